This is an optimization exercise on Yosys and OpenROAD, whose aim is small area, not a production implementation. RTL that was checked went through simulation tests only; none was proved equivalent to the original. The runs stand in the order in which they began. Some may have run side by side, so a run need not build on the results above it, and the first need not be the original design. The series may have gaps, and a smaller design here may also do less where the tests do not look. Function not checked in runs 2 to 4: the RTL went through the layout flow alone. Power figures rest on the tool's default switching activity, not on a simulated workload.

==> flow/run.sh <==
#!/bin/bash
# synth_recipe.tcl (not shown) runs the flow's synth.tcl, then flattens the netlist and writes it again
# the make line also repeats each setting of config.mk as NAME=value (left out here)
make -C /OpenROAD-flow-scripts/flow DESIGN_CONFIG=/design/flow/config.mk WORK_HOME=/design/flow/orfs CLKGATE_MAP_FILE= SYNTH_SCRIPT=/design/flow/synth_recipe.tcl finish
==> flow/config.mk <==
export PLATFORM = sky130hd
export DESIGN_NAME = iwm
export DESIGN_NICKNAME = iwm
export VERILOG_FILES = /design/flow/design.v
export SDC_FILE = /design/flow/constraint.sdc
export NUM_CORES = 4
export LEC_CHECK = 0
export CAP_MARGIN = 20
export CORE_MARGIN = 2
export CORE_UTILIZATION = 40
export SLEW_MARGIN = 20
==> flow/constraint.sdc <==
create_clock -name core_clock -period 10.0 [get_ports {clk}]
set_input_delay 2.0000 -clock core_clock [delete_from_list [all_inputs] [get_ports {clk}]]
set_output_delay 2.0000 -clock core_clock [all_outputs]
set_load 0.01 [all_outputs]
==> flow/design.v <==
/*verilator lint_off UNUSED*/
/*verilator lint_off UNDRIVEN*/
/*verilator lint_off CASEINCOMPLETE*/
module floppy_track_encoder (
   input 			clk,  
   input				ready,
   input 			rst,
   input 			side,
   input 			sides,
   input [6:0] 	track,  
	output reg [21:0] 	addr,    
   input [7:0] 	idata,
   output [7:0] 	odata 
);
always @(posedge clk) begin
	addr <= 
		{ 3'b00, soff, 9'd0 } +                  
		(sides?{ 3'b00, soff, 9'd0 }:22'd0) +    
		(side?{ 9'd0, spt, 9'd0 }:22'd0) +       
		{ 9'd0, sector, src_offset };            
end
   wire [3:0] spt =
	      (track[6:4] == 3'd0)?4'd12:  
	      (track[6:4] == 3'd1)?4'd11:  
	      (track[6:4] == 3'd2)?4'd10:  
	      (track[6:4] == 3'd3)?4'd9:   
	      4'd8;                        
   wire [9:0] track_times_12 =        
	      { track, 3'b000 } +          
	      { 1'b0, track, 2'b00 };      
   wire [9:0] track_times_11 =        
	      { track, 3'b000 } +          
	      { 2'b00, track, 1'b0 } +     
	      { 3'b000, track };           
   wire [9:0] track_times_10 =        
	      { track, 3'b000 } +          
	      { 2'b00, track, 1'b0 };      
   wire [9:0] track_times_9 =         
	      { track, 3'b000 } +          
	      { 3'b000, track };           
   wire [9:0] track_times_8 =         
	      { track, 3'b000 };           
   wire [6:0] trackm1 = track - 7'd1;
   wire [9:0] soff =
      (track == 0)?10'd0:                                                  
      (trackm1[6:4] == 3'd0)?track_times_12:                               
      (trackm1[6:4] == 3'd1)?(track_times_11 + 10'd16):                    
      (trackm1[6:4] == 3'd2)?(track_times_10 + 10'd32 + 10'd16):           
      (trackm1[6:4] == 3'd3)?(track_times_9 + 10'd48 + 10'd32 + 10'd16):   
      (track_times_8 + 10'd64 + 10'd48 + 10'd32 + 10'd16);                 
   wire [5:0] sec_in_tr = {2'b00, sector};
   wire [5:0] track_low = track[5:0];
   wire [5:0] track_hi = { side, 4'b0000, track[6] };
   wire [5:0] format = { sides, 5'h2 };           
   wire [5:0] checksum = track_low ^ sec_in_tr ^ track_hi ^ format;
   wire [5:0] sony_addr_in =
	      (count == 3)?track_low:
	      (count == 4)?sec_in_tr:
	      (count == 5)?track_hi:
	      (count == 6)?format:
	      checksum;
   wire [5:0] sony_dhdr_in = sec_in_tr;
   wire [5:0] sony_dsum_in =
	      (count == 0)?{ c3[7:6], c2[7:6], c1[7:6] }:
	      (count == 1)?c3[5:0]:
	      (count == 2)?c2[5:0]:
	      c1[5:0];
   wire [5:0] si = 
	      (state == STATE_ADDR)?sony_addr_in:
	      (state == STATE_DHDR)?sony_dhdr_in:
	      (state == STATE_DZRO)?nib_out:
	      (state == STATE_DPRE)?nib_out:
	      (state == STATE_DATA)?nib_out:
	      (state == STATE_DSUM)?sony_dsum_in:
	      6'h3f;
   wire [7:0] sony_to_disk_byte =
	      (si==6'h00)?8'h96:(si==6'h01)?8'h97:(si==6'h02)?8'h9a:(si==6'h03)?8'h9b:  
	      (si==6'h04)?8'h9d:(si==6'h05)?8'h9e:(si==6'h06)?8'h9f:(si==6'h07)?8'ha6:
	      (si==6'h08)?8'ha7:(si==6'h09)?8'hab:(si==6'h0a)?8'hac:(si==6'h0b)?8'had:
	      (si==6'h0c)?8'hae:(si==6'h0d)?8'haf:(si==6'h0e)?8'hb2:(si==6'h0f)?8'hb3:
	      (si==6'h10)?8'hb4:(si==6'h11)?8'hb5:(si==6'h12)?8'hb6:(si==6'h13)?8'hb7:  
	      (si==6'h14)?8'hb9:(si==6'h15)?8'hba:(si==6'h16)?8'hbb:(si==6'h17)?8'hbc:
	      (si==6'h18)?8'hbd:(si==6'h19)?8'hbe:(si==6'h1a)?8'hbf:(si==6'h1b)?8'hcb:
	      (si==6'h1c)?8'hcd:(si==6'h1d)?8'hce:(si==6'h1e)?8'hcf:(si==6'h1f)?8'hd3:
	      (si==6'h20)?8'hd6:(si==6'h21)?8'hd7:(si==6'h22)?8'hd9:(si==6'h23)?8'hda:  
	      (si==6'h24)?8'hdb:(si==6'h25)?8'hdc:(si==6'h26)?8'hdd:(si==6'h27)?8'hde:
	      (si==6'h28)?8'hdf:(si==6'h29)?8'he5:(si==6'h2a)?8'he6:(si==6'h2b)?8'he7:
	      (si==6'h2c)?8'he9:(si==6'h2d)?8'hea:(si==6'h2e)?8'heb:(si==6'h2f)?8'hec:
	      (si==6'h30)?8'hed:(si==6'h31)?8'hee:(si==6'h32)?8'hef:(si==6'h33)?8'hf2:  
	      (si==6'h34)?8'hf3:(si==6'h35)?8'hf4:(si==6'h36)?8'hf5:(si==6'h37)?8'hf6:
	      (si==6'h38)?8'hf7:(si==6'h39)?8'hf9:(si==6'h3a)?8'hfa:(si==6'h3b)?8'hfb:
	      (si==6'h3c)?8'hfc:(si==6'h3d)?8'hfd:(si==6'h3e)?8'hfe:            8'hff;
   localparam STATE_SYN0 = 4'd0;       
   localparam STATE_ADDR = 4'd1;       
   localparam STATE_SYN1 = 4'd2;       
   localparam STATE_DHDR = 4'd3;       
   localparam STATE_DZRO = 4'd4;       
   localparam STATE_DPRE = 4'd5;       
   localparam STATE_DATA = 4'd6;       
   localparam STATE_DSUM = 4'd7;       
   localparam STATE_DTRL = 4'd8;       
   localparam STATE_WAIT = 4'd15;      
   wire [7:0] odata_addr =
	      (count == 0)?8'hd5:
	      (count == 1)?8'haa:
	      (count == 2)?8'h96:
	      (count == 8)?8'hde:
	      (count == 9)?8'haa:
	      sony_to_disk_byte;
   wire [7:0] odata_dhdr =
	      (count == 0)?8'hd5:
	      (count == 1)?8'haa:
	      (count == 2)?8'had:
	      sony_to_disk_byte;
   wire [7:0] odata_dtrl =
	      (count == 0)?8'hde:
	      (count == 1)?8'haa:
	      8'hff;
   assign odata = (state == STATE_ADDR)?odata_addr:
		  (state == STATE_DHDR)?odata_dhdr:
		  (state == STATE_DZRO)?sony_to_disk_byte:
		  (state == STATE_DPRE)?sony_to_disk_byte:
		  (state == STATE_DATA)?sony_to_disk_byte:
		  (state == STATE_DSUM)?sony_to_disk_byte:
		  (state == STATE_DTRL)?odata_dtrl:
		  8'hff;
   reg [7:0]  c1;
   reg [7:0]  c2;
   reg 	      c2x;
   reg [7:0]  c3;
   reg 	      c3x;
   wire       nibbler_reset = (state == STATE_DHDR);
   reg [1:0]  cnt;
   reg [7:0] nib_xor_0;
   reg [7:0] nib_xor_1;
   reg [7:0] nib_xor_2;
   wire strobe = ((state == STATE_DPRE) || 
		    ((state == STATE_DATA) && (count < 683-4-1))) 
					&& (cnt != 3);
reg [7:0] data_latch;
always @(posedge clk) if(ready && strobe) data_latch <= idata;
always @(posedge clk) begin
   if(nibbler_reset) begin
		c1 <= 8'h00;
		c2 <= 8'h00;
		c2x <= 1'b0;
		c3 <= 8'h00;
		c3x <= 1'b0;
		cnt <= 2'd0;
		nib_xor_0 <= 8'h00;
		nib_xor_1 <= 8'h00;
		nib_xor_2 <= 8'h00;
   end else if(ready && ((state == STATE_DPRE) || (state == STATE_DATA))) begin
		cnt <= cnt + 2'd1;
		if(count < 683-4) begin
			if(cnt == 1) begin
				c1 <= { c1[6:0], c1[7] };
				{ c3x, c3 } <= { 1'b0, c3 } + { 1'b0, nib_in } + { 8'd0, c1[7] };
				nib_xor_0 <= nib_in ^ { c1[6:0], c1[7] };
			end
			if(cnt == 2) begin
				{ c2x, c2 } <= { 1'b0, c2 } + { 1'b0, nib_in } + { 8'd0, c3x };
				c3x <= 1'b0;
				nib_xor_1 <= nib_in ^ c3;
			end
			if(cnt == 3) begin
				c1 <= c1 + nib_in + { 7'd0, c2x };
				c2x <= 1'b0;
				nib_xor_2 <= nib_in ^ c2;
			end
		end else begin
			if(cnt == 3)
				nib_xor_2 <= 8'h00;
		end
	end
end
wire [7:0] nib_in = 
			(state == STATE_DZRO)?8'h00:
			data_latch;
wire [5:0] nib_out =
			(cnt == 1)?nib_xor_0[5:0]:
	      (cnt == 2)?nib_xor_1[5:0]:
	      (cnt == 3)?nib_xor_2[5:0]:
	      { nib_xor_0[7:6], nib_xor_1[7:6], nib_xor_2[7:6] };
reg [3:0]  state; 
reg [9:0]  count;
reg [3:0]  sector;
reg [8:0] src_offset;
always @(posedge clk or posedge rst) begin
	if(rst) begin
		count <= 10'd0;
		state <= STATE_SYN0;
		sector <= 4'd0;
	   src_offset <= 9'd0;
	end else if(ready) begin
		count <= count + 10'd1;
	   if(strobe)
			src_offset <= src_offset + 9'd1;
		case(state)
			STATE_SYN0: begin
				if(count == 55) begin
					state <= STATE_ADDR;
					count <= 10'd0;
				end
			end
			STATE_ADDR: begin
				if(count == 9) begin
					state <= STATE_SYN1;
					count <= 10'd0;
				end
			end
			STATE_SYN1: begin
				if(count == 4) begin
					state <= STATE_DHDR;
					count <= 10'd0;
				end
			end
			STATE_DHDR: begin
				if(count == 3) begin
					state <= STATE_DZRO;
					count <= 10'd0;
				end
			end
			STATE_DZRO: begin
				if(count == 11) begin
					state <= STATE_DPRE;
					count <= 10'd0;
				end
			end
			STATE_DPRE: begin
				if(count == 3) begin
					state <= STATE_DATA;
					count <= 10'd0;
				end
			end
			STATE_DATA: begin
				if(count == 682) begin
					state <= STATE_DSUM;
					count <= 10'd0;
				end
			end
			STATE_DSUM: begin
				if(count == 3) begin
					state <= STATE_DTRL;
					count <= 10'd0;
				end
			end
			STATE_DTRL: begin
				if(count == 2) begin
					state <= STATE_WAIT;
					count <= 10'd0;
				end
			end
			STATE_WAIT: begin
				begin
					count <= 10'd0;
					state <= STATE_SYN0;
				   src_offset <= 9'd0;
					if((sector == spt-4'd2) || 
						(sector == spt-4'd1))   sector <= { 3'd0, !sector[0] }; 
					else						      sector <= sector + 4'd2;
				end
			end
		endcase
   end 
end
endmodule
module floppy
(
	input clk,
	input cep,
	input cen,
	input _reset,
	input ca0,				 
	input ca1,				 
	input ca2,				 
	input SEL, 				 
	input lstrb,			 
	input _enable, 			
	input [7:0] writeData,		
	output [7:0] readData,
	input advanceDriveHead,   
	output reg newByteReady,
	input insertDisk,
	input diskSides,
	output diskEject,
	output motor,
	output act,
	output [21:0] dskReadAddr,
	input dskReadAck,
	input [7:0] dskReadData
);
	assign motor = ~driveRegs[4   ];
	assign act = lstrbEdge;
	reg [15:0] driveRegs;
	reg [6:0] driveTrack;
	reg driveSide;
	reg [7:0] diskDataIn;  
	wire [15:0] driveRegsAsRead = {
		1'b0,  
		1'b0,  
		1'b0,  
		1'b1,  
		1'b0,  
		1'b0,  
		1'b0,  
		1'b0,  
		driveRegs[7   ],  
		1'b0,  
		~(driveTrack == 7'h00),  
		driveRegs[4   ],  
		1'b0,  
		1'b1,  
		driveRegs[1   ],  
		driveRegs[0   ]  
	};
	reg dskReadAckD;
	always @(posedge clk) if(cen) dskReadAckD <= dskReadAck;
	reg [7:0] dskReadDataLatch;
	always @(posedge clk) if(cep && dskReadAckD) dskReadDataLatch <= dskReadData;
	wire [7:0] dskReadDataEnc;
	reg old_newByteReady;
	always @(posedge clk) old_newByteReady <= newByteReady;
	floppy_track_encoder enc
	(
		.clk		( clk ),
		.ready	( ~old_newByteReady & newByteReady ),
		.rst     ( !_reset ),
		.side    ( driveSide ),
		.sides   ( doubleSidedDisk ),
		.track   ( driveTrack ),
		.addr    ( dskReadAddr ),
		.idata   ( dskReadDataLatch ),
		.odata   ( dskReadDataEnc )
	);
	wire doubleSidedDisk = diskSides;
	wire [3:0] driveReadAddr = {ca2,ca1,ca0,SEL};
	reg [6:0] diskDataByteTimer; 
	reg [7:0] diskImageData;	
	reg readyToAdvanceHead;
	always @(posedge clk or negedge _reset) begin
		if (_reset == 0) begin		
			driveSide <= 0;
			diskImageData <= 8'h00;
			diskDataIn <= 8'hFF;
			diskDataByteTimer <= 0;
			readyToAdvanceHead <= 1;
			newByteReady <= 1'b0;
		end 
		else begin			
			if(cep) begin
			if (diskDataByteTimer == 0 && readyToAdvanceHead && diskImageData != 0) begin
				diskDataIn <= diskImageData;
				newByteReady <= 1;
				diskDataByteTimer <= 1;   
				diskImageData <= 0;
				readyToAdvanceHead <= 1'b1;  
			end
			else begin
				diskDataByteTimer <= diskDataByteTimer + 1'b1;
				newByteReady <= 1'b0;
				if (dskReadAck) begin
					diskImageData <= dskReadDataEnc;   
 				end
				if (advanceDriveHead) begin
					readyToAdvanceHead <= 1'b1;
				end
			end
			if (driveReadAddr == 8    && lstrb == 1'b0)
				driveSide <= 0;
			if (driveReadAddr == 9    && lstrb == 1'b0)
				driveSide <= 1;	
		end
	end
	end
	reg lstrbPrev;
	always @(posedge clk) if(cep) lstrbPrev <= lstrb;
	wire lstrbEdge = lstrb == 1'b0 && lstrbPrev == 1'b1;
	assign readData = _enable ? 8'hFF :
	                  (driveReadAddr == 8    || driveReadAddr == 9   ) ? diskDataIn :
	                  { driveRegsAsRead[driveReadAddr], 7'h00 };
	wire [2:0] driveWriteAddr = {ca1,ca0,SEL};
	always @(posedge clk or negedge _reset) begin
		if (_reset == 1'b0) begin		
			driveRegs[0   ] <= 1'b0;
		end 
		else if(cep && _enable == 1'b0 && lstrbEdge == 1'b1 && driveWriteAddr == 0   ) begin
			driveRegs[0   ] <= ca2;
		end
	end
	reg [23:0] ejectIndicatorTimer;
	assign diskEject = (ejectIndicatorTimer != 0);
	always @(posedge clk or negedge _reset) begin
		if (_reset == 1'b0) begin		
			driveRegs[1   ] <= 1'b1;
			ejectIndicatorTimer <= 24'd0;
		end 
		else if(cep) begin
			if (_enable == 1'b0 && lstrbEdge == 1'b1 && driveWriteAddr == 6    && ca2 == 1'b1) begin
				driveRegs[1   ] <= 1'b1;
				ejectIndicatorTimer <= 24'hFFFFFF;
			end
			else if (insertDisk) begin
				driveRegs[1   ] <= 1'b0;
			end
			else begin
				if (ejectIndicatorTimer != 0)
					ejectIndicatorTimer <= ejectIndicatorTimer - 1'b1;
			end
		end
	end									
	always @(posedge clk or negedge _reset) begin
		if (_reset == 1'b0) begin	
			driveTrack <= 0; 
		end 
		else if(cep && _enable == 1'b0 && lstrbEdge == 1'b1 && driveWriteAddr == 2    && ca2 == 1'b0) begin
			if (driveRegs[0   ] == 1'b0 && driveTrack != 7'h4F) begin
				driveTrack <= driveTrack + 1'b1;
			end
			if (driveRegs[0   ] == 1'b1 && driveTrack != 0) begin
				driveTrack <= driveTrack - 1'b1;
			end
		end
	end
	always @(posedge clk or negedge _reset) begin
		if (_reset == 1'b0) begin		
			driveRegs[4   ] <= 1'b1;
		end 
		else if (cep && _enable == 1'b0 && lstrbEdge == 1'b1 && driveWriteAddr == 4   ) begin
			driveRegs[4   ] <= ca2;
		end
	end
	reg [13:0] driveTachTimer; 
	reg [13:0] driveTachPeriod;
	always @(*) begin
		case (driveTrack[6:4])
			0:  
				driveTachPeriod <= 9996;
			1:  
				driveTachPeriod <= 9122;
			2:  
				driveTachPeriod <= 8292;
			3:  
				driveTachPeriod <= 7463;
			default:  
				driveTachPeriod <= 6634;	
		endcase
	end
	always @(posedge clk or negedge _reset) begin
		if (_reset == 1'b0) begin		
			driveRegs[7   ] <= 1'b0;
			driveTachTimer <= 0;
		end 
		else if(cep) begin
			if (driveTachTimer == driveTachPeriod) begin
				driveTachTimer <= 0;
				driveRegs[7   ] <= ~driveRegs[7   ];
			end
			else begin
				driveTachTimer <= driveTachTimer + 1'b1;
			end
		end
	end	
endmodule
module iwm
(
	input clk,
	input cep,
	input cen,
	input _reset,
	input selectIWM,
	input _cpuRW,
	input _cpuLDS,	
	input [15:0] dataIn,
	input [3:0] cpuAddrRegHi,
	input SEL,  
	input driveSel,  
	output [15:0] dataOut,
	input [1:0] insertDisk,
	output [1:0] diskEject,
	input [1:0] diskSides,
	output [1:0] diskMotor,
	output [1:0] diskAct,
	output [21:0] dskReadAddrInt,
	input dskReadAckInt,
	output [21:0] dskReadAddrExt,
	input dskReadAckExt,
	input [7:0] dskReadData
);
	wire [7:0] dataInLo = dataIn[7:0];
	reg [7:0] dataOutLo;
	assign dataOut = { 8'hBE, dataOutLo };
	reg ca0, ca1, ca2, lstrb, selectExternalDrive, q6, q7;
	reg ca0Next, ca1Next, ca2Next, lstrbNext, selectExternalDriveNext, q6Next, q7Next;
	wire advanceDriveHead;  
	reg [7:0] writeData;
	reg [7:0] readDataLatch;
	wire _iwmBusy, _writeUnderrun;
	assign _iwmBusy = 1'b1;  
	assign _writeUnderrun = 1'b1;
	reg diskEnableExt, diskEnableInt;
	reg diskEnableExtNext, diskEnableIntNext;
	wire newByteReadyInt;
	wire [7:0] readDataInt;
	wire senseInt = readDataInt[7];  
	wire newByteReadyExt;
	wire [7:0] readDataExt;
	wire senseExt = readDataExt[7];  
	floppy floppyInt
	(
		.clk(clk),
		.cep(cep),
		.cen(cen),
		._reset(_reset),
		.ca0(ca0),
		.ca1(ca1),
		.ca2(ca2),
		.SEL(SEL),
		.lstrb(lstrb),
		._enable(~(diskEnableInt & driveSel)),
		.writeData(writeData),
		.readData(readDataInt),
		.advanceDriveHead(advanceDriveHead),
		.newByteReady(newByteReadyInt),
		.insertDisk(insertDisk[0]),
		.diskSides(diskSides[0]),
		.diskEject(diskEject[0]),	
		.motor(diskMotor[0]),
		.act(diskAct[0]),
		.dskReadAddr(dskReadAddrInt),
		.dskReadAck(dskReadAckInt),
		.dskReadData(dskReadData)
	);
	floppy floppyExt
	(
		.clk(clk),
		.cep(cep),
		.cen(cen),
		._reset(_reset),
		.ca0(ca0),
		.ca1(ca1),
		.ca2(ca2),
		.SEL(SEL),
		.lstrb(lstrb),
		._enable(~diskEnableExt),
		.writeData(writeData),
		.readData(readDataExt),
		.advanceDriveHead(advanceDriveHead),
		.newByteReady(newByteReadyExt),
		.insertDisk(insertDisk[1]),
		.diskSides(diskSides[1]),
		.diskEject(diskEject[1]),
		.motor(diskMotor[1]),
		.act(diskAct[1]),
		.dskReadAddr(dskReadAddrExt),
		.dskReadAck(dskReadAckExt),
		.dskReadData(dskReadData)
	);
	wire [7:0] readData = selectExternalDrive ? readDataExt : readDataInt;
	wire newByteReady = selectExternalDrive ? newByteReadyExt : newByteReadyInt;
	reg [4:0] iwmMode;
	always @(*) begin
		ca0Next <= ca0;
		ca1Next <= ca1;
		ca2Next <= ca2;
		lstrbNext <= lstrb;
		diskEnableExtNext <= diskEnableExt;
		diskEnableIntNext <= diskEnableInt;
		selectExternalDriveNext <= selectExternalDrive;
		q6Next <= q6;
		q7Next <= q7;
		if (selectIWM == 1'b1 && _cpuLDS == 1'b0) begin
			case (cpuAddrRegHi[3:1])
				3'h0:  
					ca0Next <= cpuAddrRegHi[0];
				3'h1:  
					ca1Next <= cpuAddrRegHi[0];
				3'h2:  
					ca2Next <= cpuAddrRegHi[0];
				3'h3:  
					lstrbNext <= cpuAddrRegHi[0];
				3'h4:  
					if (selectExternalDrive)
						diskEnableExtNext <= cpuAddrRegHi[0];
					else
						diskEnableIntNext <= cpuAddrRegHi[0];
				3'h5:  
					selectExternalDriveNext <= cpuAddrRegHi[0];
				3'h6:  
					q6Next <= cpuAddrRegHi[0];
				3'h7:  
					q7Next <= cpuAddrRegHi[0];
			endcase
		end
	end
	always @(posedge clk or negedge _reset) begin
		if (_reset == 1'b0) begin
			ca0 <= 0;
			ca1 <= 0;
			ca2 <= 0;
			lstrb <= 0;
			diskEnableExt <= 0;
			diskEnableInt <= 0;
			selectExternalDrive <= 0;
			q6 <= 0;
			q7 <= 0;
		end
		else begin
			ca0 <= ca0Next;
			ca1 <= ca1Next;
			ca2 <= ca2Next;
			lstrb <= lstrbNext;
			diskEnableExt <= diskEnableExtNext;
			diskEnableInt <= diskEnableIntNext;
			selectExternalDrive <= selectExternalDriveNext;
			q6 <= q6Next;
			q7 <= q7Next;
		end
	end
	always @(*) begin
		dataOutLo = 8'hEF;
		case ({q7Next,q6Next}) 
			2'b00:  
				dataOutLo <= readDataLatch;
			2'b01:  
				dataOutLo <= { (selectExternalDriveNext ? senseExt : senseInt), 1'b0, diskEnableExt & diskEnableInt, iwmMode }; 
			2'b10:  
				dataOutLo <= { _iwmBusy, _writeUnderrun, 6'b000000 };
			2'b11:  
				dataOutLo <= 0;
		endcase
	end
	always @(posedge clk or negedge _reset) begin
		if (_reset == 1'b0) begin		
			iwmMode <= 0;
			writeData <= 0;
		end
		else if(cen) begin
			if (_cpuRW == 0 && selectIWM == 1'b1 && _cpuLDS == 1'b0) begin
				case ({q7Next,q6Next})
					2'b11: begin
						if (diskEnableExt | diskEnableInt)
							writeData <= dataInLo;
						else
							iwmMode <= dataInLo[4:0];
					end
				endcase
			end
		end
	end
	wire iwmRead = (_cpuRW == 1'b1 && selectIWM == 1'b1 && _cpuLDS == 1'b0);
	reg [3:0] readLatchClearTimer; 
	always @(posedge clk or negedge _reset) begin
		if (_reset == 1'b0) begin	
			readDataLatch <= 0;
			readLatchClearTimer <= 0;
		end 
		else if(cen) begin
			if (readLatchClearTimer != 0) begin
				readLatchClearTimer <= readLatchClearTimer - 1'b1;
			end
			if (iwmRead && readDataLatch[7]) begin
				readLatchClearTimer <= 4'hD;  
			end
			if (newByteReady) begin
				readDataLatch <= readData;
			end
			else if (readLatchClearTimer == 1'b1) begin
				readDataLatch <= 0;
			end
		end
	end
	assign advanceDriveHead = readLatchClearTimer == 1'b1;  
endmodule
==> out/metrics.yaml, run 1 <==
finish:
  drive_gt1_share_pct: 7.16
  fill_cells: 6901
  syn_to_final_growth_pct: 11.7
  final_nets: 3553
  mostFrequentLayoutCell: "nand2_1"
  diodes: 0
  final_cell_mix: "418 x nand2_1, 253 x nor2_1, 233 x a21oi_1"
  final_area_sq_mm: 0.0316
synthesis:
  netlist_area_sq_mm: 0.0283
  synth_top_area_share_pct: 18.3
  async_flop_share_pct: 55.4
  ys_types: 103
  syn_inst: 3301
  synth_top_area_cell: "dfrtp_1"
  synth_seq_cells: 410
  synth-main-ff-cell: "dfrtp_1"
  synth.area.top_cells: "dfrtp_1 18%, dfxtp_1 10%, ha_1 7.9%"
  synth_edf_count: 35
  ys_warn_count: 3
  syn_area_per_cell_sq_um: 8.58
  ys_seq_area_share_pct: 34.3
sta:
  worstMarginPinSlew_ns: 1.06
  fin_worst_skew_ns: 0.0267
  hold_viol_final: 0
  drv_slew: 0
  slew_headroom_pct: 29.0
  post-route-period-util_pct: 70.9
  grt_setup_unrepaired: "false"
  setup_viol: 0
  fmax_mhz: 141
  fin_tns_setup_ns: 0
  finalCriticalPeriod_ns: 7.09
placed_design:
  gp_congestion: 0.929
  io_buffer_count: 87
  dpl.hpwl_mm: 53.9
  placed_area_sq_mm: 0.0298
critical_path:
  worstReg2RegEnd: "floppyExt.enc.addr[20]$_DFF_P_"
  start_kind: "input pin"
  rr_worst_depth: 23
  end_kind: "output port"
  critPathMaxFanout: 9
  arrival_ns: 5.09
  reg2reg_from: "floppyExt.driveTrack[4]$_DFFE_PN0P_"
  crit_required_ns: 8.00
  ff2ff_setup_slack_ns: 3.20
  critPathKind: "input pin to output port"
clocking:
  hold_buffers: 0
  cts.sinks: 410
  ctsResizeCount: 0
  cts_setup_buffers: 0
  clock_latency_ns: 0.62
  cts_tree: "done"
  clockBufferDepth: 3
  numCtsBuffers: 51
  cts_root_buf: "clkbuf_16"
  clk_pin_slew_ns: 0.06
  htree_levels: 2
route:
  via_per_inst: 5.48
  wl_per_cell_um: 17.4
  vias: 23400
  dr.pass1.iters: 5
  ant_nets: 0
  drtIter0Drc: 1839
  wl_mm: 74.3
  drc: 0
run:
  maxCapViolCount: 0
global_route:
  overflow: 0
  grt_max_degree: 111
  grt_pass1_vias: 22300
  grt_util_all_layers_pct: 20.0
  grt_antenna_before_repair: 0
  grt_first_pass_wirelength_mm: 121
die:
  start_util_pct: 40.4
  fp.coreArea_sq_mm: 0.0700
  ios: 109
  die_area_sq_mm: 0.0729
  rows: 97
  die_w_um: 270
  die_h_um: 270
outcome:
  run_status: "timing/DRC/antenna clean"
min_path:
  hold_class: "flop to flop"
  min_to: "floppyExt.enc.addr[8]$_DFF_P_"
  min_from: "floppyExt.enc.src_offset[8]$_DFFE_PN0P_"
  min_path_cells: 0
power_and_ir_drop:
  ir_worst_vdd_uv: 135
  power.density_mw_per_mm2: 179
  p_leak_nw: 13.4
-- per-layer routing --
metal,vias up,part of all wire [%],GRT usage [%]
li1,11700,-,-
met4,0,2.1,5.25
met3,97,4.0,2.45
met2,477,47,33.2
met5,-,0,0
met1,11200,47,27.6
-- cell type report --
| type | instances | area (sq um) | area share, % |
|---|---|---|---|
| clock buffer | 65 | 1420 | 4.49 |
| clock inverter | 30 | 384 | 1.21 |
| inverter | 156 | 586 | 1.85 |
| multi-input combinational | 2565 | 17300 | 54.7 |
| sequential | 410 | 9720 | 30.7 |
| tap | 940 | 1180 | 3.72 |
| timing repair buffer | 111 | 1050 | 3.32 |
-- through the flow --
stage               total power [mW]  hold WS (ns)  std cells  worst slack (ns)  utilization (%)
floorplan                       3.30         0.365       3319              4.11                -
global placement                3.73         0.392       4182              2.97             42.6
detailed placement              3.74         0.394       4182              2.94             42.6
CTS                             5.73         0.405       4277              2.93             45.2
global route                    6.03         0.418       4277              2.51             45.2
finish                          5.68         0.401       4277              2.91             45.2
-- cell usage after synthesis (all sizes together) (19+ instances only) --
cell type	number
a211oi	51
a21o	65
a21oi	234
a22oi	28
a31oi	42
and2	43
and3	38
buf	46
clkbuf	142
dfrtp	207
dfstp	20
dfxtp	148
edfxtp	35
fa	36
ha	179
inv	155
mux2	46
mux2i	57
nand2	420
nand2b	34
nand3	85
nand3b	19
nand4	31
nor2	254
nor2b	46
nor3	61
nor4	34
o211ai	34
o21ai	182
o22ai	22
o31ai	28
or3	20
xnor2	149
xor2	90
-- power breakdown --
part	internal, mW	total, mW	switching (mW)
Sequential	1.96	2.24	0.284
Combinational	0.622	1.48	0.854
Clock	1.17	1.96	0.784
-- state kept, by name, summed over array words and instances (netlist names), 9 cells and up --
signal	cells
floppyExt.ejectIndicatorTimer	24
floppyInt.ejectIndicatorTimer	24
floppyExt.enc.addr	21
floppyInt.enc.addr	21
floppyExt.driveTachTimer	14
floppyInt.driveTachTimer	14
floppyExt.enc.count	10
floppyInt.enc.count	10
floppyExt.enc.src_offset	9
floppyInt.enc.src_offset	9
-- how the worst max path moves through the flow --
stage | endpoint | cells past startpoint | slack (ns) | startpoint
6_report | dataOut[5] | 10 | 2.91 | selectIWM
5_1_grt | floppyExt.enc.addr[20]$_DFF_P_ | 24 | 2.51 | floppyExt.driveTrack[4]$_DFFE_PN0P_
4_1_cts | dataOut[5] | 10 | 2.93 | selectIWM
3_5_place_dp | dataOut[5] | 10 | 2.94 | selectIWM
3_3_place_gp | dataOut[5] | 10 | 2.97 | selectIWM
2_1_floorplan | floppyExt.enc.addr[20]$_DFF_P_ | 27 | 4.11 | floppyExt.driveTrack[4]$_DFFE_PN0P_
-- worst max-delay path: stages --
cell and delay [ns]:
clkdlybuf4s50_1 0.44, nor2b_1 0.33, nand2_1 0.16, nor3b_1 0.26, mux2i_1 0.80, inv_1 0.21, and3_1 0.24, a21oi_1 0.12
nor2_1 0.05, clkdlybuf4s50_1 0.48
-- cells by family after synthesis --
logic type	count (synthesis)	synth area share, %
simple gates	1141	19.5
compound gates	843	19.3
flops	410	34.3
buf+inv	344	4.95
xor+xnor	239	7.39
fa+ha+maj	218	10.6
mux	104	3.92
other cells	2	0.0265
==> inputs of run 2 (changes only) <==
==> flow/design.v (replaced) <==
module floppy_track_encoder (
	input             clk,
	input             ready,
	input             _reset,
	input             side,
	input             sides,
	input      [6:0]  track,
	output     [21:0] addr,
	input      [7:0]  idata,
	output     [6:0]  odata    
);
	localparam STATE_SYN0 = 4'd0;
	localparam STATE_ADDR = 4'd1;
	localparam STATE_SYN1 = 4'd2;
	localparam STATE_DHDR = 4'd3;
	localparam STATE_DZRO = 4'd4;
	localparam STATE_DPRE = 4'd5;
	localparam STATE_DATA = 4'd6;
	localparam STATE_DSUM = 4'd7;
	localparam STATE_DTRL = 4'd8;
	localparam STATE_WAIT = 4'd15;
	reg [3:0] state;
	reg [9:0] count;
	reg [3:0] sector;
	wire sSYN0 = state == STATE_SYN0;
	wire sADDR = state == STATE_ADDR;
	wire sSYN1 = state == STATE_SYN1;
	wire sDHDR = state == STATE_DHDR;
	wire sDZRO = state == STATE_DZRO;
	wire sDPRE = state == STATE_DPRE;
	wire sDATA = state == STATE_DATA;
	wire sDSUM = state == STATE_DSUM;
	wire sDTRL = state == STATE_DTRL;
	wire sWAIT = state == STATE_WAIT;
	wire [1:0] cnt = count[1:0];
	wire [2:0] z = track[6:4];
	wire [3:0] r = track[3:0];
	wire [3:0] spt = 4'd12 - {1'b0, z};
	reg [9:0] kz;
	always @(*) begin
		case (z)
			3'd0: kz = 10'd0;
			3'd1: kz = 10'd192;
			3'd2: kz = 10'd368;
			3'd3: kz = 10'd528;
			default: kz = 10'd672;
		endcase
	end
	wire [9:0] soff = kz + r * spt;
	wire [10:0] upper = { 1'b0, soff } + (sides ? { 1'b0, soff } : 11'd0) +
	                    (side ? { 7'd0, spt } : 11'd0) + { 7'd0, sector };
	reg [10:0] addr_hi;
	always @(posedge clk) addr_hi <= upper;
	reg [8:0] src_offset;
	reg       src_inc;
	always @(posedge clk) begin
		src_inc <= ready & strobe;
		if (!_reset)
			src_offset <= 9'd0;
		else if (src_inc)
			src_offset <= src_offset + 9'd1;
	end
	assign addr = { 2'b00, addr_hi, src_offset };
	wire hi = count[9] & count[7] & count[5];
	wire strobe = (sDPRE & (cnt != 2'd3)) |
	              (sDATA & (cnt != 2'd3) & !(hi & (count[3] | (count[1] & count[2]))));
	wire upd    = sDPRE | (sDATA & !(hi & (count[3] | (cnt == 2'd3 & count[2]))));
	wire x2clr  = sDATA & hi & count[2] & (cnt == 2'd3);
	reg [7:0] data_latch;
	always @(posedge clk) if (ready && strobe) data_latch <= idata;
	reg [7:0] ca, cb, cc;
	reg       cx;
	reg [7:0] x0, x1, x2;
	wire step1 = cnt == 2'd1;
	wire [7:0] xop = step1 ? { ca[6:0], ca[7] } : ca;
	wire [8:0] sum = { 1'b0, cc } + { 1'b0, data_latch } + { 8'd0, step1 ? ca[7] : cx };
	wire [7:0] nx = data_latch ^ xop;
	wire step = ready & upd & (cnt != 2'd0);
	always @(posedge clk) begin
		if (sDHDR) begin
			ca <= 8'd0;
			cb <= 8'd0;
			cc <= 8'd0;
		end else if (step) begin
			ca <= sum[7:0];
			cb <= xop;
			cc <= cb;
			cx <= sum[8];
		end
	end
	always @(posedge clk) begin
		if (step && cnt == 2'd1) x0 <= nx;
		if (step && cnt == 2'd2) x1 <= nx;
		if (step && cnt == 2'd3) x2 <= nx;
		if (ready && x2clr) x2[7:6] <= 2'b00;
	end
	wire [5:0] nib_out =
		(cnt == 2'd1) ? x0[5:0] :
		(cnt == 2'd2) ? x1[5:0] :
		(cnt == 2'd3) ? x2[5:0] :
		{ x0[7:6], x1[7:6], x2[7:6] };
	wire [5:0] dsum =
		(cnt == 2'd0) ? { cb[7:6], ca[7:6], cc[7:6] } :
		(cnt == 2'd1) ? cb[5:0] :
		(cnt == 2'd2) ? ca[5:0] :
		cc[5:0];
	wire [5:0] track_hi = { side, 4'b0000, track[6] };
	wire [5:0] format = { sides, 5'h2 };
	wire [5:0] sec6 = { 2'b00, sector };
	wire [5:0] checksum = track[5:0] ^ sec6 ^ track_hi ^ format;
	reg mark;       
	reg markAA;     
	reg [5:0] si;
	always @(*) begin
		mark = 1'b0;
		markAA = 1'b0;
		si = 6'h3f;
		case (state)
			STATE_ADDR: begin
				case (count[3:0])
					4'd0: mark = 1'b1;
					4'd1: begin mark = 1'b1; markAA = 1'b1; end
					4'd2: si = 6'h00;
					4'd3: si = track[5:0];
					4'd4: si = sec6;
					4'd5: si = track_hi;
					4'd6: si = format;
					4'd7: si = checksum;
					4'd8: si = 6'h27;
					default: begin mark = 1'b1; markAA = 1'b1; end
				endcase
			end
			STATE_DHDR: begin
				case (cnt)
					2'd0: mark = 1'b1;
					2'd1: begin mark = 1'b1; markAA = 1'b1; end
					2'd2: si = 6'h0b;
					default: si = sec6;
				endcase
			end
			STATE_DZRO, STATE_DPRE: si = 6'h00;
			STATE_DATA: si = nib_out;
			STATE_DSUM: si = dsum;
			STATE_DTRL: begin
				case (cnt)
					2'd0: si = 6'h27;
					2'd1: begin mark = 1'b1; markAA = 1'b1; end
					default: si = 6'h3f;
				endcase
			end
			default: si = 6'h3f;
		endcase
	end
	reg [6:0] gcr;
	always @(*) begin
		case (si)
			6'h00: gcr = 7'h16; 6'h01: gcr = 7'h17; 6'h02: gcr = 7'h1a; 6'h03: gcr = 7'h1b;
			6'h04: gcr = 7'h1d; 6'h05: gcr = 7'h1e; 6'h06: gcr = 7'h1f; 6'h07: gcr = 7'h26;
			6'h08: gcr = 7'h27; 6'h09: gcr = 7'h2b; 6'h0a: gcr = 7'h2c; 6'h0b: gcr = 7'h2d;
			6'h0c: gcr = 7'h2e; 6'h0d: gcr = 7'h2f; 6'h0e: gcr = 7'h32; 6'h0f: gcr = 7'h33;
			6'h10: gcr = 7'h34; 6'h11: gcr = 7'h35; 6'h12: gcr = 7'h36; 6'h13: gcr = 7'h37;
			6'h14: gcr = 7'h39; 6'h15: gcr = 7'h3a; 6'h16: gcr = 7'h3b; 6'h17: gcr = 7'h3c;
			6'h18: gcr = 7'h3d; 6'h19: gcr = 7'h3e; 6'h1a: gcr = 7'h3f; 6'h1b: gcr = 7'h4b;
			6'h1c: gcr = 7'h4d; 6'h1d: gcr = 7'h4e; 6'h1e: gcr = 7'h4f; 6'h1f: gcr = 7'h53;
			6'h20: gcr = 7'h56; 6'h21: gcr = 7'h57; 6'h22: gcr = 7'h59; 6'h23: gcr = 7'h5a;
			6'h24: gcr = 7'h5b; 6'h25: gcr = 7'h5c; 6'h26: gcr = 7'h5d; 6'h27: gcr = 7'h5e;
			6'h28: gcr = 7'h5f; 6'h29: gcr = 7'h65; 6'h2a: gcr = 7'h66; 6'h2b: gcr = 7'h67;
			6'h2c: gcr = 7'h69; 6'h2d: gcr = 7'h6a; 6'h2e: gcr = 7'h6b; 6'h2f: gcr = 7'h6c;
			6'h30: gcr = 7'h6d; 6'h31: gcr = 7'h6e; 6'h32: gcr = 7'h6f; 6'h33: gcr = 7'h72;
			6'h34: gcr = 7'h73; 6'h35: gcr = 7'h74; 6'h36: gcr = 7'h75; 6'h37: gcr = 7'h76;
			6'h38: gcr = 7'h77; 6'h39: gcr = 7'h79; 6'h3a: gcr = 7'h7a; 6'h3b: gcr = 7'h7b;
			6'h3c: gcr = 7'h7c; 6'h3d: gcr = 7'h7d; 6'h3e: gcr = 7'h7e; default: gcr = 7'h7f;
		endcase
	end
	assign odata = mark ? (markAA ? 7'h2a : 7'h55) : gcr;
	wire last =
		(sSYN0 & count[5] & count[4] & count[2] & count[1] & count[0]) |   
		(sADDR & count[3] & count[0]) |                                    
		(sSYN1 & count[2]) |                                               
		((sDHDR | sDPRE | sDSUM) & count[1] & count[0]) |                  
		(sDZRO & count[3] & count[1] & count[0]) |                         
		(sDATA & count[9] & count[7] & count[5] & count[3] & count[1]) |   
		(sDTRL & count[1]) |                                               
		sWAIT;
	always @(posedge clk or negedge _reset) begin
		if (!_reset) begin
			count <= 10'd0;
			state <= STATE_SYN0;
			sector <= 4'd0;
		end else if (ready) begin
			count <= last ? 10'd0 : count + 10'd1;
			case (state)
				STATE_SYN0: if (last) state <= STATE_ADDR;
				STATE_ADDR: if (last) state <= STATE_SYN1;
				STATE_SYN1: if (last) state <= STATE_DHDR;
				STATE_DHDR: if (last) state <= STATE_DZRO;
				STATE_DZRO: if (last) state <= STATE_DPRE;
				STATE_DPRE: if (last) state <= STATE_DATA;
				STATE_DATA: if (last) state <= STATE_DSUM;
				STATE_DSUM: if (last) state <= STATE_DTRL;
				STATE_DTRL: if (last) state <= STATE_WAIT;
				default: begin
					state <= STATE_SYN0;
					if ((sector == spt - 4'd2) || (sector == spt - 4'd1))
						sector <= { 3'd0, !sector[0] };
					else
						sector <= sector + 4'd2;
				end
			endcase
		end
	end
endmodule
module floppy
(
	input clk,
	input cep,
	input cen,
	input _reset,
	input ca0,
	input ca1,
	input ca2,
	input SEL,
	input lstrbEdge,          
	input rdSide0,            
	input rdSide1,            
	input byteTime,           
	input _enable,
	output [7:0] readData,
	output reg newByteReady,
	input insertDisk,
	input diskSides,
	output diskEject,
	output motor,
	output [21:0] dskReadAddr,
	input dskReadAck,
	input [7:0] dskReadData
);
	reg dirtn, cstin, motoron, tach;
	reg [6:0] driveTrack;
	reg driveSide;
	assign motor = ~motoron;
	reg dskReadAckD;
	always @(posedge clk) if (cen) dskReadAckD <= dskReadAck;
	reg [7:0] dskReadDataLatch;
	always @(posedge clk) if (cep && dskReadAckD) dskReadDataLatch <= dskReadData;
	wire [6:0] dskReadDataEnc;
	reg old_newByteReady;
	always @(posedge clk) old_newByteReady <= newByteReady;
	floppy_track_encoder enc
	(
		.clk    ( clk ),
		.ready  ( ~old_newByteReady & newByteReady ),
		._reset ( _reset ),
		.side   ( driveSide ),
		.sides  ( diskSides ),
		.track  ( driveTrack ),
		.addr   ( dskReadAddr ),
		.idata  ( dskReadDataLatch ),
		.odata  ( dskReadDataEnc )
	);
	reg       imageValid;
	reg [6:0] diskImageData;
	reg [6:0] diskDataIn;
	always @(posedge clk or negedge _reset) begin
		if (_reset == 0) begin
			driveSide <= 0;
			imageValid <= 1'b0;
			diskDataIn <= 7'h7F;
			newByteReady <= 1'b0;
		end else if (cep) begin
			if (byteTime && imageValid) begin
				diskDataIn <= diskImageData;
				newByteReady <= 1'b1;
				imageValid <= 1'b0;
			end else begin
				newByteReady <= 1'b0;
				if (dskReadAck)
					imageValid <= 1'b1;
			end
			if (rdSide0) driveSide <= 0;
			if (rdSide1) driveSide <= 1;
		end
	end
	always @(posedge clk)
		if (cep && !(byteTime && imageValid) && dskReadAck)
			diskImageData <= dskReadDataEnc;
	wire [3:0] driveReadAddr = { ca2, ca1, ca0, SEL };
	wire rdData = { ca2, ca1, ca0 } == 3'b100;
	reg regBit;
	always @(*) begin
		case (driveReadAddr)
			4'd0:  regBit = dirtn;
			4'd1:  regBit = cstin;
			4'd2:  regBit = 1'b1;
			4'd4:  regBit = motoron;
			4'd5:  regBit = driveTrack != 7'd0;
			4'd7:  regBit = tach;
			4'd12: regBit = 1'b1;
			default: regBit = 1'b0;
		endcase
	end
	assign readData[7] = _enable | rdData | regBit;
	assign readData[6:0] = _enable ? 7'h7F : rdData ? diskDataIn : 7'h00;
	wire [2:0] driveWriteAddr = { ca1, ca0, SEL };
	wire wr = cep & ~_enable & lstrbEdge;
	always @(posedge clk or negedge _reset) begin
		if (_reset == 1'b0) begin
			dirtn <= 1'b0;
			motoron <= 1'b1;
		end else begin
			if (wr && driveWriteAddr == 3'd0) dirtn <= ca2;
			if (wr && driveWriteAddr == 3'd4) motoron <= ca2;
		end
	end
	reg [23:0] ej;
	wire ejHi = |ej[23:1];
	assign diskEject = ej[0] | ejHi;
	wire ejectNow = wr && driveWriteAddr == 3'd6 && ca2;
	always @(posedge clk or negedge _reset) begin
		if (_reset == 1'b0) begin
			cstin <= 1'b1;
			ej <= 24'd0;
		end else if (cep) begin
			if (ejectNow) begin
				cstin <= 1'b1;
				ej <= 24'd2;
			end else if (insertDisk) begin
				cstin <= 1'b0;
			end else begin
				ej <= { ej[22:2], ej[1], ej[0] & ejHi, ej[23] ^ ej[22] ^ ej[21] ^ ej[16] };
			end
		end
	end
	always @(posedge clk or negedge _reset) begin
		if (_reset == 1'b0) begin
			driveTrack <= 0;
		end else if (wr && driveWriteAddr == 3'd2 && ca2 == 1'b0) begin
			if (dirtn == 1'b0 && driveTrack != 7'h4F)
				driveTrack <= driveTrack + 1'b1;
			if (dirtn == 1'b1 && driveTrack != 0)
				driveTrack <= driveTrack - 1'b1;
		end
	end
	reg [13:0] tachTimer;
	reg [13:0] tachEnd;
	always @(*) begin
		case (driveTrack[6:4])
			3'd0: tachEnd = 14'h162d;
			3'd1: tachEnd = 14'h103b;
			3'd2: tachEnd = 14'h02e1;
			3'd3: tachEnd = 14'h0129;
			default: tachEnd = 14'h33bf;
		endcase
	end
	wire tachFb = tachTimer[13] ^ tachTimer[12] ^ tachTimer[11] ^ tachTimer[1] ^ (tachTimer[12:0] == 13'd0);
	always @(posedge clk or negedge _reset) begin
		if (_reset == 1'b0) begin
			tach <= 1'b0;
			tachTimer <= 0;
		end else if (cep) begin
			if (tachTimer == tachEnd) begin
				tachTimer <= 0;
				tach <= ~tach;
			end else begin
				tachTimer <= { tachTimer[12:0], tachFb };
			end
		end
	end
endmodule
module iwm
(
	input clk,
	input cep,
	input cen,
	input _reset,
	input selectIWM,
	input _cpuRW,
	input _cpuLDS,
	input [15:0] dataIn,
	input [3:0] cpuAddrRegHi,
	input SEL,  
	input driveSel,  
	output [15:0] dataOut,
	input [1:0] insertDisk,
	output [1:0] diskEject,
	input [1:0] diskSides,
	output [1:0] diskMotor,
	output [1:0] diskAct,
	output [21:0] dskReadAddrInt,
	input dskReadAckInt,
	output [21:0] dskReadAddrExt,
	input dskReadAckExt,
	input [7:0] dskReadData
);
	reg [7:0] dataOutLo;
	assign dataOut = { 8'hBE, dataOutLo };
	reg ca0, ca1, ca2, lstrb, selectExternalDrive, q6, q7;
	reg diskEnableExt, diskEnableInt;
	reg [7:0] readDataLatch;
	reg [4:0] iwmMode;
	wire access = selectIWM & ~_cpuLDS;
	wire [7:0] hit = access ? (8'd1 << cpuAddrRegHi[3:1]) : 8'd0;
	wire bitVal = cpuAddrRegHi[0];
	wire q6Next = hit[6] ? bitVal : q6;
	wire q7Next = hit[7] ? bitVal : q7;
	wire selectExternalDriveNext = hit[5] ? bitVal : selectExternalDrive;
	always @(posedge clk or negedge _reset) begin
		if (_reset == 1'b0) begin
			ca0 <= 0;
			ca1 <= 0;
			ca2 <= 0;
			lstrb <= 0;
			diskEnableExt <= 0;
			diskEnableInt <= 0;
			selectExternalDrive <= 0;
			q6 <= 0;
			q7 <= 0;
		end else begin
			if (hit[0]) ca0 <= bitVal;
			if (hit[1]) ca1 <= bitVal;
			if (hit[2]) ca2 <= bitVal;
			if (hit[3]) lstrb <= bitVal;
			if (hit[4] && selectExternalDrive) diskEnableExt <= bitVal;
			if (hit[4] && !selectExternalDrive) diskEnableInt <= bitVal;
			selectExternalDrive <= selectExternalDriveNext;
			q6 <= q6Next;
			q7 <= q7Next;
		end
	end
	reg lstrbPrev;
	always @(posedge clk) if (cep) lstrbPrev <= lstrb;
	wire lstrbEdge = lstrb == 1'b0 && lstrbPrev == 1'b1;
	assign diskAct = { lstrbEdge, lstrbEdge };
	wire rdSide0 = { ca2, ca1, ca0, SEL } == 4'd8 && lstrb == 1'b0;
	wire rdSide1 = { ca2, ca1, ca0, SEL } == 4'd9 && lstrb == 1'b0;
	reg [6:0] byteTimer;
	wire byteLow0 = byteTimer[5:0] == 6'd0;
	wire byteTime = byteLow0 & ~byteTimer[6];
	always @(posedge clk or negedge _reset) begin
		if (_reset == 1'b0)
			byteTimer <= 7'd0;
		else if (cep)
			byteTimer <= { byteTimer[5:0], byteTimer[6] ^ byteTimer[5] ^ byteLow0 };
	end
	wire newByteReadyInt, newByteReadyExt;
	wire [7:0] readDataInt, readDataExt;
	floppy floppyInt
	(
		.clk(clk), .cep(cep), .cen(cen), ._reset(_reset),
		.ca0(ca0), .ca1(ca1), .ca2(ca2), .SEL(SEL),
		.lstrbEdge(lstrbEdge), .rdSide0(rdSide0), .rdSide1(rdSide1), .byteTime(byteTime),
		._enable(~(diskEnableInt & driveSel)),
		.readData(readDataInt),
		.newByteReady(newByteReadyInt),
		.insertDisk(insertDisk[0]),
		.diskSides(diskSides[0]),
		.diskEject(diskEject[0]),
		.motor(diskMotor[0]),
		.dskReadAddr(dskReadAddrInt),
		.dskReadAck(dskReadAckInt),
		.dskReadData(dskReadData)
	);
	floppy floppyExt
	(
		.clk(clk), .cep(cep), .cen(cen), ._reset(_reset),
		.ca0(ca0), .ca1(ca1), .ca2(ca2), .SEL(SEL),
		.lstrbEdge(lstrbEdge), .rdSide0(rdSide0), .rdSide1(rdSide1), .byteTime(byteTime),
		._enable(~diskEnableExt),
		.readData(readDataExt),
		.newByteReady(newByteReadyExt),
		.insertDisk(insertDisk[1]),
		.diskSides(diskSides[1]),
		.diskEject(diskEject[1]),
		.motor(diskMotor[1]),
		.dskReadAddr(dskReadAddrExt),
		.dskReadAck(dskReadAckExt),
		.dskReadData(dskReadData)
	);
	wire [7:0] readData = selectExternalDrive ? readDataExt : readDataInt;
	wire newByteReady = selectExternalDrive ? newByteReadyExt : newByteReadyInt;
	wire sense = selectExternalDriveNext ? readDataExt[7] : readDataInt[7];
	always @(*) begin
		case ({ q7Next, q6Next })
			2'b00: dataOutLo = readDataLatch;
			2'b01: dataOutLo = { sense, 1'b0, diskEnableExt & diskEnableInt, iwmMode };
			2'b10: dataOutLo = 8'hC0;
			default: dataOutLo = 8'h00;
		endcase
	end
	always @(posedge clk or negedge _reset) begin
		if (_reset == 1'b0)
			iwmMode <= 0;
		else if (cen && !_cpuRW && access && q7Next && q6Next && !(diskEnableExt | diskEnableInt))
			iwmMode <= dataIn[4:0];
	end
	wire iwmRead = _cpuRW & access;
	reg [3:0] readLatchClearTimer;
	always @(posedge clk or negedge _reset) begin
		if (_reset == 1'b0) begin
			readDataLatch <= 0;
			readLatchClearTimer <= 0;
		end else if (cen) begin
			if (readLatchClearTimer != 0)
				readLatchClearTimer <= readLatchClearTimer - 1'b1;
			if (iwmRead && readDataLatch[7])
				readLatchClearTimer <= 4'hD;
			if (newByteReady)
				readDataLatch <= readData;
			else if (readLatchClearTimer == 4'd1)
				readDataLatch <= 0;
		end
	end
endmodule
--- a/flow/config.mk
+++ b/flow/config.mk
@@ -5,6 +5,7 @@
 export SDC_FILE = /design/flow/constraint.sdc
 export NUM_CORES = 4
 export LEC_CHECK = 0
+export ABC_AREA = 1
 export CAP_MARGIN = 20
 export CORE_MARGIN = 2
 export CORE_UTILIZATION = 40
==> out/metrics.yaml, run 2 <==
synthesis:
  ys_seq_area_share_pct: 41.7
  synth-main-ff-cell: "dfrtp_1"
  netlist_area_sq_mm: 0.0227
  synth_edf_count: 95
  yosys.area_share.simple_pct: 22.7
  syn_area_per_cell_sq_um: 7.94
  synth_fa_ha_area_share_pct: 9.81
  synth_most_common_cell: "nand2_1"
  synth_compound_area_share_pct: 11.8
  synth.area.top_cells: "dfrtp_1 19%, edfxtp_1 13%, nand2_1 10%"
  synth_top_area_share_pct: 18.6
  ys_types: 53
  synth_top_family_by_area: "simple AND/OR/NAND/NOR gates"
  synth_commonest_cells: "602 x nand2_1, 360 x inv_1, 271 x nor2_1, 216 x o21ai_0, 183 x nand3_1"
  async_flop_share_pct: 49.3
  syn_inst: 2852
  synth_top_area_cell: "dfrtp_1"
  ys_warn_count: 3
  synth_seq_cells: 377
  synthMuxAreaShare_pct: 0.823
  synth_xor_area_share_pct: 4.33
power_and_ir_drop:
  power.density_mw_per_mm2: 256
  ir_worst_vdd_uv: 218
  power.share.clock_pct: 25.3
  p_leak_nw: 11.6
  comb_power_share_pct: 43.2
  p_switching_mw: 2.57
  seqPwrFrac_pct: 31.6
  internal_power_mw: 3.97
  power.share.switching_pct: 39.3
clocking:
  cts_root_buf: "clkbuf_16"
  clockBufferDepth: 3
  numCtsBuffers: 44
  htree_levels: 2
  ctsResizeCount: 0
  cts_setup_buffers: 0
  cts.sinks: 377
  hold_buffers: 0
  cts_tree: "done"
  clock_latency_ns: 0.58
  clk_pin_slew_ns: 0.06
placed_design:
  dpl.hpwl_mm: 40.2
  dp_slack_ns: 3.46
  io_buffer_count: 85
  gp_congestion: 0.860
  placed_area_sq_mm: 0.0241
sta:
  worst_slack_ns: 3.44
  setup_viol: 0
  slew_headroom_pct: 39.8
  drv_slew: 0
  grt_setup_unrepaired: "false"
  post-route-period-util_pct: 65.6
  fin_tns_setup_ns: 0
  fin_worst_skew_ns: 0.0231
  fmax_mhz: 152
  worstMarginPinSlew_ns: 0.895
  finalCriticalPeriod_ns: 6.56
  hold_viol_final: 0
global_route:
  grt_pass1_vias: 18400
  overflow: 0
  grt_max_degree: 84
  grt_first_pass_wirelength_mm: 92.0
  grtUsageMet2_pct: 31.8
  grt-busiest-layer: "met2"
  met1_usage_pct: 24.7
  grt_antenna_before_repair: 3
  grt_util_met3_pct: 3.06
  grt_util_all_layers_pct: 18.9
min_path:
  min_from: "floppyExt.newByteReady$_DFFE_PN0P_"
  min_to: "floppyExt.old_newByteReady$_DFF_P_"
  hold_class: "flop to flop"
  min_path_cells: 0
die:
  ios: 109
  die_area_sq_mm: 0.0586
  fp.coreArea_sq_mm: 0.0562
  start_util_pct: 40.3
  rows: 87
  die_h_um: 242
  die_w_um: 242
route:
  vias: 18900
  dr.pass1.iters: 8
  drtIter0Drc: 1353
  wl_mm: 55.5
  via_per_inst: 5.10
  ant_nets: 0
  wl_per_cell_um: 15.0
  drc: 0
critical_path:
  reg2reg_from: "floppyInt.driveTrack[4]$_DFFE_PN0P_"
  worstReg2RegEnd: "floppyInt.enc.addr_hi[8]$_DFF_P_"
  crit_required_ns: 8.00
  ff2ff_setup_slack_ns: 3.63
  end_kind: "output port"
  arrival_ns: 4.56
  rr_worst_depth: 24
  start_kind: "input pin"
  critPathMaxFanout: 7
  critPathKind: "input pin to output port"
finish:
  final_cell_mix: "602 x nand2_1, 360 x inv_1, 271 x nor2_1"
  syn_to_final_growth_pct: 12.9
  reg.largest.list: "floppyExt.ej (24), floppyInt.ej (24)"
  final_nets: 3111
  fill_cells: 5548
  final_area_sq_mm: 0.0256
  drive_gt1_share_pct: 6.75
  mostFrequentLayoutCell: "nand2_1"
run:
  maxCapViolCount: 0
outcome:
  run_status: "timing/DRC/antenna clean"
[run 2: changes by cell type after synthesis, sizes merged, moves of 64 or more]
cell    delta
a21o      -64
nand3    +103
clkbuf   -105
nand2    +199
inv      +230
a21oi     -88
xnor2    -113
[run 2: critical path: stages]
cell,delay [ns]
clkdlybuf4s50_1,0.45
inv_1,0.03
nor2_1,0.16
nand2_1,0.13
nor3_1,0.22
o21a_1,0.22
inv_1,0.09
nor2_1,0.34
nand2_1,0.10
o21ai_0,0.23
clkdlybuf4s50_1,0.59
[run 2: cells by family (layout without fill, tap and decap cells)]
family,after synthesis,in the layout
xor gates and xnor gates,112,112
and+or+nand+nor,1206,1206
other,2,16
AOI/OAI and AO/OA,499,499
muxes,17,17
buffers and inverters,483,566
adders and majority gates,156,156
DFF,377,377
[run 2: worst max path at each step]
stage                                   startpoint                                to  slack [ns]  cells past startpoint
6_report                                 selectIWM                        dataOut[7]        3.44                     11
4_1_cts                                  selectIWM                        dataOut[7]        3.45                     11
2_1_floorplan  floppyInt.driveTrack[4]$_DFFE_PN0P_  floppyInt.enc.addr_hi[8]$_DFF_P_        4.25                     25
5_1_grt        floppyInt.driveTrack[4]$_DFFE_PN0P_  floppyInt.enc.addr_hi[8]$_DFF_P_        3.23                     24
3_5_place_dp                             selectIWM                        dataOut[7]        3.46                     11
3_3_place_gp                             selectIWM                        dataOut[7]        3.51                     11
[run 2: power by group through the flow]
stage | registers [mW] | logic (mW) | clock network, mW
2_1_floorplan | 2.03 | 2.11 | 0
3_3_place_gp | 2.09 | 2.77 | 0
3_5_place_dp | 2.09 | 2.84 | 0
4_1_cts | 2.06 | 2.86 | 1.70
5_1_grt | 2.09 | 3.27 | 1.76
6_report | 2.06 | 2.82 | 1.65
[run 2: final cells by class]
| class | count | area [sq um] | area share, % |
|---|---|---|---|
| diodes | 1 | 2.50 | 0.00978 |
| clock buffers | 60 | 1230 | 4.81 |
| clock inverters | 22 | 270 | 1.06 |
| inverters | 388 | 1460 | 5.69 |
| multi-input cells | 2005 | 11300 | 44.1 |
| flip-flops and latches | 377 | 9450 | 36.9 |
| well taps | 756 | 946 | 3.70 |
| repair buffers | 96 | 936 | 3.66 |
[run 2: layer usage]
layer,vias up,wire [um]
met5,-,21
met4,4,1380
met3,94,2610
met2,414,26500
met1,8936,25000
li1,9429,-
[run 2: stage by stage]
| stage | total power, mW | hold slack (ns) | util, % | std cells |
|---|---|---|---|---|
| after floorplan | 4.15 | 0.347 | - | 2865 |
| after detailed placement | 4.93 | 0.364 | 42.8 | 3621 |
| final | 6.54 | 0.375 | 45.5 | 3705 |
| after CTS | 6.63 | 0.379 | 45.5 | 3703 |
| after global routing | 7.12 | 0.392 | 45.5 | 3704 |
| after global placement | 4.86 | 0.355 | 42.8 | 3621 |
==> inputs of run 3 (changes only) <==
--- a/flow/config.mk
+++ b/flow/config.mk
@@ -5,7 +5,6 @@
 export SDC_FILE = /design/flow/constraint.sdc
 export NUM_CORES = 4
 export LEC_CHECK = 0
-export ABC_AREA = 1
 export CAP_MARGIN = 20
 export CORE_MARGIN = 2
 export CORE_UTILIZATION = 40
==> out/metrics.yaml, run 3 <==
global_route:
  grt_max_degree: 86
  grt_first_pass_wirelength_mm: 90.1
  grt_antenna_before_repair: 2
  overflow: 0
  grt_util_all_layers_pct: 18.4
  grt_pass1_vias: 17200
power_and_ir_drop:
  power.share.clock_pct: 36.5
  p_switching_mw: 1.46
  power.density_mw_per_mm2: 181
  ir_worst_vdd_uv: 136
  p_leak_nw: 10.5
  comb_power_share_pct: 21.2
  power.share.switching_pct: 31.2
  power.total_mw: 4.66
  internal_power_mw: 3.20
  seqPwrFrac_pct: 42.3
critical_path:
  end_kind: "output port"
  critPathMaxFanout: 8
  cpPeakStageDelay_ns: 0.75
  critPathKind: "input pin to output port"
  crit_slowest_cell: "mux2i_1"
  path_cells: "clkdlybuf4s50_1 > nor2b_1 > nand2_1 > nor3b_1 > mux2i_1 > inv_1 > and3_1 > a21oi_1 > nor2_1 > clkdlybuf4s50_1"
  crit_required_ns: 8.00
  cpMostUsedCell: "clkdlybuf4s50_1"
  start_kind: "input pin"
  arrival_ns: 5.09
finish:
  syn_to_final_growth_pct: 13.1
  final_cell_mix: "239 x nand2_1, 168 x dfrtp_1, 159 x inv_1"
  final_nets: 2595
  fill_cells: 5315
  fin_util_pct: 45.6
  reg.largest.list: "floppyExt.ej (24), floppyInt.ej (24)"
  mostFrequentLayoutCell: "nand2_1"
  multi_input_comb_area_sq_mm: 0.0121
  regArea_sq_mm: 0.00945
  drive_gt1_share_pct: 8.26
clocking:
  clock_latency_ns: 0.59
  clockBufferDepth: 3
  cts_root_buf: "clkbuf_16"
  numCtsBuffers: 45
  htree_levels: 2
  cts.sinks: 377
  cts_tree: "done"
  clk_pin_slew_ns: 0.06
  cts_setup_buffers: 0
  hold_buffers: 0
  ctsResizeCount: 0
run:
  maxCapViolCount: 0
sta:
  grt_setup_unrepaired: "false"
  fmax_mhz: 141
  fin_tns_setup_ns: 0
  timing.hold.ws_ns: 0.420
  worstMarginPinSlew_ns: 1.03
  slew_headroom_pct: 31.2
  drv_slew: 0
  post-route-period-util_pct: 70.9
  finalCriticalPeriod_ns: 7.09
  worst_slack_ns: 2.91
  setup_viol: 0
  hold_viol_final: 0
  fin_worst_skew_ns: 0.0120
min_path:
  hold_class: "flop to flop"
route:
  wl_per_cell_um: 17.0
  ant_nets: 0
  vias: 17300
  via_per_inst: 5.43
  wl_mm: 54.4
  drtIter0Drc: 1135
  dr.pass1.iters: 6
  drc: 0
die:
  start_util_pct: 40.3
  rows: 87
  fp.coreArea_sq_mm: 0.0563
  ios: 109
  die_area_sq_mm: 0.0587
  die_w_um: 242
  die_h_um: 242
synthesis:
  synth_top_area_cell: "dfrtp_1"
  ys_types: 91
  ys_seq_area_share_pct: 41.6
  ys_warn_count: 3
  synth_seq_cells: 377
  synth_most_common_cell: "nand2_1"
  synth_commonest_cells: "239 x nand2_1, 168 x dfrtp_1, 159 x inv_1, 156 x nor2_1, 120 x ha_1"
  netlist_area_sq_mm: 0.0227
  syn_area_per_cell_sq_um: 9.62
  synth.area.top_cells: "dfrtp_1 19%, edfxtp_1 13%, dfxtp_1 8.5%"
  synth-main-ff-cell: "dfrtp_1"
  synth_top_area_share_pct: 18.5
  synth_edf_count: 95
  syn_inst: 2360
  async_flop_share_pct: 49.3
placed_design:
  io_buffer_count: 85
  dp_slack_ns: 2.94
  dpl.hpwl_mm: 38.4
  gp_congestion: 0.886
outcome:
  run_status: "timing/DRC/antenna clean"
## run 3: cell count changes after synthesis, moves of 40 or more
| cell | delta |
|---|---|
| nand2_1 | -363 |
| inv_1 | -201 |
| nand3_1 | -143 |
| nor2_1 | -115 |
| o21ai_0 | -112 |
| mux2i_1 | +76 |
| a22o_1 | +54 |
| xnor2_1 | +51 |
| mux2_2 | +43 |
| nand2b_1 | +40 |
## run 3: kinds of logic after synthesis
| logic type | Yosys count | synth area share, % |
|---|---|---|
| fa+ha+maj | 156 | 9.79 |
| simple gates | 707 | 15.2 |
| buf+inv | 299 | 5.64 |
| flops | 377 | 41.6 |
| other cells | 2 | 0.0331 |
| xor+xnor | 128 | 4.94 |
| mux | 140 | 6.55 |
| compound gates | 551 | 16.2 |
## run 3: final cells by class
type / count / area share (%)
repair buffers: 109 / 4.01
well taps: 756 / 3.68
clock buffers: 57 / 4.80
diodes: 3 / 0.0292
inverters: 166 / 2.43
multi-input cells: 1697 / 47.0
clock inverters: 27 / 1.25
flip-flops and latches: 377 / 36.8
## run 3: path summary, 6_finish.rpt
kind | start | to | slack, ns | depth (start not counted)
min in group asynchronous | _reset | floppyExt.tachTimer[1]$_DFFE_PN0P_ | 1.44 | 1
min | floppyInt.dskReadDataLatch[5]$_DFFE_PP_ | floppyInt.enc.data_latch[5]$_DFFE_PP_ | 0.42 | 0
max in group asynchronous | _reset | floppyInt.enc.state[1]$_DFFE_PN0P_ | 7.18 | 2
min reg2reg | floppyInt.dskReadDataLatch[5]$_DFFE_PP_ | floppyInt.enc.data_latch[5]$_DFFE_PP_ | 0.42 | 0
max | selectIWM | dataOut[5] | 2.91 | 10
max reg2reg | floppyInt.driveTrack[4]$_DFFE_PN0P_ | floppyInt.enc.addr_hi[10]$_DFF_P_ | 3.68 | 23
## run 3: per-layer routing
| layer | GRT usage (%) | wire [um] |
|---|---|---|
| met2 | 29.9 | 25300 |
| met5 | 0 | 0 |
| met3 | 2.89 | 2690 |
| met1 | 25.0 | 25000 |
| met4 | 6.43 | 1460 |
## run 3: power groups by stage
stage | Combinational, mW | Sequential (mW) | Clock [mW]
after global routing | 1.10 | 2.00 | 1.81
final | 0.987 | 1.97 | 1.70
after CTS | 0.988 | 1.97 | 1.75
after floorplan | 0.779 | 1.90 | 0
after detailed placement | 0.983 | 2.00 | 0
after global placement | 0.966 | 1.99 | 0
## run 3: stage by stage
step                      cells  cell area [sq um]
after global routing       3191              25700
after global placement     3105              24100
final                      3192              25700
after detailed placement   3105              24100
after CTS                  3189              25700
after floorplan            2373              22800
## run 3: critical path, delay by kind of cell
kind	cells	cell delay, ns
AO/OA/AOI/OAI	1	0.12
AND/OR/NAND/NOR	5	1.08
multiplexers	1	0.75
buffers and inverters	3	1.14
==> inputs of run 4 (changes only) <==
--- a/flow/config.mk
+++ b/flow/config.mk
@@ -5,7 +5,9 @@
 export SDC_FILE = /design/flow/constraint.sdc
 export NUM_CORES = 4
 export LEC_CHECK = 0
+export ABC_AREA = 1
 export CAP_MARGIN = 20
 export CORE_MARGIN = 2
 export CORE_UTILIZATION = 40
+export CTS_BUF_LIST = sky130_fd_sc_hd__clkbuf_4
 export SLEW_MARGIN = 20
==> out/metrics.yaml, run 4 <==
outcome:
  run_status: "timing/DRC/antenna clean"
route:
  wl_mm: 56.3
  ant_nets: 0
  wl_per_cell_um: 14.8
  drc: 0
  dr.pass1.iters: 5
  vias: 19300
  drtIter0Drc: 1314
  via_per_inst: 5.05
finish:
  mostFrequentLayoutCell: "nand2_1"
  reg.largest.list: "floppyExt.ej (24), floppyInt.ej (24)"
  drive_gt1_share_pct: 9.42
  final_nets: 3169
  fin_util_pct: 45.3
  final_cell_mix: "602 x nand2_1, 360 x inv_1, 271 x nor2_1"
  syn_to_final_growth_pct: 12.3
synthesis:
  netlist_area_sq_mm: 0.0227
  syn_area_per_cell_sq_um: 7.94
  synth_most_common_cell: "nand2_1"
  syn_inst: 2852
  ys_types: 53
  synth_commonest_cells: "602 x nand2_1, 360 x inv_1, 271 x nor2_1, 216 x o21ai_0, 183 x nand3_1"
  ys_seq_area_share_pct: 41.7
  synth.area.top_cells: "dfrtp_1 19%, edfxtp_1 13%, nand2_1 10%"
  synth-main-ff-cell: "dfrtp_1"
  synth_edf_count: 95
  synth_seq_cells: 377
  async_flop_share_pct: 49.3
  synth_top_area_cell: "dfrtp_1"
  ys_warn_count: 3
  synth_top_area_share_pct: 18.6
sta:
  fin_tns_setup_ns: 0
  setup_viol: 0
  drv_slew: 0
  fmax_mhz: 153
  timing.hold.ws_ns: 0.378
  slew_headroom_pct: 39.2
  post-route-period-util_pct: 65.4
  hold_viol_final: 0
  grt_setup_unrepaired: "false"
  worstMarginPinSlew_ns: 0.904
  fin_worst_skew_ns: 0.0714
  finalCriticalPeriod_ns: 6.54
global_route:
  grt_antenna_before_repair: 3
  overflow: 0
  grt_util_all_layers_pct: 19.2
  grt_first_pass_wirelength_mm: 93.4
  grt_max_degree: 84
  grt_pass1_vias: 19000
die:
  rows: 87
  die_w_um: 242
  fp.coreArea_sq_mm: 0.0562
  ios: 109
  die_area_sq_mm: 0.0586
  start_util_pct: 40.3
  die_h_um: 242
critical_path:
  critPathMaxFanout: 7
  rr_worst_depth: 24
  crit_slowest_cell: "clkdlybuf4s50_1"
  start_kind: "input pin"
  crit_required_ns: 8.00
  path_cells: "clkdlybuf4s50_1 > inv_1 > nor2_1 > nand2_1 > nor3_1 > o21a_1 > inv_1 > nor2_1 > nand2_1 > o21ai_0 > clkdlybuf4s50_1"
  critPathKind: "input pin to output port"
  cpPeakStageDelay_ns: 0.58
  arrival_ns: 4.54
  end_kind: "output port"
power_and_ir_drop:
  ir_worst_vdd_uv: 201
  power.density_mw_per_mm2: 248
  p_leak_nw: 11.7
clocking:
  hold_buffers: 0
  clockBufferDepth: 3
  numCtsBuffers: 102
  ctsResizeCount: 0
  clk_pin_slew_ns: 0.06
  htree_levels: 3
  cts_setup_buffers: 0
  clock_latency_ns: 0.86
  cts_tree: "done"
  cts_root_buf: "clkbuf_4"
  cts.sinks: 377
placed_design:
  io_buffer_count: 85
  gp_congestion: 0.860
  dpl.hpwl_mm: 40.2
min_path:
  min_path_cells: 0
  hold_class: "flop to flop"
run:
  maxCapViolCount: 0
[run 4: changes by cell type after synthesis, moves of 54 or more]
cell     before  now
a22o_1       54    0
inv_1       159  360
mux2i_1      80    4
nand2_1     239  602
nand3_1      40  183
nor2_1      156  271
o21ai_0     104  216
[run 4: path summary, 6_finish.rpt]
path	to	slack (ns)	from
max	dataOut[7]	3.46	selectIWM
min	floppyExt.old_newByteReady$_DFF_P_	0.38	floppyExt.newByteReady$_DFFE_PN0P_
max reg2reg	floppyInt.enc.addr_hi[8]$_DFF_P_	3.62	floppyInt.driveTrack[4]$_DFFE_PN0P_
min reg2reg	floppyExt.old_newByteReady$_DFF_P_	0.38	floppyExt.newByteReady$_DFFE_PN0P_
max in group asynchronous	floppyExt.ej[23]$_DFFE_PN0P_	7.37	_reset
min in group asynchronous	floppyExt.enc.count[1]$_DFFE_PN0P_	1.19	_reset
[run 4: cells by family after synthesis]
family	after synthesis	synth area share, %
and+or+nand+nor	1206	22.7
AOI/OAI and AO/OA	499	11.8
buffers and inverters	483	8.69
DFF	377	41.7
adders and majority gates	156	9.81
xor gates and xnor gates	112	4.33
muxes	17	0.823
other	2	0.0332
[run 4: cell type report]
type / instances / area, sq um
Fill cell: 5639 / 30700
Inverter: 388 / 1460
Timing Repair Buffer: 96 / 936
Tap cell: 756 / 946
Antenna cell: 3 / 7.51
Sequential cell: 377 / 9450
Clock inverter: 42 / 248
Clock buffer: 148 / 1110
Multi-Input combinational cell: 2005 / 11300
[run 4: metal layers]
layer / up-vias / part of all wire (%) / track usage, %
li1: 9631 / - / -
met1: 9039 / 45 / 24.5
met2: 480 / 48 / 32.3
met3: 105 / 5.1 / 3.78
met4: 2 / 2.3 / 7.23
met5: - / 0.012 / 0
[run 4: power by group]
group | internal (mW) | switching (mW)
clock network | 0.738 | 0.683
registers | 1.87 | 0.191
logic | 1.12 | 1.71
total | 3.72 | 2.59
[run 4: per-stage QoR]
stage                     total power, mW  std cells  instance area, sq um  setup WS, ns
final                                6.31       3815                 25400          3.46
after CTS                            6.41       3811                 25400          3.45
after global placement               4.86       3621                 24100          3.51
after detailed placement             4.93       3621                 24100          3.46
after floorplan                      4.15       2865                 22700          4.25
after global routing                 6.92       3814                 25400          3.23
[run 4: critical path, delay by kind of cell]
family	cells	cell delay (ns)
buffers and inverters	4	1.15
AND/OR/NAND/NOR	5	0.96
AO/OA/AOI/OAI	2	0.43
==> inputs of run 5 (changes only) <==
--- a/flow/design.v
+++ b/flow/design.v
@@ -36,19 +36,32 @@
 	wire [2:0] z = track[6:4];
 	wire [3:0] r = track[3:0];
 	wire [3:0] spt = 4'd12 - {1'b0, z};
-	reg [9:0] kz;
+	reg [6:0] kq;   
 	always @(*) begin
 		case (z)
-			3'd0: kz = 10'd0;
-			3'd1: kz = 10'd192;
-			3'd2: kz = 10'd368;
-			3'd3: kz = 10'd528;
-			default: kz = 10'd672;
+			3'd0: kq = 7'd0;
+			3'd1: kq = sides ? 7'd24 : 7'd12;
+			3'd2: kq = sides ? 7'd46 : 7'd23;
+			3'd3: kq = sides ? 7'd66 : 7'd33;
+			default: kq = sides ? 7'd84 : 7'd42;
 		endcase
 	end
-	wire [9:0] soff = kz + r * spt;
-	wire [10:0] upper = { 1'b0, soff } + (sides ? { 1'b0, soff } : 11'd0) +
-	                    (side ? { 7'd0, spt } : 11'd0) + { 7'd0, sector };
+	wire [4:0] q = sides ? { r, side } : r + side;
+	wire [6:0] q4 = (z == 3'd0) ? { q, 2'b00 } : (z == 3'd1 || z == 3'd2) ? { 1'b0, q, 1'b0 } : 7'd0;
+	wire [4:0] q1 = (z == 3'd1 || z == 3'd3) ? q : 5'd0;
+	wire [10:0] ta = { kq, sector }, tb = { 3'b0, q, 3'b000 }, tc = { 4'b0, q4 }, td = { 6'b0, q1 };
+	wire [10:0] s1 = ta ^ tb ^ tc;
+	wire [10:0] c1 = { (ta[9:0] & tb[9:0]) | (ta[9:0] & tc[9:0]) | (tb[9:0] & tc[9:0]), 1'b0 };
+	wire [10:0] s2 = s1 ^ c1 ^ td;
+	wire [10:0] c2 = { (s1[9:0] & c1[9:0]) | (s1[9:0] & td[9:0]) | (c1[9:0] & td[9:0]), 1'b0 };
+	wire [11:0] rc;
+	wire [10:0] upper;
+	assign rc[0] = 1'b0;
+	genvar gi;
+	generate for (gi = 0; gi < 11; gi = gi + 1) begin : rip
+		assign upper[gi] = s2[gi] ^ c2[gi] ^ rc[gi];
+		assign rc[gi+1] = (s2[gi] & c2[gi]) | (rc[gi] & (s2[gi] ^ c2[gi]));
+	end endgenerate
 	reg [10:0] addr_hi;
 	always @(posedge clk) addr_hi <= upper;
 	reg [8:0] src_offset;
--- a/flow/config.mk
+++ b/flow/config.mk
@@ -9,5 +9,7 @@
 export CAP_MARGIN = 20
 export CORE_MARGIN = 2
 export CORE_UTILIZATION = 40
-export CTS_BUF_LIST = sky130_fd_sc_hd__clkbuf_4
+export CTS_BUF_LIST = sky130_fd_sc_hd__clkbuf_8
+export CTS_CLUSTER_DIAMETER = 50
+export CTS_CLUSTER_SIZE = 20
 export SLEW_MARGIN = 20
==> out/metrics.yaml, run 5 <==
outcome:
  run_status: "timing/DRC/antenna clean"
sta:
  post-route-period-util_pct: 66.3
  worst_slack_ns: 3.37
  hold_viol_final: 0
  fmax_mhz: 151
  setup_viol: 0
  fin_tns_setup_ns: 0
  worstMarginPinSlew_ns: 0.922
  finalCriticalPeriod_ns: 6.63
  fin_worst_skew_ns: 0.0299
  slew_headroom_pct: 38.6
  timing.hold.ws_ns: 0.402
  grt_setup_unrepaired: "false"
  drv_slew: 0
power_and_ir_drop:
  power.share.clock_pct: 23.9
  power.density_mw_per_mm2: 212
  power.total_mw: 5.16
  p_switching_mw: 2.04
  power.share.switching_pct: 39.6
  comb_power_share_pct: 36.8
  seqPwrFrac_pct: 39.3
  p_leak_nw: 11.0
  internal_power_mw: 3.12
  ir_worst_vdd_uv: 111
die:
  start_util_pct: 40.6
  die_h_um: 239
  fp.coreArea_sq_mm: 0.0541
  rows: 85
  die_w_um: 239
  die_area_sq_mm: 0.0569
  ios: 109
synthesis:
  synth_seq_cells: 377
  synth_top_area_cell: "dfrtp_1"
  netlist_area_sq_mm: 0.0220
  syn_inst: 2758
  synth_top_area_share_pct: 19.1
  synth.area.top_cells: "dfrtp_1 19%, edfxtp_1 13%, nand2_1 9.5%"
  ys_seq_area_share_pct: 43.0
  ys_warn_count: 3
  syn_area_per_cell_sq_um: 7.98
  ys_types: 56
  synth_commonest_cells: "557 x nand2_1, 356 x inv_1, 282 x nor2_1, 213 x o21ai_0, 171 x nand3_1"
  synth_edf_count: 95
  synth-main-ff-cell: "dfrtp_1"
  async_flop_share_pct: 49.3
  synth_most_common_cell: "nand2_1"
critical_path:
  cpPeakStageDelay_ns: 0.66
  critPathMaxFanout: 11
  cp-startpoint: "diskSides[0]"
  ff2ff_setup_slack_ns: 4.23
  rr_worst_depth: 17
  end_kind: "flop"
  critPathKind: "input pin to flop"
  crit_end: "floppyInt.enc.addr_hi[10]$_DFF_P_"
  crit_required_ns: 10.53
  arrival_ns: 7.16
  path_cells: "clkdlybuf4s50_1 > inv_1 > nor2_1 > inv_1 > o21ai_0 > o22ai_1 > ha_1 > fa_1 > fa_1 > fa_1 > fa_1 > fa_1 > inv_1 > fa_1 > fa_1 > fa_1 > inv_1 > fa_1 > xor2_1"
  cpMostUsedCell: "fa_1"
  reg2reg_from: "floppyInt.driveSide$_DFFE_PN0P_"
  worstReg2RegEnd: "floppyInt.enc.addr_hi[10]$_DFF_P_"
  start_kind: "input pin"
  crit_slowest_cell: "clkdlybuf4s50_1"
clocking:
  cts_setup_buffers: 0
  clock_latency_ns: 0.65
  clockBufferDepth: 3
  cts_tree: "done"
  clk_pin_slew_ns: 0.08
  ctsResizeCount: 0
  hold_buffers: 0
  cts_root_buf: "clkbuf_8"
  numCtsBuffers: 47
  cts.sinks: 377
  htree_levels: 2
route:
  via_per_inst: 5.13
  ant_nets: 0
  vias: 18200
  top_layer_used: "met4"
  wl_per_cell_um: 14.9
  drc: 0
  dr.pass1.iters: 5
  drtIter0Drc: 1003
  met2_length_mm: 24.7
  wl_met1_mm: 24.5
  wl_mm: 53.0
  wl_met3_mm: 2.49
finish:
  final_area_sq_mm: 0.0243
  fin_util_pct: 44.9
  stdcell_count: 3547
  final_cell_mix: "557 x nand2_1, 361 x inv_1, 282 x nor2_1"
  drive_gt1_share_pct: 6.95
  mostFrequentLayoutCell: "nand2_1"
  fill_cells: 5361
  syn_to_final_growth_pct: 10.5
  reg.largest.list: "floppyExt.ej (24), floppyInt.ej (24)"
  final_nets: 2985
global_route:
  overflow: 0
  grt_antenna_before_repair: 0
  grt_util_all_layers_pct: 18.8
  grt_first_pass_wirelength_mm: 88.4
  grt_pass1_vias: 17900
  grt_max_degree: 73
run:
  maxCapViolCount: 0
placed_design:
  dp_cells: 3458
  placed_area_sq_mm: 0.0233
  gp_congestion: 0.857
  dpl.hpwl_mm: 38.7
  dp_slack_ns: 2.71
  io_buffer_count: 85
min_path:
  hold_class: "flop to flop"
==> run 5: cell types whose count changed after synthesis, moves of 5 or more <==
| cell | change |
|---|---|
| ha_1 | -25 |
| o22ai_1 | +7 |
| o211ai_1 | +10 |
| xnor2_1 | -10 |
| nor2_1 | +11 |
| nand3_1 | -12 |
| nand2_1 | -45 |
| xor2_1 | -18 |
| nor4_1 | -5 |
| nor3_1 | +15 |
| nand2_2 | -8 |
| or2_2 | -7 |
| a21oi_1 | -5 |
==> run 5: kinds of logic (layout without fill, tap and decap cells) <==
| group | count (synthesis) | after routing | share of synthesized area, % |
|---|---|---|---|
| and+or+nand+nor | 1162 | 1162 | 22.7 |
| AOI/OAI and AO/OA | 505 | 505 | 12.5 |
| buffers and inverters | 484 | 566 | 9.18 |
| DFF | 377 | 377 | 43.0 |
| adders and majority gates | 131 | 131 | 8.68 |
| xor gates and xnor gates | 84 | 84 | 3.34 |
| muxes | 13 | 13 | 0.654 |
| other | 2 | 13 | 0.0341 |
==> run 5: worst min-delay path by stage <==
stage                                             from                                  to  slack [ns]  depth (start not counted)
detailed placement  floppyExt.newByteReady$_DFFE_PN0P_  floppyExt.old_newByteReady$_DFF_P_        0.37                          0
finish              floppyExt.newByteReady$_DFFE_PN0P_  floppyExt.old_newByteReady$_DFF_P_        0.40                          0
CTS                 floppyExt.newByteReady$_DFFE_PN0P_  floppyExt.old_newByteReady$_DFF_P_        0.39                          0
floorplan           floppyExt.newByteReady$_DFFE_PN0P_  floppyExt.old_newByteReady$_DFF_P_        0.35                          0
global placement    floppyExt.newByteReady$_DFFE_PN0P_  floppyExt.old_newByteReady$_DFF_P_        0.36                          0
global route        floppyExt.newByteReady$_DFFE_PN0P_  floppyExt.old_newByteReady$_DFF_P_        0.41                          0
==> run 5: power by group through the flow <==
stage | Combinational [mW] | Clock, mW | Sequential (mW)
final | 1.90 | 1.23 | 2.03
after global routing | 2.19 | 1.35 | 2.06
after CTS | 1.92 | 1.29 | 2.03
after detailed placement | 1.90 | 0 | 2.06
after global placement | 1.85 | 0 | 2.05
after floorplan | 1.41 | 0 | 2.00
==> run 5: area by class of cell <==
type	count	area, sq um	area share [%]
Multi-Input combinational cell	1907	10600	43.5
Sequential cell	377	9450	38.9
Inverter	384	1450	5.96
Timing Repair Buffer	94	917	3.77
Tap cell	696	871	3.58
Clock buffer	52	716	2.94
Clock inverter	36	329	1.35
Antenna cell	1	2.50	0.0103
==> run 5: metal layers <==
metal / global-route usage [%] / vias up
met5: 0 / -
met4: 5.28 / 0
met3: 3.07 / 91
met2: 31.5 / 376
met1: 25.1 / 8584
li1: - / 9131
==> run 5: worst max-delay path: cells and delay by family <==
kind                     cells  cell delay, ns
AND/OR/NAND/NOR              1            0.14
AO/OA/AOI/OAI                2            0.32
XOR/XNOR                     1            0.16
adder cells (fa/ha/maj)     10            3.43
buffers and inverters        5            1.11
==> inputs of run 6 (changes only) <==
--- a/flow/config.mk
+++ b/flow/config.mk
@@ -9,7 +9,7 @@
 export CAP_MARGIN = 20
 export CORE_MARGIN = 2
 export CORE_UTILIZATION = 40
-export CTS_BUF_LIST = sky130_fd_sc_hd__clkbuf_8
-export CTS_CLUSTER_DIAMETER = 50
-export CTS_CLUSTER_SIZE = 20
+export CTS_BUF_LIST = sky130_fd_sc_hd__clkbuf_16
+export CTS_CLUSTER_DIAMETER = 60
+export CTS_CLUSTER_SIZE = 30
 export SLEW_MARGIN = 20
==> out/metrics.yaml, run 6 <==
placed_design:
  dpl.hpwl_mm: 38.7
  dp_slack_ns: 2.71
  dp_cells: 3458
  placed_area_sq_mm: 0.0233
  io_buffer_count: 85
  gp_congestion: 0.857
min_path:
  min_from: "floppyExt.dskReadDataLatch[6]$_DFFE_PP_"
  min_path_cells: 0
  min_to: "floppyExt.enc.data_latch[6]$_DFFE_PP_"
  hold_class: "flop to flop"
clocking:
  cts.sinks: 377
  hold_buffers: 0
  clockBufferDepth: 3
  clk_pin_slew_ns: 0.09
  clock_latency_ns: 0.59
  cts_tree: "done"
  numCtsBuffers: 38
  htree_levels: 2
  cts_root_buf: "clkbuf_16"
  cts_setup_buffers: 0
  ctsResizeCount: 0
finish:
  final_cell_mix: "557 x nand2_1, 358 x inv_1, 282 x nor2_1"
  final_nets: 2976
  final_area_sq_mm: 0.0246
  fin_util_pct: 45.5
  syn_to_final_growth_pct: 12.0
  stdcell_count: 3529
  mostFrequentLayoutCell: "nand2_1"
  drive_gt1_share_pct: 6.46
  reg.largest.list: "floppyExt.ej (24), floppyInt.ej (24)"
synthesis:
  ys_warn_count: 3
  ys_seq_area_share_pct: 43.0
  synth_top_area_cell: "dfrtp_1"
  syn_area_per_cell_sq_um: 7.98
  synth_edf_count: 95
  synth-main-ff-cell: "dfrtp_1"
  netlist_area_sq_mm: 0.0220
  synth_most_common_cell: "nand2_1"
  synth.area.top_cells: "dfrtp_1 19%, edfxtp_1 13%, nand2_1 9.5%"
  async_flop_share_pct: 49.3
  syn_inst: 2758
  synth_top_area_share_pct: 19.1
  synth_seq_cells: 377
  ys_types: 56
  synth_commonest_cells: "557 x nand2_1, 356 x inv_1, 282 x nor2_1, 213 x o21ai_0, 171 x nand3_1"
critical_path:
  crit_family: "adder cells"
  path_cells: "clkdlybuf4s50_1 > inv_1 > nor2_1 > inv_1 > o21ai_0 > o22ai_1 > ha_1 > fa_1 > fa_1 > fa_1 > fa_1 > fa_1 > inv_1 > fa_1 > fa_1 > fa_1 > inv_1 > fa_1 > xor2_1"
  reg2reg_from: "floppyInt.driveSide$_DFFE_PN0P_"
  cp_num_buf_inv: 5
  cpMostUsedCell: "fa_1"
  critPathMaxFanout: 11
  crit_required_ns: 10.44
  start_kind: "input pin"
  rr_worst_depth: 17
  arrival_ns: 7.17
  worstReg2RegEnd: "floppyInt.enc.addr_hi[10]$_DFF_P_"
  cpPeakStageDelay_ns: 0.66
  critPathKind: "input pin to flop"
  crit_slowest_cell: "clkdlybuf4s50_1"
  end_kind: "flop"
  ff2ff_setup_slack_ns: 4.22
power_and_ir_drop:
  comb_power_share_pct: 34.6
  power.share.switching_pct: 38.5
  power.density_mw_per_mm2: 222
  p_switching_mw: 2.11
  power.share.clock_pct: 28.4
  ir_worst_vdd_uv: 144
  p_leak_nw: 11.1
  internal_power_mw: 3.37
  power.total_mw: 5.48
  seqPwrFrac_pct: 37.0
route:
  ant_nets: 0
  dr.pass1.iters: 7
  via_per_inst: 5.16
  drtIter0Drc: 1049
  wl_mm: 53.0
  drc: 0
  vias: 18200
  wl_per_cell_um: 15.0
global_route:
  grt_util_all_layers_pct: 18.8
  grt_first_pass_wirelength_mm: 88.5
  overflow: 0
  grt_antenna_before_repair: 0
  grt_max_degree: 73
  grt_pass1_vias: 17800
outcome:
  run_status: "timing/DRC/antenna clean"
sta:
  fin_worst_skew_ns: 0.0315
  finalCriticalPeriod_ns: 6.73
  hold_viol_final: 0
  timing.hold.ws_ns: 0.409
  fmax_mhz: 149
  post-route-period-util_pct: 67.3
  worstMarginPinSlew_ns: 0.936
  grt_setup_unrepaired: "false"
  drv_slew: 0
  setup_viol: 0
  slew_headroom_pct: 37.6
  worst_slack_ns: 3.27
  fin_tns_setup_ns: 0
die:
  die_w_um: 239
  die_h_um: 239
  ios: 109
  start_util_pct: 40.6
  rows: 85
  die_area_sq_mm: 0.0569
  fp.coreArea_sq_mm: 0.0541
run:
  maxCapViolCount: 0
run 6: changes by cell type in the layout (fill, tap and decap cells not counted), sizes merged:
cell	before	now
clkbuf	53	40
clkinv	14	16
clkinvlp	4	1
inv	400	396
run 6: worst register-to-register path: cells and delay by family, from the launching register on:
family / cells / cell delay, ns
buffers and inverters: 2 / 0.12
adders and majority gates: 12 / 3.98
AOI/OAI and AO/OA: 2 / 0.67
xor gates and xnor gates: 1 / 0.16
DFF: 1 / 0.71
run 6: area by class of cell:
cell class | instances | area, sq um
Antenna cell | 1 | 2.50
Timing Repair Buffer | 94 | 917
Clock buffer | 39 | 976
Tap cell | 696 | 871
Inverter | 384 | 1450
Clock inverter | 31 | 408
Sequential cell | 377 | 9450
Multi-Input combinational cell | 1907 | 10600
Fill cell | 5303 | 29500
run 6: kinds of logic after synthesis:
kind of cell,synth area share [%]
multiplexers,0.654
AND/OR/NAND/NOR,22.7
flip-flops,43.0
XOR/XNOR,3.34
adder cells (fa/ha/maj),8.68
AO/OA/AOI/OAI,12.5
other,0.0341
buffers and inverters,9.18
run 6: metal layers:
metal | wire [um] | global-route usage (%) | vias up
met5 | 0 | 0 | -
met4 | 1130 | 4.92 | 0
met3 | 2310 | 2.89 | 79
met2 | 24900 | 31.6 | 352
met1 | 24700 | 25.2 | 8652
li1 | - | - | 9113
run 6: worst max path at each step:
stage,slack (ns),endpoint,cells past startpoint,startpoint
after global placement,2.80,floppyInt.enc.addr_hi[10]$_DFF_P_,19,diskSides[0]
after detailed placement,2.71,floppyInt.enc.addr_hi[10]$_DFF_P_,19,diskSides[0]
after CTS,3.32,floppyInt.enc.addr_hi[10]$_DFF_P_,19,diskSides[0]
after floorplan,3.69,floppyInt.enc.addr_hi[10]$_DFF_P_,16,diskSides[0]
final,3.27,floppyInt.enc.addr_hi[10]$_DFF_P_,19,diskSides[0]
after global routing,2.98,floppyInt.enc.addr_hi[10]$_DFF_P_,19,diskSides[0]
run 6: power groups by stage:
stage | clock, mW | sequential, mW | combinational (mW)
2_1_floorplan | 0 | 2.00 | 1.41
3_3_place_gp | 0 | 2.05 | 1.85
3_5_place_dp | 0 | 2.06 | 1.90
4_1_cts | 1.60 | 2.03 | 1.92
5_1_grt | 1.67 | 2.06 | 2.19
6_report | 1.56 | 2.03 | 1.90

## re-timing with driven ports
The results above use ideal ports. As a check the final layouts listed here were re-extracted and re-timed, cells and wires unchanged. Step 1 assumes that a clkbuf_16 drives the clock port and a buf_2 every other input. Step 2, shift: input delay + t, output delay - t, t = (earliest + latest rising clock arrival at the registers) / 2. This alone moves slack from input paths to output paths. Three values: no drivers, after step 1, after step 2; two values: the first two.
run | t (ns) | slack for setup (ns) | hold WS [ns] | worst setup path at the end
run 1 | 0.674 | 2.912 / 2.887 / 2.887 | 0.401 / 0.401 / 0.401 | input to output
run 2 | 0.621 | 3.439 / 3.415 / 3.415 | 0.375 / 0.375 / 0.375 | input to output
run 3 | 0.641 | 2.905 / 2.882 / 2.882 | 0.420 / 0.420 / 0.420 | input to output
run 4 | 0.879 | 3.462 / 3.439 / 3.439 | 0.378 / 0.378 / 0.378 | input to output
run 5 | 0.693 | 3.367 / 3.395 / 2.703 | 0.402 / 0.402 / 0.402 | input to register
run 6 | 0.629 | 3.266 / 3.298 / 2.669 | 0.409 / 0.409 / 0.409 | input to register
After both steps every run listed still meets setup and hold. For run 5, which loses most, drivers alone change the setup slack by +0.028 ns; drivers and shift together by -0.664 ns.
